Source: an optimization exercise on an open RTL-to-GDS flow (aim: small area and a short achievable clock period). Production flows keep margins and buffers that such runs may drop.
The RTL was checked by simulation tests, not by an equivalence proof against the original design.
The runs stand in the order in which they began. Some may have run side by side, so a run need not build on the results above it, and the first need not be the original design.
Some runs may be left out. An edit can pass the tests and still lose a function that they never use.
Power and IR drop assume default switching activity.

==> flow/design.v <==
`timescale 1ns / 1ps
module ALM11_SOA(
    input [15:0] x,
    input [15:0] y,
    output [31:0] p
    );
	wire [15:0] x_abs;
	wire [15:0] y_abs;
	assign x_abs = x ^ {16{x[15]}};
	assign y_abs = y ^ {16{y[15]}};
	wire [15:0] kx;
	wire zero_x;
	wire [3:0] code_x;
	LOD16 LODx (
		.data_i(x_abs),
		.zero_o(zero_x),
		.data_o(kx)
	 ); 
	PriorityEncoder_16 PEx (
		.data_i(kx),
		.code_o(code_x)
	 ); 
	wire [15:0] ky;
	wire zero_y;
	wire [3:0] code_y;
	LOD16 LODy (
		.data_i(y_abs),
		.zero_o(zero_y),
		.data_o(ky)
	 ); 
	PriorityEncoder_16 PEy (
			.data_i(ky),
			.code_o(code_y)
		 ); 
	wire [3:0] code_x_inv;
	wire [5:0] barrel_x;
	assign code_x_inv = ~code_x;
	Barrel16L BShiftx (
		.data_i(x_abs),
		.shift_i(code_x_inv),
		.data_o(barrel_x)
 	 ); 
	wire [3:0] code_y_inv;
	wire [5:0] barrel_y;
	assign code_y_inv = ~code_y;
	Barrel16L BShifty (
		.data_i(y_abs),
		.shift_i(code_y_inv),
		.data_o(barrel_y)
 	 );
	wire [8:0] op1;
	wire [8:0] op2;
	wire [19:0] L;
	wire c_in;
	assign op1 = {1'b0,code_x,barrel_x[4:1]};
	assign op2 = {1'b0,code_y,barrel_y[4:1]};
	assign c_in = barrel_x[0] & barrel_y[0];
    assign L[19:11] = c_in + op1 + op2;
	assign L[10:0] = {11{1'b1}};
	wire [31:0] tmp_out; 
	AntiLog anti_log(
		.data_i(L),
		.data_o(tmp_out)
	);
	wire prod_sign; 
	wire [31:0] tmp_sign;
	assign prod_sign = x[15] ^ y[15];
	assign tmp_sign = {32{prod_sign}} ^ tmp_out;
	wire not_zero;
	assign not_zero = (~zero_x | x[15] | x[0]) & (~zero_y | y[15] | y[0]);
	assign p = not_zero ? tmp_sign : 32'b0;
endmodule
module AntiLog(
	input [19:0] data_i,
	output [31:0] data_o
	);
	wire [31:0] l1_in;
	wire [31:0] l1_out;
	wire [4:0] k_enc;
	wire [4:0] k_enc_inc;
	assign l1_in = {16'b0,1'b1,data_i[14:0]};
	assign k_enc = {1'b0,data_i[18:15]};
	carry_lookahead_inc inc_inst(
     .i_add1(k_enc),
     .o_result(k_enc_inc)
     );	
	Barrel32L L1shift (
		.data_i(l1_in),
		.shift_i(k_enc_inc),
		.data_o(l1_out)
 	 );
	wire [15:0] r_in;
	wire [15:0] r_out;
	wire [3:0] enc;
	assign enc = ~data_i[18:15];
	assign r_in = {1'b1,data_i[14:0]};
	Barrel16R Rshift (
		.data_i(r_in),
		.shift_i(enc),
		.data_o(r_out)
 	 );
	wire lr;
	wire [15:0] out_msb;
	assign lr = data_i[19];
	assign out_msb = {16{lr}} & l1_out[31:16];
	wire [15:0] out_lsb;
	assign out_lsb = lr ? l1_out[15:0] : r_out;
	assign data_o = {out_msb,out_lsb};
endmodule
module PriorityEncoder_16_old(
    input [15:0] data_i,
    output reg [3:0] code_o
    );
	always @*
		case (data_i)
	      16'b0000000000000001 : code_o = 4'b0000;
         16'b0000000000000010 : code_o = 4'b0001;
         16'b0000000000000100 : code_o = 4'b0010;
         16'b0000000000001000 : code_o = 4'b0011;
         16'b0000000000010000 : code_o = 4'b0100;
         16'b0000000000100000 : code_o = 4'b0101;
         16'b0000000001000000 : code_o = 4'b0110;
         16'b0000000010000000 : code_o = 4'b0111;
		   16'b0000000100000000 : code_o = 4'b1000;
         16'b0000001000000000 : code_o = 4'b1001;
         16'b0000010000000000 : code_o = 4'b1010;
         16'b0000100000000000 : code_o = 4'b1011;
         16'b0001000000000000 : code_o = 4'b1100;
         16'b0010000000000000 : code_o = 4'b1101;
         16'b0100000000000000 : code_o = 4'b1110;
         16'b1000000000000000 : code_o = 4'b1111;
			default     : code_o = 4'b0000;
		endcase
endmodule
module PriorityEncoder_16(
    input [15:0] data_i,
    output [3:0] code_o
    );
    wire [7:0] tmp0;
    assign tmp0 = {data_i[15],data_i[13],data_i[11],data_i[9],data_i[7],data_i[5],data_i[3],data_i[1]};
    OR_tree code0(tmp0,code_o[0]);
    wire [7:0] tmp1;
    assign tmp1 = {data_i[15],data_i[14],data_i[11],data_i[10],data_i[7],data_i[6],data_i[3],data_i[2]};
    OR_tree code1(tmp1,code_o[1]);
    wire [7:0] tmp2;
    assign tmp2 = {data_i[15],data_i[14],data_i[13],data_i[12],data_i[7],data_i[6],data_i[5],data_i[4]};
    OR_tree code2(tmp2,code_o[2]);
    wire [7:0] tmp3;
    assign tmp3 = {data_i[15],data_i[14],data_i[13],data_i[12],data_i[11],data_i[10],data_i[9],data_i[8]};
    OR_tree code3(tmp3,code_o[3]);
endmodule
module OR_tree(
    input [7:0] data_i,
    output data_o
    );
    wire [3:0] tmp1;
    wire [1:0] tmp2;
    assign tmp1 = data_i[3:0] | data_i[7:4];
    assign tmp2 = tmp1[1:0] | tmp1[3:2];
    assign data_o = tmp2[0] | tmp2[1];
endmodule
module LOD4(
    input [3:0] data_i,
    output [3:0] data_o
    );
	 wire mux0;
	 wire mux1;
	 wire mux2;
	 assign mux2 = (data_i[3]==1) ? 1'b0 : 1'b1;
	 assign mux1 = (data_i[2]==1) ? 1'b0 : mux2;
	 assign mux0 = (data_i[1]==1) ? 1'b0 : mux1;
	 assign data_o[3] = data_i[3];
	 assign data_o[2] =(mux2 & data_i[2]);
	 assign data_o[1] =(mux1 & data_i[1]);
	 assign data_o[0] =(mux0 & data_i[0]);
endmodule
module Muxes2in1Array4(
    input [3:0] data_i,
    input select_i,
    output [3:0] data_o
    );
	assign data_o[3] = select_i ? data_i[3] : 1'b0;
	assign data_o[2] = select_i ? data_i[2] : 1'b0;
	assign data_o[1] = select_i ? data_i[1] : 1'b0;
	assign data_o[0] = select_i ? data_i[0] : 1'b0;
endmodule
module LOD16(
    input [15:0] data_i,
    output zero_o,
    output [15:0] data_o
    );
	 wire [15:0] z;
	 wire [3:0] select;
	 wire [3:0] zdet;
	 assign zdet[3] = data_i[15] | data_i[14] | data_i[13] | data_i[12];
	 assign zdet[2] = data_i[11] | data_i[10] | data_i[9] | data_i[8];
	 assign zdet[1] = data_i[7] | data_i[6] | data_i[5] | data_i[4];
	 assign zdet[0] = data_i[3] | data_i[2] | data_i[1] | data_i[0];
	 assign zero_o = ~(zdet[3] | zdet[2] | zdet[1] | zdet[0]);
	 LOD4 lod4_3 (
		.data_i(data_i[15:12]), 
		.data_o(z[15:12])
	 );
	 LOD4 lod4_2 (
		.data_i(data_i[11:8]), 
		.data_o(z[11:8])
	 );
	 LOD4 lod4_1 (
		.data_i(data_i[7:4]), 
		.data_o(z[7:4])
	 );
	 LOD4 lod4_0 (
		.data_i(data_i[3:0]), 
		.data_o(z[3:0])
	 );
	 LOD4 lod4_middle (
		.data_i(zdet), 
		.data_o(select)
	 );
	 Muxes2in1Array4 Inst_MUX214_3 (
		.data_i(z[15:12]), 
		.select_i(select[3]), 
		.data_o(data_o[15:12])
    );
	 Muxes2in1Array4 Inst_MUX214_2 (
		.data_i(z[11:8]), 
		.select_i(select[2]), 
		.data_o(data_o[11:8])
    );
	 Muxes2in1Array4 Inst_MUX214_1 (
		.data_i(z[7:4]), 
		.select_i(select[1]), 
		.data_o(data_o[7:4])
    );
	 Muxes2in1Array4 Inst_MUX214_0 (
		.data_i(z[3:0]), 
		.select_i(select[0]), 
		.data_o(data_o[3:0])
    );
endmodule
module Barrel16L(
    input [15:0] data_i,
    input [3:0] shift_i,
    output [5:0] data_o
    );
   reg [15:0] tmp;
   always @*
      case (shift_i)
         4'b0000: tmp = data_i;
         4'b0001: tmp = data_i << 1;
         4'b0010: tmp = data_i << 2;
         4'b0011: tmp = data_i << 3;
         4'b0100: tmp = data_i << 4;
         4'b0101: tmp = data_i << 5;
         4'b0110: tmp = data_i << 6;
         4'b0111: tmp = data_i << 7;
         4'b1000: tmp = data_i << 8;
         4'b1001: tmp = data_i << 9;
         4'b1010: tmp = data_i << 10;
         4'b1011: tmp = data_i << 11;
         4'b1100: tmp = data_i << 12;
         4'b1101: tmp = data_i << 13;
         4'b1110: tmp = data_i << 14;
         default: tmp = data_i << 15;
      endcase
	assign data_o = tmp[15:10];
endmodule
module Barrel16R(
    input [15:0] data_i,
    input [3:0] shift_i,
    output reg [15:0] data_o
    );
   always @*
      case (shift_i)
         4'b0000: data_o = data_i;
         4'b0001: data_o = data_i >> 1;
         4'b0010: data_o = data_i >> 2;
         4'b0011: data_o = data_i >> 3;
         4'b0100: data_o = data_i >> 4;
         4'b0101: data_o = data_i >> 5;
         4'b0110: data_o = data_i >> 6;
         4'b0111: data_o = data_i >> 7;
         4'b1000: data_o = data_i >> 8;
         4'b1001: data_o = data_i >> 9;
         4'b1010: data_o = data_i >> 10;
         4'b1011: data_o = data_i >> 11;
         4'b1100: data_o = data_i >> 12;
         4'b1101: data_o = data_i >> 13;
         4'b1110: data_o = data_i >> 14;
         default: data_o = data_i >> 15;
      endcase
endmodule
module Barrel32L(
    input [31:0] data_i,
    input [4:0] shift_i,
    output reg [31:0] data_o
    );
   always @*
      case (shift_i)
         5'b00000: data_o = data_i;
         5'b00001: data_o = data_i << 1;
         5'b00010: data_o = data_i << 2;
         5'b00011: data_o = data_i << 3;
         5'b00100: data_o = data_i << 4;
         5'b00101: data_o = data_i << 5;
         5'b00110: data_o = data_i << 6;
         5'b00111: data_o = data_i << 7;
         5'b01000: data_o = data_i << 8;
         5'b01001: data_o = data_i << 9;
         5'b01010: data_o = data_i << 10;
         5'b01011: data_o = data_i << 11;
         5'b01100: data_o = data_i << 12;
         5'b01101: data_o = data_i << 13;
         5'b01110: data_o = data_i << 14;
			5'b01111: data_o = data_i << 15;
         default:  data_o = data_i << 16;
      endcase
endmodule
module FAd(a,b,c,cy,sm);
	input a,b,c;
	output cy,sm;
	wire x,y,z;
	xor x1(x,a,b);
	xor x2(sm,x,c);
	and a1(y,a,b);
	and a2(z,x,c);
	or o1(cy,y,z);
endmodule
module carry_lookahead_inc
  (
   input [4:0] i_add1,
   output [4:0]  o_result
   );
  wire [5:0]     w_C;
  wire [4:0]   w_SUM;
  genvar  ii;
  generate 
    for (ii=0; ii<5; ii=ii+1) 
      begin: once_told
         assign w_SUM[ii] = i_add1[ii] ^ w_C[ii];
      end
  endgenerate
  genvar jj;
  generate
    for (jj=0; jj<5; jj=jj+1) 
      begin : someone
        assign w_C[jj+1] = (i_add1[jj] & w_C[jj]);
      end
  endgenerate
  assign w_C[0] = 1'b1;  
  assign o_result = w_SUM;    
endmodule  
`timescale 1ns / 10ps
module mult_top(
    input clk,
    input  [15:0] x,
    input  [15:0] y,
    output reg [31:0] p_out
    );
    wire [31:0] P_vec;
    reg [15:0] X_vec;
    reg [15:0] Y_vec;
    ALM11_SOA mult(X_vec,Y_vec,P_vec); 
    always @(posedge clk) 
    begin
        p_out <= P_vec;
        X_vec <= x;
        Y_vec <= y;
    end
endmodule 
==> flow/run.sh <==
#!/bin/bash
# synth_recipe.tcl (not shown) runs the flow's synth.tcl, then flattens the netlist and writes it again
# the make line also repeats each setting of config.mk as NAME=value (left out here)
make -C /OpenROAD-flow-scripts/flow DESIGN_CONFIG=/design/flow/config.mk WORK_HOME=/design/flow/orfs CLKGATE_MAP_FILE= SYNTH_SCRIPT=/design/flow/synth_recipe.tcl finish
==> flow/config.mk <==
export PLATFORM = sky130hd
export DESIGN_NAME = mult_top
export DESIGN_NICKNAME = mult_top
export VERILOG_FILES = /design/flow/design.v
export SDC_FILE = /design/flow/constraint.sdc
export NUM_CORES = 4
export LEC_CHECK = 0
export CAP_MARGIN = 20
export CORE_MARGIN = 2
export CORE_UTILIZATION = 40
export SLEW_MARGIN = 20
==> flow/constraint.sdc <==
create_clock -name core_clock -period 7.0 [get_ports {clk}]
set_input_delay 1.4000 -clock core_clock [delete_from_list [all_inputs] [get_ports {clk}]]
set_output_delay 1.4000 -clock core_clock [all_outputs]
set_load 0.01 [all_outputs]
==> results.txt, run 1 <==
Worst path slowest cell -> or4_4
Post-DP Area -> 7290 sq um
Die area -> 16500 sq um
Power consumption -> 2290 uW
Worst EP required -> 7.22 ns
Clock slew at the register clock pins of the worst setup and hold paths -> 0.05 ns
Max rail drop VDD -> 0.236 mV
Fin. Hold Viols -> 0
Effective utilization at floorplan -> 0.408
FILL cells -> 1538
Num ports -> 65
Sink Count -> 64
Startpoint types -> flop
CTS Buf Count -> 9
Mapped Nets -> 901
DP HPWL -> 15800 um
Synth area leaders -> dfxtp_1 (21%), nand2_1 (6.0%), nor2_1 (5.1%)
Vias per std cell -> 6.29
Via count -> 7092
Cell area after layout -> 7670 sq um
Max Freq -> 151 MHz
Number of setup violations in the final report -> 0
Max Root-Sink Buffers -> 2
CP arrival -> 6.85 ns
Max-slew headroom -> 0.358
Placed cell count -> 1110
Synth warnings -> 4
Sequential element share of the synthesized area -> 0.206
Largest area contributor in the netlist -> dfxtp_1
Non-filler cells, final -> 1128
Sum Neg Setup Slack -> 0 ns
Via count of the first global-routing pass -> 6376
Dpl ws -> 0.201 ns
Final wirelength -> 21200 um
Post-synthesis cell area -> 6210 sq um
Worst setup margin -> 0.367 ns
Most used flip-flop cell after synthesis -> dfxtp_1
GPL Wtd Cong -> 1.01
Share of post-route cells with drive strength above 1 -> 0.152
Top cell type's share of synthesized area -> 0.206
Routed len/inst -> 18.8 um
Min-delay worst type -> reg2reg
Total gr overflow -> 0
DRT iter0 DRCs -> 1062
Post-synth EDFFs -> 0
Async SR Flop Fraction -> 0
Measured slew at the worst slew-check pin -> 0.957 ns
Crit-path max FO -> 14
Final-report max-slew violation count -> 0
Worst Skew -> 0.00934 ns
Worst setup EP type -> flop
Status -> complete, no violations
Clock Latency Late Sink -> 0.35 ns
CTS H-tree lvls -> 3
Core area -> 15200 sq um
Pleak -> 0.00301 uW
Max incr delay on CP -> 0.56 ns
Total Nets Final -> 977
Die Wd -> 129 um
Number of remaining DRC errors -> 0
DR pass1 iterations -> 9
Max-cap violations -> 0
Die height -> 129 um
Synth Register Bits -> 64
Post-route ant nets -> 0
P per Cell Area -> 299 nW/um^2
I/O Buffers -> 64
Reg2Reg Depth -> 30
ANT cells -> 0
CTS Root Cell -> clkbuf_16
GRT Total Usage -> 0.257
Syn_area_per_cell -> 7.23 sq um
First-pass GRT wire length -> 33800 um
Initial antenna violation count -> 0
Cells after synthesis -> 859
Period minus WS final -> 6.63 ns
CTS tree -> yes
CP most frequent cell -> nor2_1
Largest net degree at the start of global routing -> 27
Synth unique cells -> 97
Final worst-path cycle share -> 0.948
RSZ-0062 raised after global routing -> no
Critical path class -> reg2reg
Cell Rows -> 45
Area growth syn-to-layout -> 23.6%
Hold Path Depth -> 3
area by class of cell:
| class | instances | area, sq um | area share |
|---|---|---|---|
| clock buffer | 10 | 239 | 0.0311 |
| clock inverter | 6 | 43.8 | 0.00571 |
| tap | 188 | 235 | 0.0306 |
| sequential | 64 | 1280 | 0.167 |
| multi-input combinational | 693 | 4560 | 0.595 |
| timing repair buffer | 135 | 1180 | 0.154 |
| inverter | 32 | 128 | 0.0166 |
stage by stage:
step / hold slack [ns] / util
finish: 1.13 / 0.505
floorplan: 0.790 / -
detailed placement: 1.12 / 0.480
global route: 1.19 / 0.505
global placement: 1.13 / 0.480
CTS: 1.13 / 0.498
logic make-up (layout without fill, tap and decap cells):
kind of cell	count (synthesis)	in the layout	share of synthesized area
buffers and inverters	102	183	0.0708
muxes	34	34	0.0554
xor gates and xnor gates	28	28	0.0395
DFF	64	64	0.206
adders and majority gates	9	9	0.0206
and+or+nand+nor	306	306	0.236
AOI/OAI and AO/OA	316	316	0.371
placed cells by master, fill, tap and decap left out, types with 14 or more instances in the layout:
cell type        count
a221oi_1            15
nor3_1              18
dfxtp_1             61
xnor2_1             19
inv_1               27
nand3_1             26
o21ai_0             55
mux2i_1             30
nand2_1             98
buf_4               69
clkdlybuf4s50_1     64
nor2_1              83
o22ai_1             20
a21oi_1             58
o221ai_1            14
routing by layer:
layer	part of all wire	routed length [um]	up-vias	global-route usage
li1	-	-	3393	-
met1	0.45	9520	3238	0.361
met2	0.43	9080	390	0.385
met3	0.087	1840	71	0.0586
met4	0.034	730	0	0.0940
met5	0	0	-	0
power breakdown:
group	leakage, uW	internal, uW	switching [uW]
Combinational	0.00234	596	768
Clock	0.000127	249	177
Sequential	0.000540	464	40.6
worst max-delay path, delay by kind of cell, from the launching register on:
family | cells | cell delay (ns)
mux | 1 | 0.13
xor+xnor | 2 | 0.40
simple gates | 11 | 2.15
compound gates | 6 | 1.38
fa+ha+maj | 4 | 1.14
buf+inv | 6 | 0.91
flops | 1 | 0.37
registers in the layout, summed over array words and instances (netlist names):
signal,flops
p_out,32
X_vec,16
Y_vec,16
what timing repair did:
item / 4_1_cts / 5_1_grt
setup endpoints to repair: 0 / 31
setup buffers: 0 / 2
resized for setup: 0 / 23
endpoints found under the hold margin: 0 / 0
hold buffers: 0 / 0
final timing paths:
path,startpoint,end,slack (ns)
hold reg to reg,X_vec[0],p_out[31],1.13
hold / removal,X_vec[0],p_out[31],1.13
setup reg to reg,Y_vec[15],p_out[7],0.37
setup / recovery,Y_vec[15],p_out[7],0.37
synthesized netlist by cell type, drive strengths merged (7+ instances only):
| cell type | number |
|---|---|
| clkbuf | 50 |
| nand2 | 100 |
| a221oi | 17 |
| nand3 | 26 |
| o211ai | 11 |
| a21oi | 60 |
| inv | 31 |
| nand2b | 10 |
| o22ai | 21 |
| a31oi | 9 |
| a211oi | 14 |
| a22oi | 13 |
| o221ai | 15 |
| a32oi | 7 |
| nor3 | 18 |
| xor2 | 9 |
| nand4 | 10 |
| buf | 20 |
| dfxtp | 64 |
| nor2 | 89 |
| a222oi | 10 |
| o21ai | 63 |
| ha | 7 |
| a21o | 9 |
| mux2i | 31 |
| xnor2 | 19 |
==> inputs of run 2 (changes only) <==
==> flow/design.v (replaced) <==
`timescale 1ns / 1ps
module ALM11_SOA(
    input clk,
    input [15:0] x,
    input [15:0] y,
    output [31:0] p
    );
    wire [3:0] kx, ky;
    wire [4:0] fx, fy;
    LOG16 LOGx (.data_i(x), .k_o(kx), .f_o(fx));
    LOG16 LOGy (.data_i(y), .k_o(ky), .f_o(fy));
    reg [3:0] kx_r, ky_r;
    reg [3:0] fx_r, fy_r;
    reg       cin_r, sign_r, nz_r;
    always @(posedge clk) begin
        kx_r   <= kx;
        ky_r   <= ky;
        fx_r   <= fx[4:1];
        fy_r   <= fy[4:1];
        cin_r  <= fx[0] & fy[0];
        sign_r <= x[15] ^ y[15];
        nz_r   <= (|x) & (|y);
    end
    wire [8:0] L = {1'b0, kx_r, fx_r} + {1'b0, ky_r, fy_r} + {8'b0, cin_r};
    reg [8:0] L_r;
    reg       sign2_r, nz2_r;
    always @(posedge clk) begin
        L_r     <= L;
        sign2_r <= sign_r;
        nz2_r   <= nz_r;
    end
    wire [31:0] mag;
    AntiLog anti_log (.k_i(L_r[8:4]), .f_i(L_r[3:0]), .data_o(mag));
    assign p = nz2_r ? (mag ^ {32{sign2_r}}) : 32'b0;
endmodule
module LOG16(
    input  [15:0] data_i,
    output reg [3:0] k_o,
    output [4:0] f_o
    );
    wire [14:0] a = data_i[14:0] ^ {15{data_i[15]}};
    integer i;
    always @* begin
        k_o = 4'd0;
        for (i = 1; i < 15; i = i + 1)
            if (a[i]) k_o = i;
    end
    wire [19:0] n = {a, 5'b0} << (4'd14 - k_o);
    assign f_o = n[18:14];
endmodule
module AntiLog(
    input  [4:0] k_i,
    input  [3:0] f_i,
    output [31:0] data_o
    );
    wire [46:0] s = {31'b0, 1'b1, f_i, 11'h7FF} << k_i;
    assign data_o = s[46:15];
endmodule
`timescale 1ns / 10ps
module mult_top(
    input clk,
    input  [15:0] x,
    input  [15:0] y,
    output [31:0] p_out
    );
    ALM11_SOA mult(.clk(clk), .x(x), .y(y), .p(p_out));
endmodule
==> run 2 against run 1 <==
Net effect:
- sequential power decreased by 45%
- critical endpoint is now mult.fx_r[3]
- flip-flop and latch count decreased by 34
- non-clock buffer count decreased by 65
- largest cell class unchanged
- first-iteration DRC count decreased by 66%
- design area decreased by 24%
- combinational power decreased by about 30%
- worst hold slack got worse by 0.80 ns
- utilization decreased by 3.9 points
- area after synthesis decreased by 18%
==> results.txt, run 2 <==
CTS H-tree lvls -> 2
Final Util -> 0.466
Share of post-route cells with drive strength above 1 -> 0.0577
Commonest cells in the synthesized netlist -> nand2_1 (71), a21oi_1 (69), nor2_1 (49), o21ai_0 (47), clkbuf_1 (39)
Max Freq -> 203 MHz
CP Launch Point -> x[15]
Total Nets Final -> 806
Reg2reg start -> mult.cin_r
Sink Count -> 30
Clock Latency Late Sink -> 0.27 ns
Final wirelength -> 14900 um
Worst EP required -> 7.18 ns
Cell Rows -> 41
Vias per std cell -> 5.89
Async SR Flop Fraction -> 0
Die area -> 13600 sq um
Max-slew headroom -> 0.317
Via count -> 5500
Area of the multi-input gates -> 4030 sq um
CTS tree -> yes
Number of remaining DRC errors -> 0
Core area -> 12500 sq um
Largest family of logic cells by synthesized area -> compound AO/OA/AOI/OAI gates
CTS Root Cell -> clkbuf_16
Cells after synthesis -> 748
Min-delay worst type -> reg2reg
Worst setup EP type -> flop
Period minus WS final -> 4.94 ns
Final worst-path cycle share -> 0.705
Max rail drop VDD -> 0.111 mV
Critical path class -> in2reg
Initial antenna violation count -> 0
Final-report max-slew violation count -> 0
Pleak -> 0.00216 uW
I/O Buffers -> 64
Most used flip-flop cell after synthesis -> dfxtp_1
Commonest non-fill, non-tap cell in the layout -> nand2_1
Largest net degree at the start of global routing -> 53
Xor/xnor share of the synthesized area -> 0.0845
Die Wd -> 117 um
Clock slew at the register clock pins of the worst setup and hold paths -> 0.04 ns
Sequential element share of the synthesized area -> 0.119
Die height -> 117 um
ANT cells -> 0
Synth area leaders -> dfxtp_1 (12%), a21oi_1 (6.8%), xnor2_1 (5.9%)
Synth Register Bits -> 30
HP Start -> mult.sign_r
Complex-gate fraction of the synthesized area -> 0.338
P per Cell Area -> 244 nW/um^2
Startpoint types -> input pin
Status -> complete, no violations
DRT iter0 DRCs -> 361
DP HPWL -> 11200 um
Measured slew at the worst slew-check pin -> 1.02 ns
Post-cts resize count -> 0
Placed cell count -> 927
Syn_area_per_cell -> 6.77 sq um
First-pass GRT wire length -> 24600 um
FILL cells -> 1299
Worst Skew -> 0.00215 ns
Effective utilization at floorplan -> 0.406
Synth unique cells -> 88
Most common cell in the synthesized netlist -> nand2_1
Max Root-Sink Buffers -> 2
Total gr overflow -> 0
Biggest register -> mult.L_r
Mapped Nets -> 792
Largest area contributor in the netlist -> dfxtp_1
Num ports -> 65
Post-route ant nets -> 0
Non-filler cells, final -> 934
Max-cap violations -> 0
RSZ-0062 raised after global routing -> no
Sum Neg Setup Slack -> 0 ns
Multiplexer share of the synthesized area -> 0.0470
Number of setup violations in the final report -> 0
CTS Buf Count -> 5
Setup bufs post-CTS -> 0
Via count of the first global-routing pass -> 4927
GRT Total Usage -> 0.221
Post-synth EDFFs -> 0
Top cell type's share of synthesized area -> 0.119
Commonest cells after routing, fill and taps aside -> nand2_1 (71), a21oi_1 (69), clkdlybuf4s50_1 (64)
GPL Wtd Cong -> 0.883
Crit-path max FO -> 42
Routed len/inst -> 15.9 um
Max reg flops -> 9
Adder-Cell Fraction of Synth Area -> 0.0302
Register area -> 601 sq um
Fin. Hold Viols -> 0
Synth warnings -> 2
CP arrival -> 5.11 ns
Hold_buf cts -> 0
DR pass1 iterations -> 5
Post-synthesis cell area -> 5060 sq um
Area growth syn-to-layout -> 14.7%
Post-synthesis simple-gate area fraction -> 0.296
[run 2: changes by cell type in the layout (fill, tap and decap cells not counted), moves of 10 or more]
cell      previous run  this run
nor2b_1              6        22
mux2i_1             30        20
nor2_1              83        49
a222oi_1            10         0
xnor2_1             19        34
nand2_1             98        71
o221ai_1            14         4
and2_1               3        27
dfxtp_1             61        30
nand2b_1            10        21
a21oi_1             58        69
buf_4               69         6
a221oi_1            15         4
[run 2: cells by family (layout without fill, tap and decap cells)]
group           after synthesis  count (layout)
simple gates                285             285
compound gates              252             252
buf+inv                      99             113
xor+xnor                     48              48
flops                        30              30
mux                          23              23
fa+ha+maj                    11              11
[run 2: final timing paths]
kind | to | slack [ns] | cells past startpoint
setup / recovery | mult.fx_r[3] | 2.06 | 12
hold / removal | mult.sign2_r | 0.33 | 0
setup reg to reg | mult.L_r[8] | 4.91 | 12
hold reg to reg | mult.sign2_r | 0.33 | 0
[run 2: worst max-delay path, stage by stage]
cell             delay (ns)
clkdlybuf4s50_1        0.45
buf_4                  0.39
inv_1                  0.34
ha_1                   0.54
inv_1                  0.30
o221ai_2               0.22
or3_1                  0.53
inv_6                  0.16
mux2i_1                0.24
a211oi_1               0.10
o21bai_1               0.21
o2111ai_1              0.21
[run 2: layer usage]
metal / global-route usage / vias to the layer above / part of all wire
met3: 0.0259 / 19 / 0.052
met5: 0 / - / 0
met2: 0.355 / 192 / 0.45
met4: 0.0587 / 0 / 0.018
li1: - / 2729 / -
met1: 0.314 / 2560 / 0.48
[run 2: final cells by class]
cell class / instances / share of cell area
Inverter: 36 / 0.0241
Timing Repair Buffer: 70 / 0.118
Sequential cell: 30 / 0.103
Tap cell: 172 / 0.0371
Clock buffer: 7 / 0.0228
Multi-Input combinational cell: 619 / 0.694
[run 2: through the flow]
step	cell area [sq um]	setup slack [ns]	hold WS, ns	total power [uW]
6_report	5810	2.06	0.330	1420
5_1_grt	5810	1.76	0.352	1540
4_1_cts	5810	2.12	0.330	1420
3_5_place_dp	5670	1.85	0.319	1230
3_3_place_gp	5670	1.96	0.316	1210
2_1_floorplan	5060	2.89	0.310	907
[run 2: power breakdown]
group          internal [uW]  switching [uW]
combinational            473             477
sequential               214            65.6
clock                    129            60.8
total                    815             603
==> inputs of run 3 (changes only) <==
==> flow/design.v (replaced) <==
`timescale 1ns / 1ps
module ALM11_SOA(
    input clk,
    input [15:0] x,
    input [15:0] y,
    output [31:0] p
    );
    wire [1:0] cx, cy;
    wire [8:0] wx, wy;
    NormCoarse NCx (.data_i(x), .k_o(cx), .win_o(wx));
    NormCoarse NCy (.data_i(y), .k_o(cy), .win_o(wy));
    reg [1:0] cx_r, cy_r;
    reg [8:0] wx_r, wy_r;
    reg       sign_r, nz_r;
    always @(posedge clk) begin
        cx_r   <= cx;
        cy_r   <= cy;
        wx_r   <= wx;
        wy_r   <= wy;
        sign_r <= x[15] ^ y[15];
        nz_r   <= (|x) & (|y);
    end
    wire [3:0] kx, ky;
    wire [4:0] fx, fy;
    NormFine NFx (.k_i(cx_r), .win_i(wx_r), .k_o(kx), .f_o(fx));
    NormFine NFy (.k_i(cy_r), .win_i(wy_r), .k_o(ky), .f_o(fy));
    wire [8:0] L = {1'b0, kx, fx[4:1]} + {1'b0, ky, fy[4:1]} + {8'b0, fx[0] & fy[0]};
    reg [8:0] L_r;
    reg       sign2_r, nz2_r;
    always @(posedge clk) begin
        L_r     <= L;
        sign2_r <= sign_r;
        nz2_r   <= nz_r;
    end
    wire [31:0] mag;
    AntiLog anti_log (.k_i(L_r[8:4]), .f_i(L_r[3:0]), .data_o(mag));
    assign p = nz2_r ? (mag ^ {32{sign2_r}}) : 32'b0;
endmodule
module NormCoarse(
    input  [15:0] data_i,
    output [1:0]  k_o,
    output [8:0]  win_o
    );
    wire [15:0] b  = {1'b0, data_i[14:0] ^ {15{data_i[15]}}};
    wire        z3 = ~|b[15:8];
    wire [15:0] b1 = z3 ? {b[7:0], 8'b0} : b;
    wire        z2 = ~|b1[15:12];
    wire [15:0] b2 = z2 ? {b1[11:0], 4'b0} : b1;
    assign k_o   = {~z3, ~z2};
    assign win_o = b2[15:7];
endmodule
module NormFine(
    input  [1:0] k_i,
    input  [8:0] win_i,
    output [3:0] k_o,
    output [4:0] f_o
    );
    wire       z1 = ~|win_i[8:7];
    wire [8:0] w1 = z1 ? {win_i[6:0], 2'b0} : win_i;
    wire       z0 = ~w1[8];
    wire [8:0] w2 = z0 ? {w1[7:0], 1'b0} : w1;
    assign k_o = {k_i, ~z1, ~z0};
    assign f_o = w2[7:3];
endmodule
module AntiLog(
    input  [4:0] k_i,
    input  [3:0] f_i,
    output [31:0] data_o
    );
    wire [46:0] s = {31'b0, 1'b1, f_i, 11'h7FF} << k_i;
    assign data_o = s[46:15];
endmodule
`timescale 1ns / 10ps
module mult_top(
    input clk,
    input  [15:0] x,
    input  [15:0] y,
    output [31:0] p_out
    );
    ALM11_SOA mult(.clk(clk), .x(x), .y(y), .p(p_out));
endmodule
==> run 3 against run 2 <==
Net effect:
- largest power group unchanged
- clock skew grew 0.0042 ns
- worst setup slack gained 0.48 ns
- critical path type unchanged
- maximum frequency grew 11%
- via count shrank 39%
- combinational power shrank 27%
- first-iteration DRC count shrank 58%
- worst hold slack is essentially flat
==> results.txt, run 3 <==
Worst EP required -> 7.22 ns
CTS H-tree lvls -> 2
RSZ-0062 raised after global routing -> no
Cells after synthesis -> 433
Commonest cells in the synthesized netlist -> nor2_1 (42), dfxtp_1 (35), a21oi_1 (30), mux2i_1 (27), o21ai_0 (27)
Dpl ws -> 2.36 ns
Sequential element share of the synthesized area -> 0.211
FILL cells -> 805
Crit-path max FO -> 24
Clock Latency Late Sink -> 0.28 ns
CP endpoint -> mult.wy_r[7]
Routed len/inst -> 14.8 um
Die area -> 9030 sq um
CP arrival -> 4.68 ns
Reg2reg start -> mult.wx_r[8]
Cell Rows -> 33
Area growth syn-to-layout -> 22.7%
Syn_area_per_cell -> 7.66 sq um
I/O Buffers -> 64
ANT cells -> 0
CP Launch Point -> y[15]
Setup bufs post-CTS -> 0
Clock slew at the register clock pins of the worst setup and hold paths -> 0.07 ns
Mapped Nets -> 476
GPL Wtd Cong -> 0.901
Hold_buf cts -> 0
Number of remaining DRC errors -> 0
Pleak -> 0.00168 uW
DP HPWL -> 6750 um
Worst Skew -> 0.00635 ns
Max-cap violations -> 0
Reg2Reg Depth -> 11
Commonest non-fill, non-tap cell in the layout -> clkdlybuf4s50_1
Sum Neg Setup Slack -> 0 ns
Most used flip-flop cell after synthesis -> dfxtp_1
Synth unique cells -> 67
Most common cell in the synthesized netlist -> nor2_1
Die Wd -> 95.0 um
GRT Total Usage -> 0.193
Min-delay worst type -> reg2reg
Fin. Hold Viols -> 0
Max rail drop VDD -> 0.0851 mV
Final-report max-slew violation count -> 0
Vias per std cell -> 5.76
Power consumption -> 1150 uW
Die height -> 95.0 um
Post-route ant nets -> 0
Share of post-route cells with drive strength above 1 -> 0.0539
Measured slew at the worst slew-check pin -> 0.902 ns
Num ports -> 65
Core area -> 8130 sq um
Worst setup margin -> 2.54 ns
Post-cts resize count -> 0
Critical path class -> in2reg
Worst R2R End -> mult.L_r[6]
Post-synthesis cell area -> 3320 sq um
First-pass GRT wire length -> 14100 um
Hold Path Depth -> 0
Biggest regs -> mult.L_r x9, mult.wx_r x9, mult.wy_r x9
CTS Root Cell -> clkbuf_8
Largest net degree at the start of global routing -> 26
Max-slew headroom -> 0.397
Status -> complete, no violations
Top cell type's share of synthesized area -> 0.211
Max Root-Sink Buffers -> 2
Period minus WS final -> 4.46 ns
Number of setup violations in the final report -> 0
Post-synth EDFFs -> 0
Via count -> 3380
CTS tree -> yes
CTS Buf Count -> 5
R2R Setup Slk -> 3.50 ns
DRT iter0 DRCs -> 152
P per Cell Area -> 283 nW/um^2
Sink Count -> 35
Synth Register Bits -> 35
Via count of the first global-routing pass -> 2984
Startpoint types -> input pin
Largest area contributor in the netlist -> dfxtp_1
Total Nets Final -> 525
HP Start -> mult.nz_r
Total gr overflow -> 0
Synth warnings -> 1
Commonest cells after routing, fill and taps aside -> clkdlybuf4s50_1 (64), nor2_1 (42), dfxtp_1 (35)
Final worst-path cycle share -> 0.637
Async SR Flop Fraction -> 0
Final wirelength -> 8680 um
Initial antenna violation count -> 0
Effective utilization at floorplan -> 0.408
DR pass1 iterations -> 4
Synth area leaders -> dfxtp_1 (21%), mux2i_1 (8.2%), nor2_1 (4.8%)
Max Freq -> 224 MHz
Worst setup EP type -> flop
-- run 3: power breakdown --
group	switching (uW)	total (uW)	internal, uW	leakage, uW
clock	66.2	143	77.1	0.0000470
combinational	342	698	356	0.00134
sequential	75.9	311	236	0.000293
total	484	1150	668	0.00168
-- run 3: worst min-delay path by stage --
stage / slack [ns] / end
after global placement: 0.31 / mult.nz2_r
after detailed placement: 0.31 / mult.nz2_r
after global routing: 0.35 / mult.nz2_r
final: 0.33 / mult.nz2_r
after CTS: 0.33 / mult.nz2_r
after floorplan: 0.31 / mult.nz2_r
-- run 3: kinds of logic (layout without fill, tap and decap cells) --
group / after synthesis / in the layout / share of synthesized area
fa+ha+maj: 11 / 11 / 0.0453
buf+inv: 49 / 98 / 0.0634
flops: 35 / 35 / 0.211
simple gates: 137 / 137 / 0.210
compound gates: 147 / 147 / 0.316
mux: 28 / 28 / 0.0849
xor+xnor: 26 / 26 / 0.0687
-- run 3: final cells by class --
cell class                 instances  area, sq um  share of cell area
multi-input combinational        349         2400               0.591
sequential                        35          701               0.172
timing repair buffer              64          641               0.157
tap                              105          131              0.0323
inverter                          27          104              0.0255
clock buffer                       6         82.6              0.0203
clock inverter                     1         5.00             0.00123
-- run 3: routing by layer --
metal	track usage	vias to the layer above	part of all wire
met5	0	-	0
met4	0.0519	0	0.013
met3	0.0213	8	0.033
met2	0.368	78	0.54
met1	0.226	1584	0.42
li1	-	1710	-
-- run 3: critical path, stage by stage --
cell and delay [ns]:
clkdlybuf4s50_1 1.06, clkinv_1 0.50, ha_1 0.50, a221oi_4 0.43, inv_2 0.20, o211a_1 0.25, a21oi_1 0.16, a221o_1 0.18
-- run 3: metrics by stage --
stage	hold slack [ns]	util	cell area, sq um	std cells
floorplan	0.310	-	3320	433
global placement	0.312	0.489	3980	580
detailed placement	0.315	0.489	3980	580
CTS	0.331	0.500	4070	587
global route	0.352	0.500	4070	587
finish	0.329	0.500	4070	587
==> inputs of run 4 (changes only) <==
--- a/flow/config.mk
+++ b/flow/config.mk
@@ -8,4 +8,5 @@
 export CAP_MARGIN = 20
 export CORE_MARGIN = 2
 export CORE_UTILIZATION = 40
+export SETUP_SLACK_MARGIN = 4
 export SLEW_MARGIN = 20
==> run 4 against run 3 <==
Net effect:
- worst hold slack got worse by 0.0013 ns
- sequential share of layout area fell by 2.8 points
- register-to-register slack improved by 0.70 ns
- still clean on timing, DRC and antenna
- first-iteration DRC count rose by 35%
- highest routed layer unchanged
- via count rose by 16%
- maximum frequency rose by 28%
- flip-flop and latch count did not move
- total power rose by 42%
- global-route usage rose by 4.3 points
- worst setup slack improved by 0.96 ns
==> results.txt, run 4 <==
DR pass1 iterations -> 6
First-pass GRT wire length -> 17300 um
Hold worst-path end -> mult.nz2_r
Die area -> 9030 sq um
Switching Share -> 0.437
Startpoint types -> flop
Mapped Nets -> 476
Clock Latency Late Sink -> 0.28 ns
DP HPWL -> 6790 um
Number of remaining DRC errors -> 0
Routed len/inst -> 16.6 um
I/O Buffers -> 64
Worst EP required -> 5.60 ns
Synth unique cells -> 67
Share of post-route cells with drive strength above 1 -> 0.433
Effective utilization at floorplan -> 0.408
GPL Wtd Cong -> 0.918
Sequential element share of the synthesized area -> 0.211
Complex-gate fraction of the synthesized area -> 0.316
Area growth syn-to-layout -> 52.9%
Max Freq -> 286 MHz
CTS tree -> yes
Dpl ws -> 2.46 ns
Logic pwr share -> 0.725
Most used flip-flop cell after synthesis -> dfxtp_1
Synth area leaders -> dfxtp_1 (21%), mux2i_1 (8.2%), nor2_1 (4.8%)
Via count -> 3918
DRT iter0 DRCs -> 205
Commonest cells in the synthesized netlist -> nor2_1 (42), dfxtp_1 (35), a21oi_1 (30), mux2i_1 (27), o21ai_0 (27)
Post-synthesis simple-gate area fraction -> 0.210
Post-route ant nets -> 0
CP arrival -> 2.10 ns
Number of setup violations in the final report -> 0
Post-synthesis cell area -> 3320 sq um
Die height -> 95.0 um
Max-slew headroom -> 0.760
Final worst-path cycle share -> 0.500
Num ports -> 65
Max-cap violations -> 0
Largest area contributor in the netlist -> dfxtp_1
Worst Skew -> 0.00265 ns
Synth Register Bits -> 35
CTS Root Cell -> clkbuf_8
Via count of the first global-routing pass -> 3620
Measured slew at the worst slew-check pin -> 0.359 ns
Async SR Flop Fraction -> 0
Syn_area_per_cell -> 7.66 sq um
Hold_buf cts -> 0
Register area -> 731 sq um
Xor/xnor share of the synthesized area -> 0.0687
Reg2reg start -> mult.wx_r[8]
Synth warnings -> 1
CTS Buf Count -> 5
Largest family of logic cells by synthesized area -> compound AO/OA/AOI/OAI gates
Clock network power share -> 0.084
Vias per std cell -> 5.87
Adder-Cell Fraction of Synth Area -> 0.0453
Cell-internal power -> 919 uW
Multiplexer share of the synthesized area -> 0.0849
Total Nets Final -> 605
ANT cells -> 0
Final Util -> 0.623
Fin. Hold Viols -> 0
Cells after synthesis -> 433
Biggest regs -> mult.L_r x9, mult.wx_r x9, mult.wy_r x9
Post-synth EDFFs -> 0
Commonest non-fill, non-tap cell in the layout -> buf_4
P per Cell Area -> 322 nW/um^2
Worst setup margin -> 3.50 ns
Sum Neg Setup Slack -> 0 ns
Min-delay worst type -> reg2reg
Largest net degree at the start of global routing -> 25
Status -> complete, no violations
Critical path class -> reg2out
Max rail drop VDD -> 0.154 mV
Commonest cells after routing, fill and taps aside -> buf_4 (63), buf_2 (37), nor2_1 (31)
Top cell type's share of synthesized area -> 0.211
Clock slew at the register clock pins of the worst setup and hold paths -> 0.07 ns
Core area -> 8130 sq um
Worst R2R End -> mult.L_r[6]
HP Start -> mult.nz_r
Sink Count -> 35
RSZ-0062 raised after global routing -> yes
CTS H-tree lvls -> 2
Sequential fraction of design power -> 0.191
Pleak -> 0.00218 uW
Max Root-Sink Buffers -> 2
Final-report max-slew violation count -> 0
FILL cells -> 703
Most common cell in the synthesized netlist -> nor2_1
R2R Setup Slk -> 4.20 ns
Initial antenna violation count -> 0
Die Wd -> 95.0 um
Final wirelength -> 11100 um
Reg2Reg Depth -> 11
Area of the multi-input gates -> 2880 sq um
Period minus WS final -> 3.50 ns
CP Launch Point -> mult.L_r[4]
Total gr overflow -> 0
Hold Path Depth -> 0
GRT Total Usage -> 0.236
Worst setup EP type -> output pin
Cell Rows -> 33
Crit-path max FO -> 7
NetSw -> 714 uW
-- run 4: cell families after synthesis --
kind of cell	Yosys count
AND/OR/NAND/NOR	137
XOR/XNOR	26
adder cells (fa/ha/maj)	11
flip-flops	35
AO/OA/AOI/OAI	147
buffers and inverters	49
multiplexers	28
-- run 4: power groups by stage --
stage | registers, uW | logic, uW | clock network [uW]
floorplan | 262 | 508 | 0
global placement | 317 | 705 | 0
detailed placement | 316 | 707 | 0
CTS | 306 | 981 | 141
global route | 319 | 1260 | 149
finish | 313 | 1180 | 137
-- run 4: layer usage --
metal	GRT usage	routed length, um	vias up
li1	-	-	1880
met1	0.281	4430	1822
met2	0.418	5720	189
met3	0.0285	630	27
met4	0.115	334	0
met5	0	0	-
-- run 4: layout make-up --
cell class              instances  area share
multi-input cells             349       0.568
flip-flops and latches         35       0.144
clock buffers                   6      0.0143
inverters                      27      0.0242
well taps                     105      0.0259
clock inverters                 2     0.00247
repair buffers                144       0.221
-- run 4: worst max-delay path by stage --
stage	end	slack (ns)	cells after the start
after floorplan	mult.wy_r[8]	3.98	6
after global placement	mult.wy_r[7]	2.60	8
after detailed placement	mult.wy_r[7]	2.46	8
after CTS	p_out[12]	3.57	6
after global routing	p_out[12]	3.43	6
final	p_out[1]	3.50	7
-- run 4: critical path: stages, from the launching register on --
cell and delay (ns):
dfxtp_4 0.40, buf_4 0.13, mux2i_2 0.23, nand2_1 0.15
o21a_1 0.17, or4_1 0.51, nand3b_1 0.10, buf_2 0.13
-- run 4: timing repair --
item                                   4_1_cts  5_1_grt
endpoints found under the hold margin        0        0
gates resized for setup                    282       71
setup endpoints to repair                   57       45
pin swaps                                   54       47
setup buffers                               59       21
-- run 4: per-stage QoR --
step                cells  power [uW]  hold WS (ns)  instance area (sq um)
finish                668        1630         0.328                   5070
global route          668        1730         0.335                   5070
CTS                   647        1430         0.328                   4790
detailed placement    580        1020         0.313                   4020
global placement      580        1020         0.315                   4020
floorplan             433         770         0.310                   3380
==> inputs of run 5 (changes only) <==
==> flow/flow/run.sh (new file) <==
#!/bin/bash
# The standard ORFS layout (standard.sh) with one change: the input and
# output port buffers are sky130_fd_sc_hd__buf_2 instead of the cell buffer_ports
# picks by default (clkdlybuf4s50_1, a slow delay cell).
set -euo pipefail
bash standard.sh "BUFFER_PORTS_ARGS=-buffer_cell sky130_fd_sc_hd__buf_2" finish > flow_make.log 2>&1
==> flow/standard.sh (new file) <==
#!/bin/bash
# synth_recipe.tcl (not shown) runs the flow's synth.tcl, then flattens the netlist and writes it again
# the make line also repeats each setting of config.mk as NAME=value (left out here)
make -C /OpenROAD-flow-scripts/flow DESIGN_CONFIG=/design/flow/config.mk WORK_HOME=/design/flow/orfs CLKGATE_MAP_FILE= SYNTH_SCRIPT=/design/flow/synth_recipe.tcl "${@:-finish}"
--- a/flow/config.mk
+++ b/flow/config.mk
@@ -8,5 +8,5 @@
 export CAP_MARGIN = 20
 export CORE_MARGIN = 2
 export CORE_UTILIZATION = 40
-export SETUP_SLACK_MARGIN = 4
+export SETUP_SLACK_MARGIN = 3.3
 export SLEW_MARGIN = 20
removed: flow/run.sh
==> run 5 against run 4 <==
Net effect:
- first-iteration DRC count decreased by 25%
- critical path type unchanged
- highest routed layer unchanged
- routed wire length decreased by 25%
- flip-flop and latch count unchanged
- clock-buffer cell count increased by 1
- design area decreased by 26%
- clock power about the same
==> results.txt, run 5 <==
Cell Rows -> 33
CTS tree -> yes
Max Root-Sink Buffers -> 2
Worst path slowest cell -> dfxtp_2
Share of post-route cells with drive strength above 1 -> 0.207
Total Nets Final -> 525
HP Start -> mult.nz_r
Number of setup violations in the final report -> 0
Crit path max-delay family -> compound AO/OA/AOI/OAI gates
Crit-path max FO -> 17
Syn_area_per_cell -> 7.66 sq um
DP HPWL -> 6570 um
Die height -> 95.0 um
GPL Wtd Cong -> 0.923
FILL cells -> 864
DR pass1 iterations -> 4
Hold Path Depth -> 0
Most used flip-flop cell after synthesis -> dfxtp_1
Die Wd -> 95.0 um
Startpoint types -> flop
Biggest regs -> mult.L_r x9, mult.wx_r x9, mult.wy_r x9
Power consumption -> 1060 uW
First-pass GRT wire length -> 13900 um
Initial antenna violation count -> 0
Num ports -> 65
Synth warnings -> 1
Period minus WS final -> 3.58 ns
Max-slew headroom -> 0.527
Sequential element share of the synthesized area -> 0.211
Clock Latency Late Sink -> 0.28 ns
Hold worst-path end -> mult.nz2_r
Final wirelength -> 8380 um
Critical path class -> reg2out
Total gr overflow -> 0
CTS Buf Count -> 5
Via count -> 3392
DRT iter0 DRCs -> 153
Max-cap violations -> 0
Mapped Nets -> 476
Sum Neg Setup Slack -> 0 ns
Die area -> 9030 sq um
Top cell type's share of synthesized area -> 0.211
Effective utilization at floorplan -> 0.408
Pleak -> 0.00168 uW
Worst R2R End -> mult.L_r[6]
Commonest cells after routing, fill and taps aside -> buf_2 (64), nor2_1 (39), a21oi_1 (30), dfxtp_1 (30), mux2i_1 (27)
Final-report max-slew violation count -> 0
Max incr delay on CP -> 0.51 ns
Worst EP required -> 5.60 ns
Reg2reg start -> mult.wx_r[8]
Post-synth EDFFs -> 0
Area growth syn-to-layout -> 13.6%
Routed len/inst -> 14.3 um
Async SR Flop Fraction -> 0
Post-synthesis cell area -> 3320 sq um
Max Freq -> 279 MHz
Reg2Reg Depth -> 11
CTS Root Cell -> clkbuf_8
Commonest non-fill, non-tap cell in the layout -> buf_2
Synth Register Bits -> 35
CP arrival -> 2.18 ns
Fin. Hold Viols -> 0
R2R Setup Slk -> 3.64 ns
Final Util -> 0.463
Largest net degree at the start of global routing -> 26
Commonest cells in the synthesized netlist -> nor2_1 (42), dfxtp_1 (35), a21oi_1 (30), mux2i_1 (27), o21ai_0 (27)
Largest area contributor in the netlist -> dfxtp_1
RSZ-0062 raised after global routing -> yes
Bufs and invs on worst path -> 1
CTS H-tree lvls -> 2
Synth area leaders -> dfxtp_1 (21%), mux2i_1 (8.2%), nor2_1 (4.8%)
Number of remaining DRC errors -> 0
Post-route ant nets -> 0
ANT cells -> 0
CP Depth -> 6
I/O Buffers -> 64
Max rail drop VDD -> 0.107 mV
Worst setup EP type -> output pin
Final worst-path cycle share -> 0.512
Synth unique cells -> 67
Worst-path cell chain -> mux2i_1 -> nor3_1 -> a211oi_1 -> nor2_1 -> a211o_1 -> buf_2
Cells after synthesis -> 433
Status -> complete, no violations
Clock slew at the register clock pins of the worst setup and hold paths -> 0.07 ns
Min-delay worst type -> reg2reg
GRT Total Usage -> 0.189
Via count of the first global-routing pass -> 3074
Core area -> 8130 sq um
Sink Count -> 35
Worst Skew -> 0.00153 ns
Most common cell in the synthesized netlist -> nor2_1
Setup bufs post-CTS -> 0
P per Cell Area -> 282 nW/um^2
Measured slew at the worst slew-check pin -> 0.703 ns
Vias per std cell -> 5.77
[run 5: cell counts after synthesis]
No cell type changed its count.
[run 5: cell type report]
type	count	area, sq um	share of cell area
Inverter	27	109	0.0289
Clock buffer	7	76.3	0.0203
Sequential cell	35	709	0.188
Tap cell	105	131	0.0349
Timing Repair Buffer	64	320	0.0850
Multi-Input combinational cell	349	2410	0.641
Clock inverter	1	5.00	0.00133
[run 5: cells by family (layout without fill, tap and decap cells)]
logic type | Yosys count | count (layout) | share of synthesized area
AOI/OAI and AO/OA | 147 | 147 | 0.316
xor gates and xnor gates | 26 | 26 | 0.0687
adders and majority gates | 11 | 11 | 0.0453
buffers and inverters | 49 | 99 | 0.0634
DFF | 35 | 35 | 0.211
muxes | 28 | 28 | 0.0849
and+or+nand+nor | 137 | 137 | 0.210
[run 5: power breakdown]
group | total, uW | switching (uW) | leakage, uW | internal [uW]
clock network | 136 | 66.6 | 0.0000422 | 69.7
logic | 611 | 337 | 0.00135 | 274
registers | 315 | 76.8 | 0.000292 | 239
[run 5: worst max path at each step]
stage / start / to / slack, ns
final: mult.L_r[5] / p_out[3] / 3.42
after global routing: mult.L_r[5] / p_out[3] / 3.22
after detailed placement: x[15] / mult.wx_r[3] / 3.21
after CTS: mult.L_r[4] / p_out[21] / 3.34
after floorplan: mult.L_r[4] / p_out[22] / 3.84
after global placement: x[15] / mult.wx_r[7] / 3.27
[run 5: metal layers]
metal,vias to the layer above,share of wire,GRT usage
met3,10,0.048,0.0285
met5,-,0,0
met4,0,0.018,0.0543
met2,103,0.52,0.360
li1,1714,-,-
met1,1565,0.41,0.217
[run 5: timing repair]
action,in CTS,in global routing
hold buffers,0,0
endpoints found under the setup margin,25,15
gates resized for setup,6,7
pin swaps,0,0
[run 5: worst reg2reg max path: stages, from the launching register on]
cell and delay, ns:
dfxtp_1 0.38, nor2_2 0.37, mux2i_1 0.29, nor2b_1 0.17
a211oi_1 0.08, fa_1 0.48, fa_1 0.47, a21o_1 0.18
a21oi_1 0.22, nor2b_1 0.09, o311ai_0 0.34, a21boi_0 0.21
[run 5: metrics by stage]
step | hold slack (ns) | instances | area [sq um] | setup slack [ns]
after CTS | 0.344 | 588 | 3750 | 3.34
after global routing | 0.348 | 588 | 3770 | 3.22
after detailed placement | 0.328 | 580 | 3660 | 3.21
after global placement | 0.313 | 580 | 3660 | 3.27
after floorplan | 0.310 | 433 | 3320 | 3.84
final | 0.339 | 588 | 3770 | 3.42
==> inputs of run 6 (changes only) <==
==> flow/design.v (replaced) <==
`timescale 1ns / 1ps
module ALM11_SOA(
    input clk,
    input [15:0] x,
    input [15:0] y,
    output [31:0] p
    );
    wire [3:0] kx, ky;
    wire [4:0] fx, fy;
    wire       nzx, nzy;
    LOG16 LOGx (.data_i(x), .k_o(kx), .f_o(fx), .nz_o(nzx));
    LOG16 LOGy (.data_i(y), .k_o(ky), .f_o(fy), .nz_o(nzy));
    reg [3:0] kx_r, ky_r;
    reg [3:0] fx_r, fy_r;
    reg       cin_r, sign_r, nz_r;
    always @(posedge clk) begin
        kx_r   <= kx;
        ky_r   <= ky;
        fx_r   <= fx[4:1];
        fy_r   <= fy[4:1];
        cin_r  <= fx[0] & fy[0];
        sign_r <= x[15] ^ y[15];
        nz_r   <= nzx & nzy;
    end
    wire [8:0] L = {1'b0, kx_r, fx_r} + {1'b0, ky_r, fy_r} + {8'b0, cin_r};
    reg [4:0] k_r;
    reg [3:0] g_r;       
    reg       u_r;       
    reg       v_r;       
    always @(posedge clk) begin
        k_r <= L[8:4];
        g_r <= (L[3:0] ^ {4{sign_r}}) & {4{nz_r}};
        u_r <= sign_r & nz_r;
        v_r <= ~sign_r & nz_r;
    end
    AntiLog anti_log (.k_i(k_r), .g_i(g_r), .u_i(u_r), .v_i(v_r), .data_o(p));
endmodule
module LOG16(
    input  [15:0] data_i,
    output [3:0]  k_o,
    output [4:0]  f_o,
    output        nz_o
    );
    wire [15:0] b  = {1'b0, data_i[14:0] ^ {15{data_i[15]}}};
    wire        z3 = ~|b[15:8];
    wire [15:0] b1 = z3 ? {b[7:0], 8'b0} : b;
    wire        z2 = ~|b1[15:12];
    wire [15:0] b2 = z2 ? {b1[11:0], 4'b0} : b1;
    wire        z1 = ~|b2[15:14];
    wire [15:0] b3 = z1 ? {b2[13:0], 2'b0} : b2;
    wire        z0 = ~b3[15];
    wire [15:0] b4 = z0 ? {b3[14:0], 1'b0} : b3;
    assign k_o  = {~z3, ~z2, ~z1, ~z0};
    assign f_o  = b4[14:10];
    assign nz_o = b4[15] | data_i[15];
endmodule
module AntiLog(
    input  [4:0]  k_i,
    input  [3:0]  g_i,
    input         u_i,
    input         v_i,
    output [31:0] data_o
    );
    wire [77:0]  w = {{31{u_i}}, v_i, g_i, {11{v_i}}, {31{u_i}}};
    wire [108:0] t = {31'b0, w} << k_i;
    assign data_o = {u_i, u_i, t[75:46]};
endmodule
`timescale 1ns / 10ps
module mult_top(
    input clk,
    input  [15:0] x,
    input  [15:0] y,
    output [31:0] p_out
    );
    ALM11_SOA mult(.clk(clk), .x(x), .y(y), .p(p_out));
endmodule
--- a/flow/config.mk
+++ b/flow/config.mk
@@ -5,6 +5,7 @@
 export SDC_FILE = /design/flow/constraint.sdc
 export NUM_CORES = 4
 export LEC_CHECK = 0
+export ABC_AREA = 1
 export CAP_MARGIN = 20
 export CORE_MARGIN = 2
 export CORE_UTILIZATION = 40
==> run 6 against run 5 <==
Net effect:
- still clean on timing, DRC and antenna
- global-route usage is 2.4 points lower
- synthesized cell count is 20% higher
- maximum frequency is 3.8% higher
- sequential share of layout area is 2.0 points lower
- via count is 7.4% lower
- largest power group unchanged
==> results.txt, run 6 <==
ANT cells -> 0
GRT Total Usage -> 0.165
CTS Buf Count -> 5
Share of post-route cells with drive strength above 1 -> 0.214
Hold slack -> 0.450 ns
HP Start -> mult.nz_r
R2R Setup Slk -> 4.78 ns
Status -> complete, no violations
Startpoint types -> flop
Via count of the first global-routing pass -> 2796
Async SR Flop Fraction -> 0
Die Wd -> 92.6 um
Measured slew at the worst slew-check pin -> 0.433 ns
Area of the multi-input gates -> 2130 sq um
Number of setup violations in the final report -> 0
Top cell type's share of synthesized area -> 0.191
Post-synthesis cell area -> 3140 sq um
Reg2Reg Depth -> 9
DRT iter0 DRCs -> 69
Crit-path max FO -> 6
CTS tree -> yes
CTS Root Cell -> clkbuf_8
Core area -> 7690 sq um
CTS H-tree lvls -> 2
Routed len/inst -> 10.3 um
Cell Rows -> 32
Total Nets Final -> 611
CP arrival -> 2.05 ns
Most common cell in the synthesized netlist -> nand2_1
I/O Buffers -> 64
Biggest register -> mult.k_r
DR pass1 iterations -> 5
DP HPWL -> 5750 um
Post-synth EDFFs -> 0
GPL Wtd Cong -> 0.918
Die height -> 92.6 um
Commonest cells after routing, fill and taps aside -> nand2_1 (159), buf_2 (64), inv_1 (61)
Num ports -> 65
Synth area leaders -> dfxtp_1 (19%), nand2_1 (19%), o21ai_0 (8.8%)
Worst R2R End -> mult.k_r[4]
Sum Neg Setup Slack -> 0 ns
P per Cell Area -> 274 nW/um^2
Register area -> 603 sq um
Sequential element share of the synthesized area -> 0.191
Mapped Nets -> 560
Worst Skew -> 0.00446 ns
Worst EP required -> 5.60 ns
Commonest non-fill, non-tap cell in the layout -> nand2_1
Commonest cells in the synthesized netlist -> nand2_1 (159), inv_1 (62), o21ai_0 (55), nor2_1 (33), dfxtp_1 (30)
RSZ-0062 raised after global routing -> no
Number of remaining DRC errors -> 0
Largest area contributor in the netlist -> dfxtp_1
Max Freq -> 290 MHz
Via count -> 3141
Largest net degree at the start of global routing -> 26
CP Launch Point -> mult.v_r
Final-report max-slew violation count -> 0
Max reg flops -> 5
Hold Path Depth -> 2
First-pass GRT wire length -> 11800 um
Clock Latency Late Sink -> 0.28 ns
Min-delay worst type -> reg2reg
Max Root-Sink Buffers -> 2
Post-route ant nets -> 0
Die area -> 8580 sq um
Reg2reg start -> mult.cin_r
Initial antenna violation count -> 0
Syn_area_per_cell -> 6.07 sq um
Final worst-path cycle share -> 0.493
Synth unique cells -> 38
Worst setup EP type -> output pin
Max-cap violations -> 0
Final wirelength -> 6890 um
Area growth syn-to-layout -> 13.7%
Worst setup margin -> 3.55 ns
Clock slew at the register clock pins of the worst setup and hold paths -> 0.06 ns
Synth warnings -> 1
Max-slew headroom -> 0.711
Critical path class -> reg2out
Final Util -> 0.465
Dpl ws -> 3.50 ns
Most used flip-flop cell after synthesis -> dfxtp_1
Cells after synthesis -> 518
Fin. Hold Viols -> 0
Synth Register Bits -> 30
Max rail drop VDD -> 0.114 mV
Hold_buf cts -> 0
Period minus WS final -> 3.45 ns
Sink Count -> 30
CP endpoint -> p_out[0]
Effective utilization at floorplan -> 0.409
Power consumption -> 980 uW
Vias per std cell -> 4.67
Total gr overflow -> 0
Pleak -> 0.00197 uW
FILL cells -> 823
==> run 6: worst min-delay path by stage <==
stage | slack [ns] | to
2_1_floorplan | 0.41 | mult.u_r
3_3_place_gp | 0.44 | mult.u_r
3_5_place_dp | 0.44 | mult.u_r
4_1_cts | 0.46 | mult.u_r
5_1_grt | 0.47 | mult.u_r
6_report | 0.45 | mult.u_r
==> run 6: per-stage QoR <==
stage | area [sq um] | instances
6_report | 3570 | 672
5_1_grt | 3570 | 672
4_1_cts | 3560 | 671
3_5_place_dp | 3450 | 663
3_3_place_gp | 3450 | 663
2_1_floorplan | 3140 | 518
==> run 6: logic make-up (layout without fill, tap and decap cells) <==
kind of cell	after synthesis	after routing	share of synthesized area
adder cells (fa/ha/maj)	9	9	0.0406
XOR/XNOR	28	28	0.0828
AO/OA/AOI/OAI	116	116	0.200
AND/OR/NAND/NOR	241	241	0.349
multiplexers	2	2	0.00637
buffers and inverters	92	144	0.130
flip-flops	30	30	0.191
==> run 6: metal layers <==
layer / vias up / part of all wire / GRT usage
met5: - / 0 / 0
met4: 0 / 0.011 / 0.0441
met3: 7 / 0.042 / 0.0260
met2: 66 / 0.52 / 0.316
met1: 1339 / 0.43 / 0.188
li1: 1729 / - / -
==> run 6: where the power goes <==
group | internal (uW) | switching [uW] | leakage [uW]
Sequential | 210 | 43.4 | 0.000250
Combinational | 216 | 342 | 0.00166
Clock | 105 | 63.7 | 0.0000579
Total | 530 | 449 | 0.00197
==> run 6: timing repair <==
item,4_1_cts,5_1_grt
cloned,0,1
resized for setup,1,3
setup endpoints to repair,4,20
setup buffers,0,0
==> run 6: worst max-delay path, stage by stage, from the launching register on <==
cell     delay (ns)
dfxtp_1        0.44
inv_1          0.11
nor2_1         0.13
a21oi_1        0.06
inv_1          0.08
o21ai_0        0.10
nand2_1        0.09
o21ai_0        0.14
o21ai_0        0.29
nand2_1        0.08
o21ai_0        0.08
buf_2          0.17
==> run 6: layout make-up <==
| cell class | instances | share of cell area |
|---|---|---|
| multi-input cells | 396 | 0.597 |
| flip-flops and latches | 30 | 0.169 |
| repair inverters | 1 | 0.00140 |
| well taps | 102 | 0.0357 |
| clock buffers | 5 | 0.0193 |
| clock inverters | 3 | 0.0112 |
| repair buffers | 64 | 0.0896 |
| inverters | 71 | 0.0770 |
==> inputs of run 7 (changes only) <==
--- a/flow/design.v
+++ b/flow/design.v
@@ -23,17 +23,23 @@
         nz_r   <= nzx & nzy;
     end
     wire [8:0] L = {1'b0, kx_r, fx_r} + {1'b0, ky_r, fy_r} + {8'b0, cin_r};
-    reg [4:0] k_r;
-    reg [3:0] g_r;       
-    reg       u_r;       
-    reg       v_r;       
+    wire       u = sign_r & nz_r;
+    wire       v = ~sign_r & nz_r;
+    wire [3:0] g = (L[3:0] ^ {4{sign_r}}) & {4{nz_r}};
+    wire [21:0] qs = {u, u, u, v, g, {11{v}}, u, u, u} << L[5:4];
+    wire [18:0] q = qs[21:3];    
+    reg [2:0] kh_r;      
+    reg [7:0] qh_r;      
+    reg [2:0] ql_r;      
+    reg       u_r, v_r;
     always @(posedge clk) begin
-        k_r <= L[8:4];
-        g_r <= (L[3:0] ^ {4{sign_r}}) & {4{nz_r}};
-        u_r <= sign_r & nz_r;
-        v_r <= ~sign_r & nz_r;
+        kh_r <= L[8:6];
+        qh_r <= q[18:11];
+        ql_r <= q[2:0];
+        u_r  <= u;
+        v_r  <= v;
     end
-    AntiLog anti_log (.k_i(k_r), .g_i(g_r), .u_i(u_r), .v_i(v_r), .data_o(p));
+    AntiLog anti_log (.kh_i(kh_r), .qh_i(qh_r), .ql_i(ql_r), .u_i(u_r), .v_i(v_r), .data_o(p));
 endmodule
 module LOG16(
     input  [15:0] data_i,
@@ -55,15 +61,16 @@
     assign nz_o = b4[15] | data_i[15];
 endmodule
 module AntiLog(
-    input  [4:0]  k_i,
-    input  [3:0]  g_i,
+    input  [2:0]  kh_i,
+    input  [7:0]  qh_i,
+    input  [2:0]  ql_i,
     input         u_i,
     input         v_i,
     output [31:0] data_o
     );
-    wire [77:0]  w = {{31{u_i}}, v_i, g_i, {11{v_i}}, {31{u_i}}};
-    wire [108:0] t = {31'b0, w} << k_i;
-    assign data_o = {u_i, u_i, t[75:46]};
+    wire [59:0] z = {{28{u_i}}, qh_i, {8{v_i}}, ql_i, {13{u_i}}};
+    wire [87:0] t = {28'b0, z} << {kh_i, 2'b0};
+    assign data_o = {u_i, u_i, t[57:28]};
 endmodule
 `timescale 1ns / 10ps
 module mult_top(
--- a/flow/config.mk
+++ b/flow/config.mk
@@ -9,5 +9,5 @@
 export CAP_MARGIN = 20
 export CORE_MARGIN = 2
 export CORE_UTILIZATION = 40
-export SETUP_SLACK_MARGIN = 3.3
+export SETUP_SLACK_MARGIN = 4.0
 export SLEW_MARGIN = 20
==> run 7 against run 6 <==
Net effect:
- total power grew 4.8%
- global-route usage grew 0.54 points
- clock-buffer cell count grew 1
- worst setup slack gained 0.53 ns
- critical path depth shrank 5
- flip-flop and latch count grew 5
- utilization grew 2.9 points
- largest cell class unchanged
==> results.txt, run 7 <==
Status -> complete, no violations
Logic pwr share -> 0.539
Worst Skew -> 0.00575 ns
Number of remaining DRC errors -> 0
Total Nets Final -> 620
Startpoint types -> flop
Crit path max-delay family -> flip-flops
Post-synth EDFFs -> 0
Largest net degree at the start of global routing -> 18
FILL cells -> 832
Commonest cells in the synthesized netlist -> nand2_1 (165), inv_1 (58), o21ai_0 (54), dfxtp_1 (35), a21oi_1 (29)
Crit-path max FO -> 14
GPL Wtd Cong -> 0.818
I/O Buffers -> 64
Cell Rows -> 32
Core area -> 7770 sq um
Max Freq -> 342 MHz
Sink Count -> 35
Clock Latency Late Sink -> 0.29 ns
Max rail drop VDD -> 0.0810 mV
Top cell type's share of synthesized area -> 0.218
Worst setup EP type -> output pin
Vias per std cell -> 4.90
CP Depth -> 6
CTS Root Cell -> clkbuf_8
GRT Total Usage -> 0.170
Clock network power share -> 0.182
DRT iter0 DRCs -> 83
HP Start -> mult.sign_r
Synth warnings -> 1
Worst R2R End -> mult.qh_r[2]
Via count -> 3339
Synth Register Bits -> 35
Post-synthesis cell area -> 3210 sq um
Area growth syn-to-layout -> 19.5%
Max-cap violations -> 0
Biggest register -> mult.qh_r
Hold_buf cts -> 0
R2R Setup Slk -> 4.60 ns
Hold worst-path end -> mult.u_r
Sequential fraction of design power -> 0.278
Commonest cells after routing, fill and taps aside -> nand2_1 (162), buf_2 (63), inv_1 (55)
Critical path class -> reg2out
Synth area leaders -> dfxtp_1 (22%), nand2_1 (19%), o21ai_0 (8.4%)
Period minus WS final -> 2.92 ns
Die height -> 93.6 um
Measured slew at the worst slew-check pin -> 0.378 ns
Die area -> 8750 sq um
Final worst-path cycle share -> 0.417
Switching Share -> 0.437
Sequential element share of the synthesized area -> 0.218
NetSw -> 448 uW
Clock slew at the register clock pins of the worst setup and hold paths -> 0.07 ns
Commonest non-fill, non-tap cell in the layout -> nand2_1
Cells after synthesis -> 514
Reg2Reg Depth -> 10
Max-slew headroom -> 0.745
Min-delay worst type -> reg2reg
CTS Buf Count -> 5
CTS H-tree lvls -> 2
Max reg flops -> 8
DR pass1 iterations -> 5
Final wirelength -> 7570 um
Hold Path Depth -> 2
Pleak -> 0.00203 uW
RSZ-0062 raised after global routing -> yes
Max incr delay on CP -> 0.43 ns
Reg2reg start -> mult.cin_r
Cell-internal power -> 578 uW
Synth unique cells -> 35
Effective utilization at floorplan -> 0.413
Routed len/inst -> 11.1 um
Final-report max-slew violation count -> 0
Mapped Nets -> 556
Bufs and invs on worst path -> 2
Worst EP required -> 5.60 ns
Fin. Hold Viols -> 0
Share of post-route cells with drive strength above 1 -> 0.261
Initial antenna violation count -> 0
Worst-path cell chain -> inv_4 -> nand2_1 -> o21ai_0 -> a211oi_1 -> nor2_1 -> buf_2
Num ports -> 65
P per Cell Area -> 268 nW/um^2
CTS tree -> yes
Via count of the first global-routing pass -> 2813
Most used flip-flop cell after synthesis -> dfxtp_1
Sum Neg Setup Slack -> 0 ns
Worst path slowest cell -> dfxtp_4
Syn_area_per_cell -> 6.24 sq um
First-pass GRT wire length -> 12300 um
Post-route ant nets -> 0
Total gr overflow -> 0
CP arrival -> 1.52 ns
Most common cell in the synthesized netlist -> nand2_1
DP HPWL -> 5900 um
Die Wd -> 93.6 um
Hold slack -> 0.577 ns
Async SR Flop Fraction -> 0
Max Root-Sink Buffers -> 2
ANT cells -> 0
Number of setup violations in the final report -> 0
Largest area contributor in the netlist -> dfxtp_1
## run 7: changes by cell type in the layout (fill, tap and decap cells not counted), moves of 4 or more
cell	change
buf_4	+9
o21ai_2	+5
or2_2	+4
a22oi_1	+7
nor2_1	-17
o21ai_0	-7
inv_1	-6
## run 7: worst max path at each step
stage / from / endpoint / slack [ns]
floorplan: y[15] / mult.cin_r / 4.07
global placement: x[15] / mult.nz_r / 3.60
detailed placement: y[15] / mult.cin_r / 3.58
CTS: mult.kh_r[0] / p_out[21] / 4.00
global route: y[15] / mult.cin_r / 3.94
finish: mult.kh_r[0] / p_out[15] / 4.08
## run 7: power groups by stage
| stage | clock, uW | combinational (uW) | sequential, uW |
|---|---|---|---|
| after floorplan | 0 | 394 | 274 |
| after global placement | 0 | 528 | 289 |
| after detailed placement | 0 | 531 | 290 |
| after CTS | 193 | 541 | 286 |
| after global routing | 201 | 629 | 291 |
| final | 187 | 553 | 286 |
## run 7: layout make-up
class | count | area, sq um | share of cell area
Multi-Input combinational cell | 394 | 2180 | 0.569
Sequential cell | 35 | 713 | 0.186
Timing Repair Buffer | 74 | 414 | 0.108
Inverter | 67 | 272 | 0.0708
Tap cell | 102 | 128 | 0.0333
Clock buffer | 6 | 82.6 | 0.0215
Clock inverter | 2 | 35.0 | 0.00914
Timing Repair inverter | 1 | 7.51 | 0.00196
## run 7: kinds of logic after synthesis
group / synth area share
compound gates: 0.215
fa+ha+maj: 0.0398
flops: 0.218
simple gates: 0.336
buf+inv: 0.122
xor+xnor: 0.0628
mux: 0.00624
## run 7: routing by layer
layer,vias to the layer above,GRT usage,part of all wire
met4,0,0.0338,0.013
met3,12,0.0290,0.041
met1,1483,0.213,0.43
met2,78,0.307,0.51
met5,-,0,0
li1,1766,-,-
## run 7: metrics by stage
stage	worst slack [ns]	total power, uW	cells	util	cell area (sq um)
2_1_floorplan	4.07	668	514	-	3210
3_3_place_gp	3.60	816	662	0.454	3520
3_5_place_dp	3.58	821	662	0.454	3520
4_1_cts	4.00	1020	677	0.481	3730
5_1_grt	3.94	1120	681	0.494	3830
6_report	4.08	1030	681	0.494	3830
## run 7: timing repair
action | CTS | global route
gates resized for setup | 18 | 23
pin swaps | 0 | 4
setup endpoints to repair | 40 | 38
buffers inserted | 6 | 4
cloned | 1 | 0
endpoints found under the hold margin | 0 | 0
## run 7: worst min-delay path: cells and delay by family, from the launching register on
kind | cells | cell delay [ns]
flip-flops | 1 | 0.35
AND/OR/NAND/NOR | 1 | 0.10
buffers and inverters | 1 | 0.08
==> inputs of run 8 (changes only) <==
--- a/flow/design.v
+++ b/flow/design.v
@@ -5,24 +5,27 @@
     input [15:0] y,
     output [31:0] p
     );
-    wire [3:0] kx, ky;
-    wire [4:0] fx, fy;
+    wire [2:0] cx, cy;
+    wire [6:0] wx, wy;
     wire       nzx, nzy;
-    LOG16 LOGx (.data_i(x), .k_o(kx), .f_o(fx), .nz_o(nzx));
-    LOG16 LOGy (.data_i(y), .k_o(ky), .f_o(fy), .nz_o(nzy));
-    reg [3:0] kx_r, ky_r;
-    reg [3:0] fx_r, fy_r;
-    reg       cin_r, sign_r, nz_r;
+    NormCoarse NCx (.data_i(x), .k_o(cx), .win_o(wx), .nz_o(nzx));
+    NormCoarse NCy (.data_i(y), .k_o(cy), .win_o(wy), .nz_o(nzy));
+    reg [2:0] cx_r, cy_r;
+    reg [6:0] wx_r, wy_r;
+    reg       sign_r, nz_r;
     always @(posedge clk) begin
-        kx_r   <= kx;
-        ky_r   <= ky;
-        fx_r   <= fx[4:1];
-        fy_r   <= fy[4:1];
-        cin_r  <= fx[0] & fy[0];
+        cx_r   <= cx;
+        cy_r   <= cy;
+        wx_r   <= wx;
+        wy_r   <= wy;
         sign_r <= x[15] ^ y[15];
         nz_r   <= nzx & nzy;
     end
-    wire [8:0] L = {1'b0, kx_r, fx_r} + {1'b0, ky_r, fy_r} + {8'b0, cin_r};
+    wire [3:0] kx, ky;
+    wire [4:0] fx, fy;
+    NormFine NFx (.k_i(cx_r), .win_i(wx_r), .k_o(kx), .f_o(fx));
+    NormFine NFy (.k_i(cy_r), .win_i(wy_r), .k_o(ky), .f_o(fy));
+    wire [8:0] L = {1'b0, kx, fx[4:1]} + {1'b0, ky, fy[4:1]} + {8'b0, fx[0] & fy[0]};
     wire       u = sign_r & nz_r;
     wire       v = ~sign_r & nz_r;
     wire [3:0] g = (L[3:0] ^ {4{sign_r}}) & {4{nz_r}};
@@ -41,10 +44,10 @@
     end
     AntiLog anti_log (.kh_i(kh_r), .qh_i(qh_r), .ql_i(ql_r), .u_i(u_r), .v_i(v_r), .data_o(p));
 endmodule
-module LOG16(
+module NormCoarse(
     input  [15:0] data_i,
-    output [3:0]  k_o,
-    output [4:0]  f_o,
+    output [2:0]  k_o,
+    output [6:0]  win_o,
     output        nz_o
     );
     wire [15:0] b  = {1'b0, data_i[14:0] ^ {15{data_i[15]}}};
@@ -54,11 +57,19 @@
     wire [15:0] b2 = z2 ? {b1[11:0], 4'b0} : b1;
     wire        z1 = ~|b2[15:14];
     wire [15:0] b3 = z1 ? {b2[13:0], 2'b0} : b2;
-    wire        z0 = ~b3[15];
-    wire [15:0] b4 = z0 ? {b3[14:0], 1'b0} : b3;
-    assign k_o  = {~z3, ~z2, ~z1, ~z0};
-    assign f_o  = b4[14:10];
-    assign nz_o = b4[15] | data_i[15];
+    assign k_o   = {~z3, ~z2, ~z1};
+    assign win_o = b3[15:9];
+    assign nz_o  = (|b1[15:8]) | data_i[15];
+endmodule
+module NormFine(
+    input  [2:0] k_i,
+    input  [6:0] win_i,
+    output [3:0] k_o,
+    output [4:0] f_o
+    );
+    wire z0 = ~win_i[6];
+    assign k_o = {k_i, ~z0};
+    assign f_o = z0 ? win_i[4:0] : win_i[5:1];
 endmodule
 module AntiLog(
     input  [2:0]  kh_i,
==> flow/flow/run.sh (replaced) <==
#!/bin/bash
# The standard ORFS layout (standard.sh) with two changes:
#  - synthesis maps the logic with ABC script flow/abc.script (synth.tcl is
#    synth_recipe.tcl with only the ABC script replaced);
#  - the input and output port buffers are sky130_fd_sc_hd__buf_1 instead of
#    the cell buffer_ports picks by default (clkdlybuf4s50_1, a delay cell);
#    the resizer upsizes the ones on critical paths.
# All output goes to flow_make.log here; ORFS's own logs stay under orfs/logs.
set -euo pipefail
F="$(cd "$(dirname "${BASH_SOURCE[0]}")" && pwd)"
export CUSTOM_ABC_SCRIPT="$F/abc.script"
bash standard.sh "SYNTH_SCRIPT=$F/synth.tcl" \
  "BUFFER_PORTS_ARGS=-buffer_cell sky130_fd_sc_hd__buf_1" finish > flow_make.log 2>&1
==> flow/flow/abc.script (new file) <==
strash
dc2
dch -f
map -D 1600
topo
stime -c
buffer -c
upsize -c
dnsize -c
==> flow/flow/synth.tcl (new file) <==
# The standard synthesis script (synth_recipe.tcl) with one change: ABC maps
# the logic with the script named by CUSTOM_ABC_SCRIPT instead of ORFS's.
proc synth {args} { yosys synth -nofsm -noshare {*}$args }
proc abc {args} {
  set i [lsearch -exact $args -script]
  if { $i >= 0 } { lset args [expr { $i + 1 }] $::env(CUSTOM_ABC_SCRIPT) }
  yosys abc {*}$args
}
source $::env(SCRIPTS_DIR)/synth.tcl
# left out here: clear keep_hierarchy, flatten, clean up, hide names made inside functions, write 1_2_yosys.v
--- a/flow/config.mk
+++ b/flow/config.mk
@@ -5,9 +5,8 @@
 export SDC_FILE = /design/flow/constraint.sdc
 export NUM_CORES = 4
 export LEC_CHECK = 0
-export ABC_AREA = 1
 export CAP_MARGIN = 20
 export CORE_MARGIN = 2
 export CORE_UTILIZATION = 40
-export SETUP_SLACK_MARGIN = 4.0
+export SETUP_SLACK_MARGIN = 3.6
 export SLEW_MARGIN = 20
==> run 8 against run 7 <==
Net effect:
- total power grew 2.1%
- sequential power grew 9.4%
- worst hold slack got worse by 0.030 ns
- clock-buffer cell count stayed put
- largest cell class unchanged
==> results.txt, run 8 <==
Status -> complete, no violations
Initial antenna violation count -> 0
R2R Setup Slk -> 4.17 ns
Num ports -> 65
GRT Total Usage -> 0.166
Largest area contributor in the netlist -> dfxtp_1
CTS Buf Count -> 5
Clock Latency Late Sink -> 0.29 ns
Register area -> 766 sq um
Max-cap violations -> 0
CTS H-tree lvls -> 2
Final worst-path cycle share -> 0.461
Fin. Hold Viols -> 0
Max-slew headroom -> 0.718
RSZ-0062 raised after global routing -> yes
Max reg flops -> 8
Worst path slowest cell -> dfxtp_1
Mapped Nets -> 489
Reg2reg start -> mult.wy_r[6]
Cell Rows -> 31
Min-delay worst type -> reg2reg
Cell-internal power -> 558 uW
Commonest cells after routing, fill and taps aside -> nand2_1 (98), buf_1 (62), o21ai_0 (58)
DRT iter0 DRCs -> 91
Worst setup EP type -> output pin
Number of remaining DRC errors -> 0
Final-report max-slew violation count -> 0
Crit-path max FO -> 19
ANT cells -> 0
Xor/xnor share of the synthesized area -> 0.0886
Logic pwr share -> 0.553
Share of post-route cells with drive strength above 1 -> 0.0837
Biggest register -> mult.qh_r
I/O Buffers -> 64
CTS Root Cell -> clkbuf_8
Sequential element share of the synthesized area -> 0.257
Measured slew at the worst slew-check pin -> 0.422 ns
Hold slack -> 0.547 ns
Post-synth EDFFs -> 0
Clock network power share -> 0.148
P per Cell Area -> 311 nW/um^2
Clock slew at the register clock pins of the worst setup and hold paths -> 0.07 ns
NetSw -> 489 uW
Syn_area_per_cell -> 6.63 sq um
Effective utilization at floorplan -> 0.411
Complex-gate fraction of the synthesized area -> 0.260
CP arrival -> 1.83 ns
Worst EP required -> 5.60 ns
Commonest non-fill, non-tap cell in the layout -> nand2_1
Most used flip-flop cell after synthesis -> dfxtp_1
Met2 wire len -> 3320 um
Die Wd -> 90.1 um
Hold Path Depth -> 2
Critical path class -> reg2out
M1 WL -> 3090 um
Switching Share -> 0.467
Pleak -> 0.00149 uW
Max Root-Sink Buffers -> 2
Largest net degree at the start of global routing -> 21
Routed len/inst -> 11.3 um
Synth area leaders -> dfxtp_1 (26%), nand2_1 (12%), o21ai_0 (9.8%)
Post-route ant nets -> 0
Max rail drop VDD -> 0.0894 mV
Total gr overflow -> 0
Total Nets Final -> 543
Async SR Flop Fraction -> 0
Period minus WS final -> 3.23 ns
Sum Neg Setup Slack -> 0 ns
Sequential fraction of design power -> 0.298
HP Start -> mult.cx_r[2]
Post-synthesis cell area -> 2960 sq um
Cells after synthesis -> 447
Reg2Reg Depth -> 14
CTS tree -> yes
First-pass GRT wire length -> 11300 um
Die height -> 90.1 um
Die area -> 8110 sq um
Max incr delay on CP -> 0.53 ns
Hold_buf cts -> 0
Area of the multi-input gates -> 1920 sq um
Startpoint types -> flop
Biggest regs -> mult.qh_r x8, mult.wx_r x7, mult.wy_r x7
Final Util -> 0.467
Synth unique cells -> 46
Multiplexer share of the synthesized area -> 0.0190
Worst R2R End -> mult.qh_r[6]
Number of setup violations in the final report -> 0
Via count of the first global-routing pass -> 2641
Worst-path cell chain -> clkinv_2 -> a21oi_2 -> a22oi_1 -> buf_1
Commonest cells in the synthesized netlist -> nand2_1 (98), o21ai_0 (58), inv_1 (45), a21oi_1 (40)
Max layer used -> met4
Area growth syn-to-layout -> 13.7%
Largest family of logic cells by synthesized area -> compound AO/OA/AOI/OAI gates
DR pass1 iterations -> 4
Via count -> 2926
Core area -> 7210 sq um
Synth Register Bits -> 38
Post-synthesis simple-gate area fraction -> 0.227
Most common cell in the synthesized netlist -> nand2_1
Vias per std cell -> 4.87
DP HPWL -> 5450 um
Synth warnings -> 1
Sink Count -> 38
Worst Skew -> 0.00483 ns
Metal3 WL -> 322 um
FILL cells -> 791
Adder-Cell Fraction of Synth Area -> 0.0431
Max Freq -> 310 MHz
GPL Wtd Cong -> 0.837
Hold worst-path end -> mult.kh_r[2]
Top cell type's share of synthesized area -> 0.257
Final wirelength -> 6810 um
run 8: cell types whose count changed after synthesis, sizes merged, moves of 9 or more:
cell,delta
a21oi,+11
inv,-16
nand2,-83
nand3,-14
nor2,+11
o21ai,-9
xnor2,+10
run 8: power groups by stage:
stage | logic (uW) | registers [uW] | clock network [uW]
6_report | 579 | 313 | 155
4_1_cts | 576 | 312 | 161
3_3_place_gp | 565 | 316 | 0
2_1_floorplan | 444 | 296 | 0
5_1_grt | 659 | 322 | 173
3_5_place_dp | 571 | 316 | 0
run 8: worst max-delay path: cells and delay by family, from the launching register on:
kind                   cells  cell delay (ns)
AO/OA/AOI/OAI              2             0.56
buffers and inverters      2             0.45
flip-flops                 1             0.53
run 8: per-layer routing:
metal,GRT usage,up-vias
li1,-,1583
met1,0.201,1260
met2,0.298,77
met3,0.0285,6
met4,0.0487,0
met5,0,-
run 8: logic make-up (layout without fill, tap and decap cells):
| family | count (synthesis) | after routing |
|---|---|---|
| simple gates | 158 | 158 |
| compound gates | 135 | 135 |
| buf+inv | 72 | 127 |
| flops | 38 | 38 |
| xor+xnor | 30 | 30 |
| fa+ha+maj | 9 | 9 |
| mux | 5 | 5 |
run 8: what timing repair did:
action                                  4_1_cts  5_1_grt
gates cloned                                  0        1
endpoints found under the setup margin       38       30
gates resized for setup                      11       11
setup buffers                                 2        0
pin swaps                                     1        1
run 8: stage by stage:
stage | setup slack (ns) | cells | instance area, sq um | total power (uW)
finish | 3.77 | 601 | 3370 | 1050
CTS | 3.60 | 600 | 3340 | 1050
detailed placement | 2.82 | 590 | 3210 | 887
global route | 3.59 | 601 | 3370 | 1150
global placement | 2.88 | 590 | 3210 | 881
floorplan | 3.85 | 447 | 2960 | 740
run 8: how the worst max path moves through the flow:
stage            startpoint           end  cells after the start
2_1_floorplan         y[15]  mult.wy_r[3]                     12
3_3_place_gp          x[15]  mult.wx_r[3]                     12
3_5_place_dp          x[15]  mult.wx_r[3]                     12
4_1_cts               x[15]  mult.wx_r[3]                     12
5_1_grt            mult.u_r      p_out[7]                      7
6_report       mult.kh_r[2]      p_out[4]                      4
run 8: area by class of cell:
class,count,area share
Multi-Input combinational cell,337,0.569
Sequential cell,38,0.227
Timing Repair Buffer,66,0.0780
Inverter,52,0.0594
Tap cell,99,0.0367
Clock buffer,6,0.0245
Clock inverter,2,0.00371
Timing Repair inverter,1,0.00148
==> inputs of run 9 (changes only) <==
--- a/flow/design.v
+++ b/flow/design.v
@@ -51,15 +51,16 @@
     output        nz_o
     );
     wire [15:0] b  = {1'b0, data_i[14:0] ^ {15{data_i[15]}}};
-    wire        z3 = ~|b[15:8];
-    wire [15:0] b1 = z3 ? {b[7:0], 8'b0} : b;
-    wire        z2 = ~|b1[15:12];
-    wire [15:0] b2 = z2 ? {b1[11:0], 4'b0} : b1;
-    wire        z1 = ~|b2[15:14];
-    wire [15:0] b3 = z1 ? {b2[13:0], 2'b0} : b2;
-    assign k_o   = {~z3, ~z2, ~z1};
+    wire        k3 = |b[15:8];
+    wire        k2 = k3 ? |b[15:12] : |b[7:4];
+    wire [3:0]  o1 = {|b[15:14], |b[11:10], |b[7:6], |b[3:2]};
+    wire        k1 = o1[{k3, k2}];
+    wire [15:0] b1 = k3 ? b  : {b[7:0], 8'b0};
+    wire [15:0] b2 = k2 ? b1 : {b1[11:0], 4'b0};
+    wire [15:0] b3 = k1 ? b2 : {b2[13:0], 2'b0};
+    assign k_o   = {k3, k2, k1};
     assign win_o = b3[15:9];
-    assign nz_o  = (|b1[15:8]) | data_i[15];
+    assign nz_o  = (|b) | data_i[15];
 endmodule
 module NormFine(
     input  [2:0] k_i,
--- a/flow/config.mk
+++ b/flow/config.mk
@@ -8,5 +8,6 @@
 export CAP_MARGIN = 20
 export CORE_MARGIN = 2
 export CORE_UTILIZATION = 40
-export SETUP_SLACK_MARGIN = 3.6
+export SETUP_SLACK_MARGIN = 3.8
 export SLEW_MARGIN = 20
+export TNS_END_PERCENT = 5
==> run 9 against run 8 <==
Net effect:
- still clean on timing, DRC and antenna
- sequential power is 4% higher
- maximum frequency increased by 3.5%
- synthesized cell count decreased by 2.0%
- final cell count down 0.67%
- utilization increased by 0.74 points
- clock skew grew 0.0012 ns
- die area is 2.1% higher
- routed wire length up 1.1%
- global-route usage shrank 0.089 points
- first-iteration DRC count grew 11%
==> results.txt, run 9 <==
Status -> complete, no violations
Post-synthesis cell area -> 3030 sq um
Startpoint types -> flop
Logic pwr share -> 0.580
CTS H-tree lvls -> 2
Max Freq -> 321 MHz
Commonest cells after routing, fill and taps aside -> nand2_1 (89), buf_1 (63), o21ai_0 (57)
Number of setup violations in the final report -> 0
Number of remaining DRC errors -> 0
DP HPWL -> 5690 um
Sink Count -> 38
Area growth syn-to-layout -> 14.3%
Die area -> 8280 sq um
RSZ-0062 raised after global routing -> yes
Max Root-Sink Buffers -> 2
Biggest regs -> mult.qh_r x8, mult.wx_r x7, mult.wy_r x7
Clock slew at the register clock pins of the worst setup and hold paths -> 0.07 ns
Reg2Reg Depth -> 15
Vias per std cell -> 4.87
Max incr delay on CP -> 0.50 ns
Total Nets Final -> 539
Fin. Hold Viols -> 0
Die height -> 91.0 um
Synth warnings -> 1
Synth unique cells -> 46
GRT Total Usage -> 0.165
Min-delay worst type -> reg2reg
Critical path class -> reg2out
Worst path slowest cell -> dfxtp_4
Synth area leaders -> dfxtp_1 (25%), nand2_1 (11%), o21ai_0 (9.8%)
Hold_buf cts -> 0
Share of post-route cells with drive strength above 1 -> 0.100
Final worst-path cycle share -> 0.445
Crit-path max FO -> 25
Max-slew headroom -> 0.696
Clock Latency Late Sink -> 0.28 ns
Sum Neg Setup Slack -> 0 ns
CTS Root Cell -> clkbuf_8
Async SR Flop Fraction -> 0
NetSw -> 531 uW
I/O Buffers -> 64
CP Depth -> 5
Routed len/inst -> 11.5 um
Largest net degree at the start of global routing -> 27
Initial antenna violation count -> 0
Die Wd -> 91.0 um
Via count of the first global-routing pass -> 2621
P per Cell Area -> 326 nW/um^2
Switching Share -> 0.471
Clock network power share -> 0.133
Measured slew at the worst slew-check pin -> 0.451 ns
Post-route ant nets -> 0
First-pass GRT wire length -> 11500 um
Reg2reg start -> mult.wy_r[6]
Mapped Nets -> 480
Cell-internal power -> 597 uW
Worst setup EP type -> output pin
Total gr overflow -> 0
CP Launch Point -> mult.kh_r[1]
DR pass1 iterations -> 4
CTS Buf Count -> 5
Worst R2R End -> mult.ql_r[0]
Commonest cells in the synthesized netlist -> nand2_1 (89), o21ai_0 (59), inv_1 (46), nor2_1 (40), dfxtp_1 (38)
Top cell type's share of synthesized area -> 0.251
CP arrival -> 1.72 ns
Effective utilization at floorplan -> 0.415
Largest area contributor in the netlist -> dfxtp_1
ANT cells -> 0
Max reg flops -> 8
Pleak -> 0.00150 uW
Post-synth EDFFs -> 0
Max-cap violations -> 0
Most common cell in the synthesized netlist -> nand2_1
Sequential fraction of design power -> 0.287
Worst Skew -> 0.00601 ns
Synth Register Bits -> 38
Final wirelength -> 6890 um
Num ports -> 65
Worst EP required -> 5.60 ns
Crit path max-delay family -> flip-flops
CP endpoint -> p_out[3]
Syn_area_per_cell -> 6.91 sq um
Final-report max-slew violation count -> 0
GPL Wtd Cong -> 0.878
Commonest non-fill, non-tap cell in the layout -> nand2_1
Period minus WS final -> 3.12 ns
Biggest register -> mult.qh_r
DRT iter0 DRCs -> 101
Worst-path cell chain -> inv_1 -> nor2_1 -> a21oi_1 -> a22oi_1 -> buf_1
Core area -> 7290 sq um
R2R Setup Slk -> 4.22 ns
Hold slack -> 0.553 ns
CTS tree -> yes
Via count -> 2909
Sequential element share of the synthesized area -> 0.251
Bufs and invs on worst path -> 2
Max rail drop VDD -> 0.0907 mV
Final Util -> 0.475
Most used flip-flop cell after synthesis -> dfxtp_1
Cells after synthesis -> 438
Cell Rows -> 31
-- run 9: how the worst min path moves through the flow --
stage                            start           end  slack (ns)  cells after the start
final                     mult.cy_r[2]  mult.kh_r[2]        0.55                      2
after global routing      mult.cy_r[2]  mult.kh_r[2]        0.57                      2
after CTS                 mult.cy_r[2]  mult.kh_r[2]        0.55                      2
after detailed placement  mult.cy_r[2]  mult.kh_r[2]        0.54                      2
after global placement    mult.cy_r[2]  mult.kh_r[2]        0.53                      2
after floorplan              mult.nz_r      mult.v_r        0.50                      2
-- run 9: cell families after synthesis --
family / after synthesis / synth area share
multiplexers: 7 / 0.0231
flip-flops: 38 / 0.251
AO/OA/AOI/OAI: 130 / 0.255
buffers and inverters: 75 / 0.109
XOR/XNOR: 31 / 0.103
AND/OR/NAND/NOR: 148 / 0.216
adder cells (fa/ha/maj): 9 / 0.0421
-- run 9: area by class of cell --
class / instances / area (sq um)
clock buffers: 7 / 86.3
clock inverters: 1 / 5.00
fillers: 798 / 3830
inverters: 58 / 225
multi-input cells: 325 / 1970
flip-flops and latches: 38 / 768
well taps: 99 / 124
repair buffers: 68 / 278
repair inverters: 1 / 7.51
-- run 9: what timing repair did --
| action | CTS | global route |
|---|---|---|
| pin swaps | 0 | 1 |
| gates resized for setup | 10 | 11 |
| gates cloned | 0 | 1 |
| setup buffers | 0 | 3 |
| endpoints found under the setup margin | 34 | 40 |
-- run 9: metrics by stage --
stage / area, sq um / setup slack, ns / std cells / total power (uW)
after floorplan: 3030 / 3.99 / 438 / 801
after detailed placement: 3290 / 2.97 / 585 / 962
after CTS: 3400 / 3.75 / 593 / 1120
final: 3460 / 3.88 / 597 / 1130
after global placement: 3290 / 3.00 / 585 / 957
after global routing: 3460 / 3.68 / 597 / 1240
-- run 9: metal layers --
metal	up-vias	part of all wire	global-route usage
met3	8	0.038	0.0290
li1	1567	-	-
met2	62	0.49	0.280
met1	1272	0.46	0.212
met5	-	0	0
met4	0	0.012	0.0492
-- run 9: power by group through the flow --
stage          clock (uW)  combinational [uW]  sequential, uW
2_1_floorplan           0                 502             299
3_3_place_gp            0                 635             322
3_5_place_dp            0                 640             323
4_1_cts               154                 643             319
5_1_grt               164                 748             333
6_report              150                 655             324
-- run 9: worst min-delay path, stage by stage, from the launching register on --
cell	delay (ns)
dfxtp_1	0.32
ha_1	0.14
a21o_1	0.08
==> inputs of run 10 (changes only) <==
==> flow/flow/run.sh (replaced) <==
#!/bin/bash
# The standard ORFS layout (standard.sh) with two changes:
#  - synthesis (synth.tcl: synth_recipe.tcl with only the ABC step replaced)
#    maps each pipeline stage's logic with its own ABC script and delay
#    target: abc_in.script for the logic from the inputs to the first
#    registers, abc_mid.script between registers, abc_out.script from the
#    registers to the outputs;
#  - the input and output port buffers are sky130_fd_sc_hd__buf_1 instead of
#    the cell buffer_ports picks by default (clkdlybuf4s50_1, a delay cell);
#    the resizer upsizes the ones on critical paths.
# All output goes to flow_make.log here; ORFS's own logs stay under orfs/logs.
set -euo pipefail
F="$(cd "$(dirname "${BASH_SOURCE[0]}")" && pwd)"
export CUSTOM_ABC_DIR="$F"
bash standard.sh "SYNTH_SCRIPT=$F/synth.tcl" \
  "BUFFER_PORTS_ARGS=-buffer_cell sky130_fd_sc_hd__buf_1" finish > flow_make.log 2>&1
==> flow/flow/abc_in.script (new file) <==
strash
dc2
dch -f
map -D 1400
topo
stime -c
buffer -c
upsize -c
dnsize -c
==> flow/flow/abc_mid.script (new file) <==
strash
dc2
dch -f
map -D 2500
topo
stime -c
buffer -c
upsize -c
dnsize -c
==> flow/flow/abc_out.script (new file) <==
strash
dc2
dch -f
map -D 600
topo
stime -c
buffer -c
upsize -c
dnsize -c
==> flow/flow/synth.tcl (replaced) <==
# The standard synthesis script (synth_recipe.tcl) with one change: ABC maps
# the logic of each pipeline stage separately, with a delay target that suits
# the stage: the logic from the inputs to the first registers with
# $CUSTOM_ABC_DIR/abc_in.script, the logic from registers to the outputs with
# abc_out.script, and the logic between registers with abc_mid.script.
# Registers are mapped before ABC runs, so their names and cells are unchanged.
proc synth {args} { yosys synth -nofsm -noshare {*}$args }
proc abc {args} {
  set i [lsearch -exact $args -script]
  set dir $::env(CUSTOM_ABC_DIR)
  set ff sky130_fd_sc_hd__dfxtp_1
  set stop "${ff}\[D,Q,CLK\]"
  yosys select -set s_out o:* %ci*:-$stop o:* %d
  yosys select -set s_in i:* %co*:-$stop i:* %d
  lset args [expr { $i + 1 }] $dir/abc_out.script
  yosys abc {*}$args @s_out
  lset args [expr { $i + 1 }] $dir/abc_in.script
  yosys abc {*}$args @s_in
  lset args [expr { $i + 1 }] $dir/abc_mid.script
  yosys abc {*}$args
}
source $::env(SCRIPTS_DIR)/synth.tcl
# left out here: clear keep_hierarchy, flatten, clean up, hide names made inside functions, write 1_2_yosys.v
removed: flow/flow/abc.script
==> run 10 against run 9 <==
Net effect:
- flip-flop and latch count stayed put
- clock skew down 0.0019 ns
- critical path depth shrank 1
- via count rose by 3.8%
- total power rose by 5.6%
- largest cell class unchanged
- critical endpoint is now p_out[8]
- non-clock buffer count is 4 lower
- clock power is 3% higher
- design area down 1.6%
- largest power group unchanged
- synthesized cell count increased by 1.1%
- clock-buffer cell count fell by 1
- combinational power increased by 8.7%
==> results.txt, run 10 <==
Status -> complete, no violations
Effective utilization at floorplan -> 0.416
Most common cell in the synthesized netlist -> nand2_1
P per Cell Area -> 350 nW/um^2
Cell area after layout -> 3410 sq um
Number of setup violations in the final report -> 0
Crit path max-delay family -> flip-flops
Largest area contributor in the netlist -> dfxtp_1
Routed len/inst -> 11.7 um
Synth unique cells -> 49
Syn_area_per_cell -> 6.88 sq um
Total gr overflow -> 0
Via count -> 3020
Post-route ant nets -> 0
Sum Neg Setup Slack -> 0 ns
Cells after synthesis -> 443
Commonest non-fill, non-tap cell in the layout -> nand2_1
Crit-path max FO -> 19
Vias per std cell -> 5.06
Synth warnings -> 1
Total Nets Final -> 539
Worst Skew -> 0.00407 ns
Final-report max-slew violation count -> 0
DP HPWL -> 5770 um
Max-slew headroom -> 0.651
Bufs and invs on worst path -> 2
Sink Count -> 38
CTS tree -> yes
Biggest regs -> mult.qh_r x8, mult.wx_r x7, mult.wy_r x7
Worst setup EP type -> output pin
Cell Rows -> 31
Most used flip-flop cell after synthesis -> dfxtp_1
Die area -> 8330 sq um
Period minus WS final -> 3.11 ns
RSZ-0062 raised after global routing -> yes
Max reg flops -> 8
Worst-path cell chain -> clkinv_2 -> a21oi_4 -> a22oi_1 -> buf_1
Initial antenna violation count -> 0
Critical path class -> reg2out
Commonest cells after routing, fill and taps aside -> nand2_1 (100), buf_1 (62), nor2_1 (43)
ANT cells -> 0
Via count of the first global-routing pass -> 2713
Worst EP required -> 5.60 ns
Clock slew at the register clock pins of the worst setup and hold paths -> 0.07 ns
Setup bufs post-CTS -> 0
Post-synthesis cell area -> 3050 sq um
CTS H-tree lvls -> 2
Clock Latency Late Sink -> 0.28 ns
Post-DP Area -> 3270 sq um
Biggest register -> mult.qh_r
Final worst-path cycle share -> 0.444
Largest net degree at the start of global routing -> 24
Mapped Nets -> 485
Max-cap violations -> 0
Hold slack -> 0.560 ns
Min-delay worst type -> reg2reg
Max Root-Sink Buffers -> 2
Startpoint types -> flop
Share of post-route cells with drive strength above 1 -> 0.106
Fin. Hold Viols -> 0
Number of remaining DRC errors -> 0
First-pass GRT wire length -> 11600 um
Top cell type's share of synthesized area -> 0.250
Async SR Flop Fraction -> 0
Num ports -> 65
Measured slew at the worst slew-check pin -> 0.521 ns
Core area -> 7330 sq um
Synth Register Bits -> 38
DR pass1 iterations -> 4
CP arrival -> 1.71 ns
GPL Wtd Cong -> 0.890
I/O Buffers -> 64
GRT Total Usage -> 0.167
CTS Root Cell -> clkbuf_8
Max Freq -> 322 MHz
Final wirelength -> 7000 um
CTS Buf Count -> 5
Max incr delay on CP -> 0.52 ns
Max rail drop VDD -> 0.0900 mV
Die height -> 91.3 um
Area growth syn-to-layout -> 11.8%
Commonest cells in the synthesized netlist -> nand2_1 (102), nor2_1 (44), o21ai_0 (39), dfxtp_1 (38), inv_1 (31)
FILL cells -> 777
Synth area leaders -> dfxtp_1 (25%), nand2_1 (13%), o21ai_0 (6.4%)
Post-synth EDFFs -> 0
Worst path slowest cell -> dfxtp_1
Die Wd -> 91.3 um
Power consumption -> 1190 uW
DRT iter0 DRCs -> 112
Sequential element share of the synthesized area -> 0.250
R2R Setup Slk -> 4.31 ns
Pleak -> 0.00150 uW
## run 10: cell count changes in the layout (fill, tap and decap cells not counted), moves of 4 or more
cell      before  now
a221oi_1       6    1
inv_1         45   31
inv_2          7   11
nand2_1       89  100
nand3_1        2    9
nor2_1        38   43
nor2_2         2    6
nor2_4         4    0
o21ai_0       57   37
o21ai_1        8   17
## run 10: final timing paths
check	startpoint	endpoint	cells past startpoint
max	mult.kh_r[2]	p_out[8]	4
min	mult.cx_r[2]	mult.kh_r[2]	2
max reg2reg	mult.wy_r[6]	mult.qh_r[3]	13
min reg2reg	mult.cx_r[2]	mult.kh_r[2]	2
## run 10: area by class of cell
class / instances / area, sq um / area share
tap: 99 / 124 / 0.0364
clock inverter: 2 / 12.5 / 0.00367
timing repair buffer: 64 / 248 / 0.0727
sequential: 38 / 768 / 0.225
multi-input combinational: 342 / 1990 / 0.585
inverter: 46 / 179 / 0.0525
clock buffer: 6 / 82.6 / 0.0242
## run 10: power by group
part	internal, uW	total [uW]	switching, uW	leakage [uW]
sequential	281	325	44.1	0.000319
clock	79.1	154	74.5	0.0000472
combinational	256	712	457	0.00114
total	616	1190	575	0.00150
## run 10: timing repair
action / in CTS / in global routing
hold buffers: 0 / 0
setup endpoints to repair: 41 / 40
gates resized for setup: 10 / 13
## run 10: tightest hold or removal path: cells and delay by family, from the launching register on
kind,cells,cell delay [ns]
DFF,1,0.32
adders and majority gates,1,0.14
AOI/OAI and AO/OA,1,0.08
## run 10: per-stage QoR
stage / std cells / setup slack (ns) / util
4_1_cts: 597 / 3.74 / 0.460
2_1_floorplan: 443 / 3.97 / -
3_5_place_dp: 589 / 3.01 / 0.446
6_report: 597 / 3.89 / 0.465
3_3_place_gp: 589 / 3.00 / 0.446
5_1_grt: 597 / 3.74 / 0.465
## run 10: kinds of logic (layout without fill, tap and decap cells)
group,after synthesis,count (layout),synth area share
flip-flops,38,38,0.250
AND/OR/NAND/NOR,172,172,0.239
AO/OA/AOI/OAI,122,122,0.245
adder cells (fa/ha/maj),9,9,0.0419
buffers and inverters,63,118,0.104
XOR/XNOR,31,31,0.0940
multiplexers,8,8,0.0263
## run 10: metal layers
| layer | track usage | wire length, um | up-vias |
|---|---|---|---|
| met1 | 0.204 | 3110 | 1354 |
| met4 | 0.0593 | 135 | 0 |
| met3 | 0.0282 | 283 | 11 |
| met5 | 0 | 0 | - |
| li1 | - | - | 1584 |
| met2 | 0.294 | 3470 | 71 |
==> inputs of run 11 (changes only) <==
--- a/flow/config.mk
+++ b/flow/config.mk
@@ -8,6 +8,6 @@
 export CAP_MARGIN = 20
 export CORE_MARGIN = 2
 export CORE_UTILIZATION = 40
-export SETUP_SLACK_MARGIN = 3.8
+export SETUP_SLACK_MARGIN = 3.9
 export SLEW_MARGIN = 20
 export TNS_END_PERCENT = 5
==> run 11 against run 10 <==
Net effect:
- worst setup slack improved by 0.14 ns
- sequential share of layout area fell by 0.24 points
- flip-flop and latch count did not move
- total power rose by 0.49%
- register-to-register slack barely moved
- clock skew barely moved
- worst hold slack got worse by 0.00051 ns
- critical path type unchanged
- largest cell class unchanged
==> results.txt, run 11 <==
CP Launch Point -> mult.kh_r[0]
Worst-path cell chain -> o21ai_0 -> a21oi_1 -> o21ai_0 -> buf_1
CP arrival -> 1.57 ns
CP Depth -> 4
Post-synth EDFFs -> 0
DRT iter0 DRCs -> 91
R2R Setup Slk -> 4.31 ns
Commonest cells after routing, fill and taps aside -> nand2_1 (100), buf_1 (62), nor2_1 (42)
Sink Count -> 38
Biggest register -> mult.qh_r
Final wirelength -> 7100 um
Max reg flops -> 8
Crit-path max FO -> 14
First-pass GRT wire length -> 11600 um
Reg2Reg Depth -> 13
CP most frequent cell -> o21ai_0
Final-report max-slew violation count -> 0
Max-slew headroom -> 0.647
Vias per std cell -> 5.08
Min-delay worst type -> reg2reg
Pleak -> 0.00152 uW
Via count -> 3039
Largest area contributor in the netlist -> dfxtp_1
Switching Share -> 0.483
Total gr overflow -> 0
Top cell type's share of synthesized area -> 0.250
Multiplexer share of the synthesized area -> 0.0263
Initial antenna violation count -> 0
Worst R2R End -> mult.qh_r[3]
I/O Buffers -> 64
Max rail drop VDD -> 0.0884 mV
Clock Latency Late Sink -> 0.28 ns
Complex-gate fraction of the synthesized area -> 0.245
Synth Register Bits -> 38
Fin. Hold Viols -> 0
Crit path max-delay family -> compound AO/OA/AOI/OAI gates
ANT cells -> 0
Max Root-Sink Buffers -> 2
Post-route ant nets -> 0
Clock slew at the register clock pins of the worst setup and hold paths -> 0.07 ns
Share of post-route cells with drive strength above 1 -> 0.118
Commonest cells in the synthesized netlist -> nand2_1 (102), nor2_1 (44), o21ai_0 (39), dfxtp_1 (38), inv_1 (31)
Startpoint types -> flop
GRT Total Usage -> 0.167
Bufs and invs on worst path -> 1
Cells after synthesis -> 443
Synth area leaders -> dfxtp_1 (25%), nand2_1 (13%), o21ai_0 (6.4%)
Max incr delay on CP -> 0.39 ns
Sequential element share of the synthesized area -> 0.250
Worst path slowest cell -> dfxtp_4
Sum Neg Setup Slack -> 0 ns
Worst Skew -> 0.00443 ns
Number of remaining DRC errors -> 0
GPL Wtd Cong -> 0.890
Critical path class -> reg2out
Measured slew at the worst slew-check pin -> 0.528 ns
DP HPWL -> 5770 um
Die area -> 8330 sq um
Routed len/inst -> 11.9 um
Worst setup margin -> 4.03 ns
Non-filler cells, final -> 598
Reg2reg start -> mult.wy_r[6]
DR pass1 iterations -> 4
CTS tree -> yes
Most common cell in the synthesized netlist -> nand2_1
Effective utilization at floorplan -> 0.416
Biggest regs -> mult.qh_r x8, mult.wx_r x7, mult.wy_r x7
Synth warnings -> 1
Commonest non-fill, non-tap cell in the layout -> nand2_1
Hold slack -> 0.559 ns
P per Cell Area -> 347 nW/um^2
Largest family of logic cells by synthesized area -> compound AO/OA/AOI/OAI gates
Cell-internal power -> 619 uW
Period minus WS final -> 2.97 ns
Post-synthesis simple-gate area fraction -> 0.239
NetSw -> 578 uW
RSZ-0062 raised after global routing -> yes
Dpl ws -> 3.01 ns
Cell Rows -> 31
CTS Root Cell -> clkbuf_8
Max-cap violations -> 0
Worst setup EP type -> output pin
Mapped Nets -> 485
Number of setup violations in the final report -> 0
Logic pwr share -> 0.602
Adder-Cell Fraction of Synth Area -> 0.0419
Core area -> 7330 sq um
Status -> complete, no violations
Async SR Flop Fraction -> 0
Clock network power share -> 0.128
Area growth syn-to-layout -> 13.2%
Sequential fraction of design power -> 0.270
CP endpoint -> p_out[0]
Die Wd -> 91.3 um
Die height -> 91.3 um
Total Nets Final -> 540
Syn_area_per_cell -> 6.88 sq um
Post-synthesis cell area -> 3050 sq um
Max Freq -> 337 MHz
Largest net degree at the start of global routing -> 24
Most used flip-flop cell after synthesis -> dfxtp_1
Final worst-path cycle share -> 0.424
Xor/xnor share of the synthesized area -> 0.0940
Placed cell count -> 589
CTS H-tree lvls -> 2
Num ports -> 65
Synth unique cells -> 49
CTS Buf Count -> 5
Worst EP required -> 5.60 ns
Via count of the first global-routing pass -> 2713
-- run 11: area by class of cell --
class                   instances  area [sq um]
clock buffers                   6          82.6
clock inverters                 2          12.5
fillers                       772          3880
inverters                      46           180
multi-input cells             342          2020
flip-flops and latches         38           769
well taps                      99           124
repair buffers                 65           263
-- run 11: repair_timing --
item                                    4_1_cts  5_1_grt
endpoints found under the setup margin       47       42
gates resized for setup                      12       20
buffers inserted                              0        1
hold buffers                                  0        0
-- run 11: tightest hold or removal path: stages, from the launching register on --
cell	delay (ns)
dfxtp_1	0.31
ha_1	0.14
a21o_1	0.08
-- run 11: metrics by stage --
step | instance area (sq um) | power, uW | util
after global routing | 3450 | 1320 | 0.471
after floorplan | 3050 | 876 | -
after detailed placement | 3270 | 1040 | 0.446
after global placement | 3270 | 1030 | 0.446
final | 3450 | 1200 | 0.471
after CTS | 3370 | 1190 | 0.460
-- run 11: metal layers --
metal | vias up | track usage | share of wire
met4 | 0 | 0.0593 | 0.022
met1 | 1360 | 0.204 | 0.44
met2 | 85 | 0.294 | 0.49
met3 | 13 | 0.0282 | 0.049
li1 | 1581 | - | -
met5 | - | 0 | 0
-- run 11: worst min-delay path by stage --
stage,cells after the start,startpoint,to
6_report,2,mult.cx_r[2],mult.kh_r[2]
5_1_grt,2,mult.cx_r[2],mult.kh_r[2]
4_1_cts,2,mult.cx_r[2],mult.kh_r[2]
3_5_place_dp,2,mult.cy_r[2],mult.kh_r[2]
3_3_place_gp,2,mult.cy_r[2],mult.kh_r[2]
2_1_floorplan,2,mult.nz_r,mult.u_r
-- run 11: power groups by stage --
stage	combinational [uW]	sequential (uW)	clock, uW
floorplan	572	304	0
global placement	701	326	0
detailed placement	708	328	0
CTS	712	323	158
global route	818	331	167
finish	720	323	153
-- run 11: kinds of logic (layout without fill, tap and decap cells) --
group / Yosys count / count (layout)
fa+ha+maj: 9 / 9
buf+inv: 63 / 119
compound gates: 122 / 122
simple gates: 172 / 172
xor+xnor: 31 / 31
mux: 8 / 8
flops: 38 / 38
==> inputs of run 12 (changes only) <==
--- a/flow/config.mk
+++ b/flow/config.mk
@@ -8,6 +8,6 @@
 export CAP_MARGIN = 20
 export CORE_MARGIN = 2
 export CORE_UTILIZATION = 40
-export SETUP_SLACK_MARGIN = 3.9
+export SETUP_SLACK_MARGIN = 4.0
 export SLEW_MARGIN = 20
 export TNS_END_PERCENT = 5
==> run 12 against run 11 <==
Net effect:
- still clean on timing, DRC and antenna
- worst hold slack lost 0.015 ns
- flip-flop and latch count is the same
- design area is essentially flat
- area after synthesis is the same
- maximum frequency grew 1.3%
- synthesized cell count is the same
- register-to-register slack gained 0.05 ns
==> results.txt, run 12 <==
Most common cell in the synthesized netlist -> nand2_1
Complex-gate fraction of the synthesized area -> 0.245
DRT iter0 DRCs -> 160
CTS Buf Count -> 5
Effective utilization at floorplan -> 0.416
Post-route ant nets -> 0
Number of remaining DRC errors -> 0
I/O Buffers -> 64
Die area -> 8330 sq um
Area of the multi-input gates -> 2020 sq um
Worst EP required -> 5.60 ns
FILL cells -> 766
Dpl ws -> 3.00 ns
M1 GR Usage -> 0.220
Post-synthesis cell area -> 3050 sq um
Max-cap violations -> 0
Measured slew at the worst slew-check pin -> 0.448 ns
Hold worst-path end -> mult.kh_r[2]
Multiplexer share of the synthesized area -> 0.0263
Area growth syn-to-layout -> 13.1%
R2R Setup Slk -> 4.36 ns
Commonest cells after routing, fill and taps aside -> nand2_1 (98), buf_1 (61), nor2_1 (40)
Max-slew headroom -> 0.699
Via count -> 2984
Total gr overflow -> 0
Max incr delay on CP -> 0.39 ns
Startpoint types -> flop
Cell Rows -> 31
Adder-Cell Fraction of Synth Area -> 0.0419
Final wirelength -> 6790 um
CTS Root Cell -> clkbuf_8
Num ports -> 65
Most used flip-flop cell after synthesis -> dfxtp_1
First-pass GRT wire length -> 11500 um
Max reg flops -> 8
ANT cells -> 0
Synth Register Bits -> 38
GR Util met3 -> 0.0307
RSZ-0062 raised after global routing -> yes
Period minus WS final -> 2.93 ns
HP Start -> mult.cy_r[2]
GRT Total Usage -> 0.165
Power consumption -> 1200 uW
Reg2Reg Depth -> 14
Crit-path max FO -> 14
Vias per std cell -> 4.99
Worst setup EP type -> output pin
Worst-path cell chain -> o21ai_0 -> nand2_1 -> a22oi_1 -> buf_1
Commonest cells in the synthesized netlist -> nand2_1 (102), nor2_1 (44), o21ai_0 (39), dfxtp_1 (38), inv_1 (31)
Max Root-Sink Buffers -> 2
P per Cell Area -> 347 nW/um^2
Hold Path Depth -> 2
Initial antenna violation count -> 0
Synth area leaders -> dfxtp_1 (25%), nand2_1 (13%), o21ai_0 (6.4%)
Min-delay worst type -> reg2reg
Post-synthesis simple-gate area fraction -> 0.239
Mapped Nets -> 485
Syn_area_per_cell -> 6.88 sq um
Largest net degree at the start of global routing -> 24
Fin. Hold Viols -> 0
CTS H-tree lvls -> 2
Top cell type's share of synthesized area -> 0.250
Final-report max-slew violation count -> 0
Final worst-path cycle share -> 0.419
Die Wd -> 91.3 um
Synth warnings -> 1
Number of setup violations in the final report -> 0
GR peak layer -> met2
Pleak -> 0.00151 uW
Commonest non-fill, non-tap cell in the layout -> nand2_1
Sink Count -> 38
Biggest register -> mult.qh_r
Clock Latency Late Sink -> 0.29 ns
Post-synth EDFFs -> 0
Worst path slowest cell -> dfxtp_4
Worst R2R End -> mult.kh_r[2]
Share of post-route cells with drive strength above 1 -> 0.124
DP HPWL -> 5620 um
Max rail drop VDD -> 0.107 mV
GR Layer Usage met2 -> 0.267
CTS tree -> yes
Cells after synthesis -> 443
Sequential element share of the synthesized area -> 0.250
DR pass1 iterations -> 4
Register area -> 771 sq um
Via count of the first global-routing pass -> 2566
CP arrival -> 1.53 ns
Core area -> 7330 sq um
Critical path class -> reg2out
Die height -> 91.3 um
Xor/xnor share of the synthesized area -> 0.0940
GPL Wtd Cong -> 0.943
Largest family of logic cells by synthesized area -> compound AO/OA/AOI/OAI gates
Hold_buf cts -> 0
Cell area after layout -> 3450 sq um
Synth unique cells -> 49
Sum Neg Setup Slack -> 0 ns
Total Nets Final -> 540
Status -> complete, no violations
Worst setup margin -> 4.07 ns
Async SR Flop Fraction -> 0
Largest area contributor in the netlist -> dfxtp_1
Biggest regs -> mult.qh_r x8, mult.wx_r x7, mult.wy_r x7
Max Freq -> 341 MHz
Clock slew at the register clock pins of the worst setup and hold paths -> 0.07 ns
Worst Skew -> 0.00617 ns
Post-DP Area -> 3280 sq um
Routed len/inst -> 11.4 um
Reg2reg start -> mult.wy_r[6]
==> run 12: how the worst max path moves through the flow <==
stage | from | end | slack (ns)
after floorplan | y[15] | mult.wy_r[3] | 3.98
after global placement | x[15] | mult.wx_r[0] | 3.03
after detailed placement | y[15] | mult.wy_r[4] | 3.00
after CTS | mult.kh_r[1] | p_out[9] | 3.97
after global routing | mult.kh_r[0] | p_out[23] | 3.95
final | mult.kh_r[0] | p_out[11] | 4.07
==> run 12: final cells by class <==
type | instances | area share
clock buffers | 7 | 0.0250
clock inverters | 1 | 0.00145
inverters | 46 | 0.0530
multi-input cells | 342 | 0.585
flip-flops and latches | 38 | 0.224
well taps | 99 | 0.0359
repair buffers | 65 | 0.0766
==> run 12: power breakdown <==
part | total [uW] | internal (uW) | leakage [uW] | switching [uW]
registers | 323 | 281 | 0.000318 | 41.7
clock network | 153 | 79.4 | 0.0000482 | 73.5
logic | 719 | 261 | 0.00114 | 458
==> run 12: routing by layer <==
metal,vias up,wire [um]
met5,-,0
met4,0,149
met3,14,321
met2,76,3250
met1,1310,3070
li1,1584,-
==> run 12: timing repair <==
| action | CTS | global route |
|---|---|---|
| hold endpoints to repair | 0 | 0 |
| setup buffers | 0 | 1 |
| pin swaps | 0 | 1 |
| resized for setup | 23 | 16 |
| setup endpoints to repair | 47 | 45 |
==> run 12: logic make-up after synthesis <==
kind of cell | count (synthesis)
xor+xnor | 31
simple gates | 172
mux | 8
buf+inv | 63
compound gates | 122
fa+ha+maj | 9
flops | 38
==> run 12: critical path, delay by kind of cell, from the launching register on <==
| family | cells | cell delay [ns] |
|---|---|---|
| AO/OA/AOI/OAI | 2 | 0.54 |
| buffers and inverters | 1 | 0.17 |
| flip-flops | 1 | 0.39 |
| AND/OR/NAND/NOR | 1 | 0.14 |
==> run 12: stage by stage <==
| stage | cells | util | hold WS, ns |
|---|---|---|---|
| floorplan | 443 | - | 0.502 |
| CTS | 597 | 0.464 | 0.549 |
| finish | 598 | 0.470 | 0.545 |
| detailed placement | 589 | 0.447 | 0.538 |
| global route | 598 | 0.470 | 0.579 |
| global placement | 589 | 0.447 | 0.528 |
==> inputs of run 13 (changes only) <==
--- a/flow/flow/run.sh
+++ b/flow/flow/run.sh
@@ -4,7 +4,8 @@
 #    maps each pipeline stage's logic with its own ABC script and delay
 #    target: abc_in.script for the logic from the inputs to the first
 #    registers, abc_mid.script between registers, abc_out.script from the
-#    registers to the outputs;
+#    registers to the outputs; adders are left to ABC too (no ADDER_MAP_FILE,
+#    so no sky130 full-adder cells);
 #  - the input and output port buffers are sky130_fd_sc_hd__buf_1 instead of
 #    the cell buffer_ports picks by default (clkdlybuf4s50_1, a delay cell);
 #    the resizer upsizes the ones on critical paths.
@@ -12,5 +13,5 @@
 set -euo pipefail
 F="$(cd "$(dirname "${BASH_SOURCE[0]}")" && pwd)"
 export CUSTOM_ABC_DIR="$F"
-bash standard.sh "SYNTH_SCRIPT=$F/synth.tcl" \
+bash standard.sh "SYNTH_SCRIPT=$F/synth.tcl" "ADDER_MAP_FILE=" \
   "BUFFER_PORTS_ARGS=-buffer_cell sky130_fd_sc_hd__buf_1" finish > flow_make.log 2>&1
==> run 13 against run 12 <==
Net effect:
- synthesized cell count is 0.90% lower
- first-iteration DRC count is 45% lower
- design area is 1.2% lower
- non-clock buffer count stayed put
- clock-buffer cell count stayed put
- still clean on timing, DRC and antenna
- clock skew is 0.00089 ns lower
- critical path depth stayed put
- flip-flop and latch count stayed put
==> results.txt, run 13 <==
Synth area leaders -> dfxtp_1 (25%), nand2_1 (12%), o21ai_0 (6.8%)
RSZ-0062 raised after global routing -> yes
Max incr delay on CP -> 0.54 ns
Hold Path Depth -> 2
Measured slew at the worst slew-check pin -> 0.429 ns
Vias per std cell -> 4.98
Startpoint types -> flop
Number of setup violations in the final report -> 0
P per Cell Area -> 346 nW/um^2
Max Root-Sink Buffers -> 2
Worst R2R End -> mult.qh_r[6]
Async SR Flop Fraction -> 0
Via count -> 2953
Die area -> 8300 sq um
Status -> complete, no violations
Sequential element share of the synthesized area -> 0.251
Most used flip-flop cell after synthesis -> dfxtp_1
Pleak -> 0.00147 uW
Syn_area_per_cell -> 6.91 sq um
Max-slew headroom -> 0.711
Max-cap violations -> 0
DRT iter0 DRCs -> 88
Mapped Nets -> 472
Area growth syn-to-layout -> 12.3%
Die height -> 91.1 um
Most common cell in the synthesized netlist -> nand2_1
Final-report max-slew violation count -> 0
Critical path class -> reg2out
Max rail drop VDD -> 0.0935 mV
DP HPWL -> 5620 um
Min-delay worst type -> reg2reg
Period minus WS final -> 2.94 ns
Core area -> 7290 sq um
CTS H-tree lvls -> 2
Biggest register -> mult.qh_r
Total Nets Final -> 526
CP arrival -> 1.54 ns
Post-synthesis cell area -> 3040 sq um
GRT Total Usage -> 0.165
Clock slew at the register clock pins of the worst setup and hold paths -> 0.07 ns
Cell Rows -> 31
R2R Setup Slk -> 4.24 ns
Top cell type's share of synthesized area -> 0.251
Num ports -> 65
Area of the multi-input gates -> 1990 sq um
CTS tree -> yes
Worst Skew -> 0.00528 ns
Die Wd -> 91.1 um
Clock Latency Late Sink -> 0.28 ns
Sum Neg Setup Slack -> 0 ns
Final wirelength -> 6880 um
Synth Register Bits -> 38
Number of remaining DRC errors -> 0
Synth warnings -> 1
Hold_buf cts -> 0
Max Freq -> 340 MHz
Worst setup EP type -> output pin
Worst path slowest cell -> dfxtp_1
HP Start -> mult.cx_r[2]
Total gr overflow -> 0
Effective utilization at floorplan -> 0.416
Bufs and invs on worst path -> 1
Sink Count -> 38
Final worst-path cycle share -> 0.420
ANT cells -> 0
Fin. Hold Viols -> 0
Biggest regs -> mult.qh_r x8, mult.wx_r x7, mult.wy_r x7
Synth unique cells -> 50
Max reg flops -> 8
Crit path max-delay family -> flip-flops
Reg2Reg Depth -> 18
Routed len/inst -> 11.6 um
Initial antenna violation count -> 0
Worst EP required -> 5.60 ns
Worst-path cell chain -> nor2_1 -> nor2_1 -> o21ai_0 -> buf_1
CTS Root Cell -> clkbuf_8
CTS Buf Count -> 5
Largest area contributor in the netlist -> dfxtp_1
GPL Wtd Cong -> 0.881
Post-route ant nets -> 0
Post-synth EDFFs -> 0
Final Util -> 0.467
First-pass GRT wire length -> 11600 um
Commonest cells in the synthesized netlist -> nand2_1 (98), nor2_1 (42), o21ai_0 (41), dfxtp_1 (38), inv_1 (31)
I/O Buffers -> 64
Register area -> 772 sq um
Commonest cells after routing, fill and taps aside -> nand2_1 (95), buf_1 (62), o21ai_0 (39), nor2_1 (39), dfxtp_1 (33)
Share of post-route cells with drive strength above 1 -> 0.121
Commonest non-fill, non-tap cell in the layout -> nand2_1
FILL cells -> 803
Crit-path max FO -> 8
Reg2reg start -> mult.wx_r[6]
CP most frequent cell -> nor2_1
Largest net degree at the start of global routing -> 24
Via count of the first global-routing pass -> 2668
DR pass1 iterations -> 5
Hold worst-path end -> mult.kh_r[2]
Cells after synthesis -> 439
run 13: cell count changes after synthesis, moves of 3 or more:
cell / change
inv_2: -5
a31oi_1: +5
nand2_1: -4
ha_1: -7
xor2_1: +9
nand2_2: +3
a21oi_1: -6
run 13: worst min-delay path, cell delays in order, from the launching register on:
cell and delay [ns]:
dfxtp_1 0.31, nand2_1 0.07, a31oi_1 0.08
run 13: cell type report:
type / count / area share
multi-input cells: 341 / 0.583
clock inverters: 1 / 0.00147
flip-flops and latches: 38 / 0.227
repair buffers: 65 / 0.0771
inverters: 42 / 0.0507
well taps: 99 / 0.0363
clock buffers: 7 / 0.0253
run 13: worst max-delay path by stage:
stage | start | to | slack, ns | depth (start not counted)
after global routing | x[15] | mult.wx_r[0] | 3.90 | 13
after global placement | y[15] | mult.wy_r[1] | 3.12 | 11
after floorplan | y[15] | mult.wy_r[3] | 3.98 | 12
after detailed placement | x[15] | mult.wx_r[0] | 3.03 | 13
after CTS | mult.kh_r[2] | p_out[8] | 3.94 | 4
final | mult.kh_r[2] | p_out[25] | 4.06 | 4
run 13: logic make-up (layout without fill, tap and decap cells):
| group | Yosys count | after routing | share of synthesized area |
|---|---|---|---|
| compound gates | 122 | 122 | 0.247 |
| xor+xnor | 39 | 39 | 0.117 |
| fa+ha+maj | 2 | 2 | 0.00742 |
| buf+inv | 60 | 115 | 0.106 |
| flops | 38 | 38 | 0.251 |
| mux | 10 | 10 | 0.0330 |
| simple gates | 168 | 168 | 0.239 |
run 13: repair_timing:
action	in CTS	in global routing
gates resized for setup	18	14
pin swaps	0	1
endpoints found under the setup margin	51	48
buffers inserted	0	1
run 13: per-stage QoR:
step	setup slack, ns	cells	instance area, sq um	hold WS [ns]	total power [uW]
after detailed placement	3.03	584	3250	0.513	1020
final	4.06	593	3410	0.514	1180
after CTS	3.94	592	3370	0.523	1180
after floorplan	3.98	439	3050	0.476	873
after global routing	3.90	593	3410	0.547	1300
after global placement	3.12	584	3250	0.496	1020
run 13: power by group:
| group | leakage, uW | total, uW | internal (uW) | switching [uW] |
|---|---|---|---|---|
| Clock | 0.0000482 | 150 | 79.4 | 70.9 |
| Combinational | 0.00110 | 703 | 256 | 446 |
| Sequential | 0.000319 | 326 | 282 | 44.8 |
run 13: per-layer routing:
layer,share of wire,vias to the layer above,track usage
met5,0,-,0
met4,0.0064,0,0.0442
met3,0.042,2,0.0274
met2,0.50,71,0.294
met1,0.45,1309,0.206
li1,-,1571,-

-- afterwards: timing with drivers on the ports --
The results above use ideal ports. As a check the final layouts listed here were re-extracted and re-timed, cells and wires unchanged.
Step 1: set_driving_cell puts a clkbuf_16 on clk and a buf_2 on each other input, an assumption about the parent block.
Step 2 also shifts input and output timing later by t, the mid clock arrival at the registers, as if the neighbouring blocks saw the same clock.
Three values: ideal ports, drivers, drivers and shift; two values: the first two.
run	t, ns	setup WS [ns]	hold WS [ns]	clock arrival spread, ns
run 1	0.390	0.367 / 0.367 / 0.367	1.133 / 1.133 / 1.133	0.011 / 0.011
run 2	0.300	2.064 / 2.074 / 1.774	0.330 / 0.330 / 0.330	0.002 / 0.003
run 3	0.301	2.540 / 2.531 / 2.230	0.329 / 0.329 / 0.329	0.007 / 0.006
run 4	0.305	3.503 / 3.477 / 3.741	0.328 / 0.328 / 0.328	0.002 / 0.002
run 5	0.303	3.416 / 3.390 / 3.161	0.339 / 0.339 / 0.339	0.002 / 0.002
run 6	0.307	3.546 / 3.518 / 3.584	0.450 / 0.450 / 0.450	0.005 / 0.004
run 7	0.309	4.080 / 4.054 / 3.804	0.577 / 0.577 / 0.577	0.006 / 0.006
run 8	0.314	3.773 / 3.745 / 3.483	0.547 / 0.547 / 0.547	0.005 / 0.005
run 9	0.309	3.882 / 3.855 / 3.621	0.553 / 0.553 / 0.553	0.006 / 0.006
run 10	0.310	3.891 / 3.863 / 3.597	0.560 / 0.560 / 0.560	0.005 / 0.005
run 11	0.310	4.030 / 4.002 / 3.728	0.559 / 0.559 / 0.559	0.005 / 0.005
run 12	0.312	4.069 / 4.041 / 3.753	0.545 / 0.545 / 0.545	0.006 / 0.007
run 13	0.308	4.060 / 4.031 / 3.764	0.514 / 0.514 / 0.514	0.006 / 0.006
After both steps setup and hold are still met in every run listed. For run 12, which loses most, drivers alone change the setup slack by -0.028 ns; drivers and shift together by -0.316 ns.
